This design comes from an exercise in tuning for small area on the open sky130 flow, not from production work. Only simulation tests tie the RTL to the original design; equivalence was not proved. The runs stand in the order in which they began. Some may have run side by side, so a run need not build on the results above it, and the first need not be the original design. Some runs may be left out. An edit can pass the tests and still lose a function that they never use. Power and IR drop assume default switching activity. No driver is modelled on the clock port, so clocking that relies on it looks cheaper here than on a real chip.

==> design/flow/design.v <==
module alu(
    input   wire    [4:0]   opcode,
    input   wire    [15:0]  a,
    input   wire    [15:0]  b,
    output  logic   [15:0]  out
);
always_comb begin
    casez (opcode)
        5'd0:    out = a + b;
        5'd1:    out = a - b;
        5'd2:    out = $signed(a) * $signed(b);
        5'd3:    out = a & b;
        5'd4:     out = a | b;
        5'd5:    out = a ^ b;
        5'd6:    out = a << b;
        5'd7:    out = a >> b;
        5'd8:   out = $signed(a) >>> b;
        5'd9:     out = 16'(a == b);
        5'd10:    out = 16'(a != b);
        5'd11:     out = 16'($signed(a) < $signed(b));
        5'd12:     out = 16'($signed(a) <= $signed(b));
        5'd13:     out = 16'($signed(a) > $signed(b));
        5'd14:     out = 16'($signed(a) >= $signed(b));
        5'd15:    out = 16'(a < b);
        default: out = 16'b0;
    endcase
end
endmodule
module stack
#(
    parameter WIDTH = 5,  
    parameter SIZE  = 32
)
(
    input wire clk,
    input wire [WIDTH-1:0] mem_dout_addr0,
    output wire [15:0] mem_dout0,
    input wire [WIDTH-1:0] mem_dout_addr1,
    output wire [15:0] mem_dout1,
    input wire we,
    input wire [WIDTH-1:0] mem_din_addr,
    input wire [15:0] mem_din
);
reg [15:0] data [SIZE-1:0];
always @(posedge clk) begin
    if (we) begin
        data[mem_din_addr] <= mem_din;
    end
end
assign mem_dout0 = data[mem_dout_addr0];  
assign mem_dout1 = data[mem_dout_addr1];  
endmodule
module rstack
#(
    parameter WIDTH         = 4,
    parameter SIZE          = 16,
    parameter DATA_WIDTH    = 13
)
(
    input   wire                    clk,
    input   wire [WIDTH-1:0]        mem_dout_addr,
    output  wire [DATA_WIDTH-1:0]   mem_dout,
    input   wire                    we,
    input   wire [WIDTH-1:0]        mem_din_addr,
    input   wire [DATA_WIDTH-1:0]   mem_din
);
reg [DATA_WIDTH-1:0] data [SIZE-1:0];
always @(posedge clk) begin
    if (we) begin
        data[mem_din_addr] <= mem_din;
    end
end
assign mem_dout = data[mem_dout_addr];  
endmodule
module cpu
#(
    parameter CODE_ADDR_WIDTH   = 13,
    parameter DATA_ADDR_WIDTH   = 13,
    parameter STACK_DEPTH       = 5,
    parameter RSTACK_DEPTH      = 4,
    parameter FP                = (1 << 13) - (1 << 6) * 6 - 16 - 16 * 4
)
(
    input   wire                        clk,
    input   wire                        reset,           
    input   wire                        resume,          
    output  wire [CODE_ADDR_WIDTH-1:0]  code_addr,       
    input   wire [15:0]                 instruction,     
    output  wire [DATA_ADDR_WIDTH-1:0]  mem_addr,        
    input   wire [15:0]                 mem_din,         
    output  wire                        mem_dout_we,     
    output  wire [15:0]                 mem_dout         
);
reg     [STACK_DEPTH-1:0] sp;    
logic   [STACK_DEPTH-1:0] sp_new;
wire    [STACK_DEPTH-1:0] sp_plus_1  = sp + 1;
wire    [STACK_DEPTH-1:0] sp_minus_1 = sp - 1;
wire    [15:0] stack_top;        
logic   [15:0] stack_top_new;
wire    [15:0] stack_pre_top;    
logic write_to_stack;            
stack #(
    .WIDTH(STACK_DEPTH),
    .SIZE(1 << STACK_DEPTH)
)
stack(
    .clk(clk),
    .mem_dout_addr0(sp),
    .mem_dout0(stack_top),
    .mem_dout_addr1(sp_minus_1),
    .mem_dout1(stack_pre_top),
    .we(write_to_stack),
    .mem_din_addr(sp_new),
    .mem_din(stack_top_new)
);
reg     [RSTACK_DEPTH-1:0] rsp;              
logic   [RSTACK_DEPTH-1:0] rsp_new;
reg     [CODE_ADDR_WIDTH-1:0] rstack_top;    
logic   [CODE_ADDR_WIDTH-1:0] rstack_top_new;
logic write_to_rstack;                       
rstack #(
    .WIDTH(RSTACK_DEPTH),
    .SIZE(1 << RSTACK_DEPTH),
    .DATA_WIDTH(CODE_ADDR_WIDTH)
)
rstack(
    .clk(clk),
    .mem_dout_addr(rsp),
    .mem_dout(rstack_top),
    .we(write_to_rstack),
    .mem_din_addr(rsp_new),
    .mem_din(rstack_top_new)
);
wire [15:0] instr       = reset ? 18944 : instruction;  
wire [15:0] instr_simm9 = {{7{instr[8]}}, instr[8:0]};
wire [15:0] instr_imm13 = {3'b0, instr[12:0]};
wire [4:0]  opcode      = instr[14:10];
wire cmd_type   = instr[15];     
wire mode       = instr[9];      
reg     [CODE_ADDR_WIDTH-1:0] pc;    
logic   [CODE_ADDR_WIDTH-1:0] pc_new;
wire    [CODE_ADDR_WIDTH-1:0] pc_plus_1 = pc + 1;
wire    [CODE_ADDR_WIDTH-1:0] pc_jz     = (~|stack_top) ? instr_imm13[12:0] : pc_plus_1;
reg     [DATA_ADDR_WIDTH-1:0] fp;    
logic   [DATA_ADDR_WIDTH-1:0] fp_new;
reg     wait_flag;
logic   wait_flag_new;
assign code_addr = pc_new;
wire [DATA_ADDR_WIDTH-1:0] mem_abs_addr =  (mode ?
                                            fp :
                                            stack_top[DATA_ADDR_WIDTH-1:0]
                                            ) + instr_simm9[DATA_ADDR_WIDTH-1:0];
assign mem_dout_we   = (!cmd_type && opcode == 5'd17) ? 1'b1 : 1'b0;
assign mem_dout      = mode ? stack_top : stack_pre_top;
assign mem_addr = mem_abs_addr;
wire [15:0] alu_x = mode ? stack_top : stack_pre_top;
wire [15:0] alu_y = mode ? instr_simm9 : stack_top;
wire [15:0] alu_out;
wire is_alu = !cmd_type && opcode < 5'd16;
alu alu(
    .opcode(opcode),
    .a(alu_x),
    .b(alu_y),
    .out(alu_out)
);
always_comb begin
    casez ({cmd_type, opcode, wait_flag, resume})
        8'b?_??_???_?_1:     pc_new = pc_plus_1;          
        8'b?_??_???_1_0,                                  
        {1'b0, 5'd23, 2'b0}: pc_new = pc;                 
        8'b1_00_???_0_0,                                  
        8'b1_10_???_0_0:     pc_new = instr_imm13[12:0];  
        8'b1_01_???_0_0:     pc_new = pc_jz;              
        {1'b0, 5'd20, 2'b0}:  pc_new = rstack_top;         
        default:             pc_new = pc_plus_1;
    endcase
end
always_comb begin
    case ({cmd_type, opcode})
        {1'b0, 5'd18}: fp_new = fp - instr_simm9[DATA_ADDR_WIDTH-1:0];
        {1'b0, 5'd20}:    fp_new = fp + instr_simm9[DATA_ADDR_WIDTH-1:0];
        {1'b0, 5'd19}: fp_new = stack_top[DATA_ADDR_WIDTH-1:0];
        default:         fp_new = fp;
    endcase
end
always_comb begin
    casez ({cmd_type, opcode})
        6'b1_10_???: rstack_top_new = pc_plus_1;  
        default:     rstack_top_new = DATA_ADDR_WIDTH'('x);
    endcase
end
always_comb begin
    casez ({cmd_type, opcode})
        6'b1_10_???:  rsp_new = rsp + 1;  
        {1'b0, 5'd20}: rsp_new = rsp - 1;
        default:      rsp_new = rsp;
    endcase
end
always_comb begin
    casez ({cmd_type, opcode})
        6'b1_10_???: write_to_rstack = 1'b1;  
        default:     write_to_rstack = 1'b0;
    endcase
end
always_comb begin
    casez ({cmd_type, is_alu, opcode})
        {2'b00, 5'd16},
        7'b01?????:         sp_new = mode ? sp : sp_minus_1;     
        {2'b00, 5'd17}:    sp_new = mode ? sp_minus_1 : sp - 2;
        {2'b00, 5'd19},
        {7'b10_01_???}:     sp_new = sp_minus_1;                 
        {2'b00, 5'd21},
        {2'b00, 5'd22},
        7'b10_11_???:       sp_new = sp_plus_1;                  
        default:            sp_new = sp;                         
    endcase
end
always_comb begin
    casez ({cmd_type, is_alu, opcode})
        7'b01?????:         stack_top_new = alu_out;         
        {2'b00, 5'd21}: stack_top_new = instr_simm9;
        {2'b00, 5'd22}:  stack_top_new = mem_din;
        7'b10_11_???:       stack_top_new = instr_imm13;     
        default:            stack_top_new = 16'bx;
    endcase
end
always_comb begin
    casez ({cmd_type, is_alu, opcode})
        7'b01?????,                                  
        {2'b00, 5'd21},
        {2'b00, 5'd22},
        7'b10_11_???:       write_to_stack = 1'b1;   
        default:            write_to_stack = 1'b0;
    endcase
end
always_comb begin
    casez({cmd_type, opcode, resume})
        {1'b0, 5'd23, 1'b0}: wait_flag_new = 1'b1;
        {7'b?_?????_1}:      wait_flag_new = 1'b0;
        default:             wait_flag_new = wait_flag;
    endcase
end
always_ff @(posedge clk) begin
    if (reset) begin
        pc  <= {CODE_ADDR_WIDTH{1'b1}};
        sp  <= STACK_DEPTH'(0);
        rsp <= RSTACK_DEPTH'(0);
        fp  <= DATA_ADDR_WIDTH'(FP);
        wait_flag <= 1'b0;
    end else begin
        pc  <= pc_new;
        sp  <= sp_new;
        rsp <= rsp_new;
        fp  <= fp_new;
        wait_flag <= wait_flag_new;
    end
end
endmodule
==> design/flow/run.sh <==
#!/bin/bash
# synth_recipe.tcl (not shown) runs the flow's synth.tcl, then flattens the netlist and writes it again
# the make line also repeats each setting of config.mk as NAME=value (left out here)
make -C /OpenROAD-flow-scripts/flow DESIGN_CONFIG=/design/flow/config.mk WORK_HOME=/design/flow/orfs CLKGATE_MAP_FILE= SYNTH_SCRIPT=/design/flow/synth_recipe.tcl finish
==> design/flow/config.mk <==
export PLATFORM = sky130hd
export DESIGN_NAME = cpu
export DESIGN_NICKNAME = cpu
export VERILOG_FILES = /design/flow/design.v
export SDC_FILE = /design/flow/constraint.sdc
export NUM_CORES = 4
export LEC_CHECK = 0
export CAP_MARGIN = 20
export CORE_MARGIN = 2
export CORE_UTILIZATION = 40
export SLEW_MARGIN = 20
==> design/flow/constraint.sdc <==
create_clock -name core_clock -period 10.0 [get_ports {clk}]
set_input_delay 2.0000 -clock core_clock [delete_from_list [all_inputs] [get_ports {clk}]]
set_output_delay 2.0000 -clock core_clock [all_outputs]
set_load 0.01 [all_outputs]
==> results.toml, run 1 <==
[placement]
placed_cells = 4873
dp_hpwl_um = 107000
port_buffers = 77
globalplace.congestion = 1.01

[clock_tree]
cts_buffers = 82
cts_hold_buf = 0
path_clk_slew_ns = 0.06
clock_path_buffers = 3
h-tree-depth = 3
clock_sinks = 756
cts.repair.resized = 0
cts_tree = "built"
clock_latency_ns = 0.67
cts_setup_buffers = 0
clock_tree.root_cell = "clkbuf_16"

[synthesis]
ys.warnings.count = 4
syn_nets = 3563
synth.most_common_cell = "edfxtp_1"
synth_top_area_cell = "edfxtp_1"
synthArstFlopShare_pct = 0
ys_ff_latch = 756
synthFlopType = "edfxtp_1"
synthDominantCellAreaShare_pct = 48.2
postSynthCellCount = 3301
ys_seq_area_share_pct = 49.9
syn-mean-instance-area_um2 = 13.6
yosysUniqueCellTypes = 102
syn_area_um2 = 44800
synth_area_leaders = "edfxtp_1, mux4_2, ha_1"
synth_edf_count = 720
synthTopCellsByCount = "edfxtp_1, mux4_2, nor2_1"

[final_layout]
drive_gt1_share_pct = 22.1
fin_util_pct = 45.8
layout.nets = 3731
area_growth_pct = 13.4
post_layout_nonfiller_instances = 5021
fill_cells = 9942

[sta]
rsz0062_at_grt = "false"
relSlewSlack_pct = 28.2
slew_violations = 0
fmax_mhz = 104
skew_ns = 0.0567
hold-worst-slack_ns = 0.514
hold_viol = 0
fin_crit_sh_pct = 96.1
setup_violations = 0
min_period_ns = 9.61
fin_setup_tns_ns = 0
tightest_slew_ns = 1.07

[worst_setup_path]
cp.required_ns = 10.38
path_class = "register to register"
slowest_delay_ns = 0.74
cp-end-kind = "register"
cp_common_cell = "inv_1"
critical_path.max_fanout = 32
worst_ep_arrival_time_ns = 9.99
cpMaxStageDelayCell = "ha_4"
critPathLaunchType = "register"
ff2ff_setup_slack_ns = 0.39

[global_routing]
antenna_found_initial = 5
grt_usage_pct = 26.2
gr-total-overflow = 0
grt_pass1_wl_um = 218000
grt_max_degree = 105
grt_pass1_vias = 30300

[hold_path]
hold_class = "register to register"

[floorplan]
fp.dieW_um = 339
ioPinCount = 78
fp.dieH_um = 339
fp.coreArea_um2 = 111000
rows = 122
initial_core_util_pct = 40.4
die_area_um2 = 115000

[routing]
drc = 0
drt_iter0_drc = 4366
routed_wl_um = 153000
ant_nets = 0
wl_per_cell_um = 30.4
vias = 31400
firstDrtPassIters = 6
avgViaCountPerCell = 6.26

[status]
outcome = "no timing/DRC/antenna violations"

[power]
power_density_nw_per_um2 = 267
ir_drop_mv = 0.499
p_total_mw = 13.6
power_leakage_nw = 17.7

[job]
drv_cap = 0
layer usage:
| metal | share of wire, % | vias to the layer above | track usage [%] |
|---|---|---|---|
| li1 | - | 13100 | - |
| met1 | 40 | 16200 | 36.3 |
| met2 | 46 | 1842 | 40.3 |
| met3 | 9.6 | 334 | 5.30 |
| met4 | 4.6 | 2 | 11.0 |
| met5 | 0.010 | - | 0 |
layout make-up:
| type | instances | area (um2) | share of cell area, % |
|---|---|---|---|
| sequential | 756 | 22400 | 44.0 |
| multi-input combinational | 2114 | 20600 | 40.6 |
| timing repair buffer | 291 | 2470 | 4.87 |
| clock buffer | 107 | 2210 | 4.35 |
| tap | 1488 | 1860 | 3.66 |
| inverter | 224 | 841 | 1.65 |
| clock inverter | 40 | 422 | 0.830 |
| antenna | 1 | 2.50 | 0.00493 |
registers in the layout, indices dropped and copies added (netlist names):
name         flops
fp              13
wait_flag        1
pc              13
rstack.data    208
stack.data     512
rsp              4
sp               5
worst max-delay path: cells and delay by family (launching register included):
| kind | cells | cell delay (ns) |
|---|---|---|
| DFF | 1 | 0.35 |
| AOI/OAI and AO/OA | 5 | 1.03 |
| xor gates and xnor gates | 1 | 0.30 |
| muxes | 4 | 1.69 |
| adders and majority gates | 9 | 3.94 |
| buffers and inverters | 10 | 1.68 |
| and+or+nand+nor | 3 | 0.25 |
cell families after synthesis:
| logic type | share of synthesized area, % |
|---|---|
| buf+inv | 4.64 |
| fa+ha+maj | 7.73 |
| flops | 49.9 |
| mux | 19.0 |
| compound gates | 9.11 |
| simple gates | 7.73 |
| xor+xnor | 1.91 |
report_power, final:
group          leakage, nW  switching, mW  total (mW)  internal [mW]
Clock                 1.26           1.28        2.98           1.70
Sequential            6.84         0.0499        3.95           3.90
Combinational         9.59           4.17        6.66           2.48
Total                 17.7           5.50        13.6           8.09
placed cells by master (no fill, tap or decap), drive strengths merged, types with 83 or more instances in the layout:
master,instances
mux2i,115
inv,221
buf,215
a21oi,111
clkbuf,107
nand2,245
o21ai,133
fa,83
ha,144
mux4,318
nor2,246
edfxtp,720
metrics by stage:
stage	instance area (um2)	setup slack (ns)
floorplan	44800	0.396
global placement	48100	0.264
detailed placement	48200	0.210
CTS	50800	0.344
global route	50800	0.0339
finish	50800	0.395
final timing paths:
check | from | end | cells after the start
hold / removal | fp[11] | fp[11] | 2
setup reg to reg | sp[1] | stack.data[26][14] | 32
setup / recovery | sp[1] | stack.data[26][14] | 32
hold reg to reg | fp[11] | fp[11] | 2
==> run 2: changes to the inputs <==
==> design/flow/design.v (replaced) <==
module alu(
    input   wire    [3:0]   opcode,
    input   wire    [15:0]  a,       
    input   wire    [15:0]  b,       
    input   wire    [15:0]  sum,     
    input   wire            cout,    
    output  logic   [15:0]  out
);
wire [15:0] prod;
mul16 mul(.a(a), .b(b), .o(prod));
wire        shift_left = (opcode == 4'd6);
wire        fill       = (opcode == 4'd8) && a[15];
wire [15:0] a_rev;
wire [15:0] sh_res;
genvar gi;
generate for (gi = 0; gi < 16; gi = gi + 1) begin : g_rev
    assign a_rev[gi] = shift_left ? a[15-gi] : a[gi];
end endgenerate
wire [15:0] sh0 = b[0] ? {fill, a_rev[15:1]} : a_rev;
wire [15:0] sh1 = b[1] ? {{2{fill}}, sh0[15:2]} : sh0;
wire [15:0] sh2 = b[2] ? {{4{fill}}, sh1[15:4]} : sh1;
wire [15:0] sh3 = b[3] ? {{8{fill}}, sh2[15:8]} : sh2;
assign sh_res   = (|b[15:4]) ? {16{fill}} : sh3;
wire [15:0] shr = sh_res;
wire [15:0] shl;
generate for (gi = 0; gi < 16; gi = gi + 1) begin : g_unrev
    assign shl[gi] = sh_res[15-gi];
end endgenerate
wire eq  = (a == b);
wire ltu = !cout;
wire lt  = (a[15] ^ b[15]) ? a[15] : sum[15];
always_comb begin
    case (opcode)
        4'd0, 4'd1: out = sum;
        4'd2:   out = prod;
        4'd3:   out = a & b;
        4'd4:   out = a | b;
        4'd5:   out = a ^ b;
        4'd6:   out = shl;
        4'd7,
        4'd8:   out = shr;
        4'd9:   out = 16'(eq);
        4'd10:  out = 16'(!eq);
        4'd11:  out = 16'(lt);
        4'd12:  out = 16'(lt | eq);
        4'd13:  out = 16'(!(lt | eq));
        4'd14:  out = 16'(!lt);
        default: out = 16'(ltu);
    endcase
end
endmodule
module mul16(input wire [15:0] a, input wire [15:0] b, output wire [15:0] o);
wire [15:0] pp [15:0];
genvar gi;
generate for (gi = 0; gi < 16; gi = gi + 1) begin : g_pp
    assign pp[gi] = b[gi] ? a : 16'b0;
end endgenerate
wire t1 = pp[0][13] ^ pp[1][12];
wire t2 = pp[0][13] & pp[1][12];
wire t3 = pp[0][14] ^ pp[1][13] ^ pp[2][12];
wire t4 = (pp[0][14] & pp[1][13]) | (pp[0][14] & pp[2][12]) | (pp[1][13] & pp[2][12]);
wire t5 = pp[3][11] ^ pp[4][10];
wire t6 = pp[3][11] & pp[4][10];
wire t7 = pp[0][9] ^ pp[1][8];
wire t8 = pp[0][9] & pp[1][8];
wire t9 = pp[0][10] ^ pp[1][9] ^ pp[2][8];
wire t10 = (pp[0][10] & pp[1][9]) | (pp[0][10] & pp[2][8]) | (pp[1][9] & pp[2][8]);
wire t11 = pp[3][7] ^ pp[4][6];
wire t12 = pp[3][7] & pp[4][6];
wire t13 = pp[0][11] ^ pp[1][10] ^ pp[2][9];
wire t14 = (pp[0][11] & pp[1][10]) | (pp[0][11] & pp[2][9]) | (pp[1][10] & pp[2][9]);
wire t15 = pp[3][8] ^ pp[4][7] ^ pp[5][6];
wire t16 = (pp[3][8] & pp[4][7]) | (pp[3][8] & pp[5][6]) | (pp[4][7] & pp[5][6]);
wire t17 = pp[6][5] ^ pp[7][4];
wire t18 = pp[6][5] & pp[7][4];
wire t19 = pp[0][12] ^ pp[1][11] ^ pp[2][10];
wire t20 = (pp[0][12] & pp[1][11]) | (pp[0][12] & pp[2][10]) | (pp[1][11] & pp[2][10]);
wire t21 = pp[3][9] ^ pp[4][8] ^ pp[5][7];
wire t22 = (pp[3][9] & pp[4][8]) | (pp[3][9] & pp[5][7]) | (pp[4][8] & pp[5][7]);
wire t23 = pp[6][6] ^ pp[7][5] ^ pp[8][4];
wire t24 = (pp[6][6] & pp[7][5]) | (pp[6][6] & pp[8][4]) | (pp[7][5] & pp[8][4]);
wire t25 = pp[9][3] ^ pp[10][2];
wire t26 = pp[9][3] & pp[10][2];
wire t27 = pp[2][11] ^ pp[3][10] ^ pp[4][9];
wire t28 = (pp[2][11] & pp[3][10]) | (pp[2][11] & pp[4][9]) | (pp[3][10] & pp[4][9]);
wire t29 = pp[5][8] ^ pp[6][7] ^ pp[7][6];
wire t30 = (pp[5][8] & pp[6][7]) | (pp[5][8] & pp[7][6]) | (pp[6][7] & pp[7][6]);
wire t31 = pp[8][5] ^ pp[9][4] ^ pp[10][3];
wire t32 = (pp[8][5] & pp[9][4]) | (pp[8][5] & pp[10][3]) | (pp[9][4] & pp[10][3]);
wire t33 = pp[11][2] ^ pp[12][1] ^ pp[13][0];
wire t34 = (pp[11][2] & pp[12][1]) | (pp[11][2] & pp[13][0]) | (pp[12][1] & pp[13][0]);
wire t35 = pp[5][9] ^ pp[6][8] ^ pp[7][7];
wire t36 = (pp[5][9] & pp[6][8]) | (pp[5][9] & pp[7][7]) | (pp[6][8] & pp[7][7]);
wire t37 = pp[8][6] ^ pp[9][5] ^ pp[10][4];
wire t38 = (pp[8][6] & pp[9][5]) | (pp[8][6] & pp[10][4]) | (pp[9][5] & pp[10][4]);
wire t39 = pp[11][3] ^ pp[12][2] ^ pp[13][1];
wire t40 = (pp[11][3] & pp[12][2]) | (pp[11][3] & pp[13][1]) | (pp[12][2] & pp[13][1]);
wire t41 = pp[14][0] ^ t3 ^ t5;
wire t42 = (pp[14][0] & t3) | (pp[14][0] & t5) | (t3 & t5);
wire t43 = pp[0][6] ^ pp[1][5];
wire t44 = pp[0][6] & pp[1][5];
wire t45 = pp[0][7] ^ pp[1][6] ^ pp[2][5];
wire t46 = (pp[0][7] & pp[1][6]) | (pp[0][7] & pp[2][5]) | (pp[1][6] & pp[2][5]);
wire t47 = pp[3][4] ^ pp[4][3];
wire t48 = pp[3][4] & pp[4][3];
wire t49 = pp[0][8] ^ pp[1][7] ^ pp[2][6];
wire t50 = (pp[0][8] & pp[1][7]) | (pp[0][8] & pp[2][6]) | (pp[1][7] & pp[2][6]);
wire t51 = pp[3][5] ^ pp[4][4] ^ pp[5][3];
wire t52 = (pp[3][5] & pp[4][4]) | (pp[3][5] & pp[5][3]) | (pp[4][4] & pp[5][3]);
wire t53 = pp[6][2] ^ pp[7][1];
wire t54 = pp[6][2] & pp[7][1];
wire t55 = pp[2][7] ^ pp[3][6] ^ pp[4][5];
wire t56 = (pp[2][7] & pp[3][6]) | (pp[2][7] & pp[4][5]) | (pp[3][6] & pp[4][5]);
wire t57 = pp[5][4] ^ pp[6][3] ^ pp[7][2];
wire t58 = (pp[5][4] & pp[6][3]) | (pp[5][4] & pp[7][2]) | (pp[6][3] & pp[7][2]);
wire t59 = pp[8][1] ^ pp[9][0] ^ t7;
wire t60 = (pp[8][1] & pp[9][0]) | (pp[8][1] & t7) | (pp[9][0] & t7);
wire t61 = pp[5][5] ^ pp[6][4] ^ pp[7][3];
wire t62 = (pp[5][5] & pp[6][4]) | (pp[5][5] & pp[7][3]) | (pp[6][4] & pp[7][3]);
wire t63 = pp[8][2] ^ pp[9][1] ^ pp[10][0];
wire t64 = (pp[8][2] & pp[9][1]) | (pp[8][2] & pp[10][0]) | (pp[9][1] & pp[10][0]);
wire t65 = t9 ^ t11 ^ t8;
wire t66 = (t9 & t11) | (t9 & t8) | (t11 & t8);
wire t67 = pp[8][3] ^ pp[9][2] ^ pp[10][1];
wire t68 = (pp[8][3] & pp[9][2]) | (pp[8][3] & pp[10][1]) | (pp[9][2] & pp[10][1]);
wire t69 = pp[11][0] ^ t13 ^ t15;
wire t70 = (pp[11][0] & t13) | (pp[11][0] & t15) | (t13 & t15);
wire t71 = t17 ^ t10 ^ t12;
wire t72 = (t17 & t10) | (t17 & t12) | (t10 & t12);
wire t73 = pp[11][1] ^ pp[12][0] ^ t19;
wire t74 = (pp[11][1] & pp[12][0]) | (pp[11][1] & t19) | (pp[12][0] & t19);
wire t75 = t21 ^ t23 ^ t25;
wire t76 = (t21 & t23) | (t21 & t25) | (t23 & t25);
wire t77 = t14 ^ t16 ^ t18;
wire t78 = (t14 & t16) | (t14 & t18) | (t16 & t18);
wire t79 = t1 ^ t27 ^ t29;
wire t80 = (t1 & t27) | (t1 & t29) | (t27 & t29);
wire t81 = t31 ^ t33 ^ t20;
wire t82 = (t31 & t33) | (t31 & t20) | (t33 & t20);
wire t83 = t22 ^ t24 ^ t26;
wire t84 = (t22 & t24) | (t22 & t26) | (t24 & t26);
wire t85 = t2 ^ t35 ^ t37;
wire t86 = (t2 & t35) | (t2 & t37) | (t35 & t37);
wire t87 = t39 ^ t41 ^ t28;
wire t88 = (t39 & t41) | (t39 & t28) | (t41 & t28);
wire t89 = t30 ^ t32 ^ t34;
wire t90 = (t30 & t32) | (t30 & t34) | (t32 & t34);
wire t91 = pp[0][4] ^ pp[1][3];
wire t92 = pp[0][4] & pp[1][3];
wire t93 = pp[0][5] ^ pp[1][4] ^ pp[2][3];
wire t94 = (pp[0][5] & pp[1][4]) | (pp[0][5] & pp[2][3]) | (pp[1][4] & pp[2][3]);
wire t95 = pp[3][2] ^ pp[4][1];
wire t96 = pp[3][2] & pp[4][1];
wire t97 = pp[2][4] ^ pp[3][3] ^ pp[4][2];
wire t98 = (pp[2][4] & pp[3][3]) | (pp[2][4] & pp[4][2]) | (pp[3][3] & pp[4][2]);
wire t99 = pp[5][1] ^ pp[6][0] ^ t43;
wire t100 = (pp[5][1] & pp[6][0]) | (pp[5][1] & t43) | (pp[6][0] & t43);
wire t101 = pp[5][2] ^ pp[6][1] ^ pp[7][0];
wire t102 = (pp[5][2] & pp[6][1]) | (pp[5][2] & pp[7][0]) | (pp[6][1] & pp[7][0]);
wire t103 = t45 ^ t47 ^ t44;
wire t104 = (t45 & t47) | (t45 & t44) | (t47 & t44);
wire t105 = pp[8][0] ^ t49 ^ t51;
wire t106 = (pp[8][0] & t49) | (pp[8][0] & t51) | (t49 & t51);
wire t107 = t53 ^ t46 ^ t48;
wire t108 = (t53 & t46) | (t53 & t48) | (t46 & t48);
wire t109 = t55 ^ t57 ^ t59;
wire t110 = (t55 & t57) | (t55 & t59) | (t57 & t59);
wire t111 = t50 ^ t52 ^ t54;
wire t112 = (t50 & t52) | (t50 & t54) | (t52 & t54);
wire t113 = t61 ^ t63 ^ t65;
wire t114 = (t61 & t63) | (t61 & t65) | (t63 & t65);
wire t115 = t56 ^ t58 ^ t60;
wire t116 = (t56 & t58) | (t56 & t60) | (t58 & t60);
wire t117 = t67 ^ t69 ^ t71;
wire t118 = (t67 & t69) | (t67 & t71) | (t69 & t71);
wire t119 = t62 ^ t64 ^ t66;
wire t120 = (t62 & t64) | (t62 & t66) | (t64 & t66);
wire t121 = t73 ^ t75 ^ t77;
wire t122 = (t73 & t75) | (t73 & t77) | (t75 & t77);
wire t123 = t68 ^ t70 ^ t72;
wire t124 = (t68 & t70) | (t68 & t72) | (t70 & t72);
wire t125 = t79 ^ t81 ^ t83;
wire t126 = (t79 & t81) | (t79 & t83) | (t81 & t83);
wire t127 = t74 ^ t76 ^ t78;
wire t128 = (t74 & t76) | (t74 & t78) | (t76 & t78);
wire t129 = t85 ^ t87 ^ t89;
wire t130 = (t85 & t87) | (t85 & t89) | (t87 & t89);
wire t131 = t80 ^ t82 ^ t84;
wire t132 = (t80 & t82) | (t80 & t84) | (t82 & t84);
wire t133 = pp[0][3] ^ pp[1][2];
wire t134 = pp[0][3] & pp[1][2];
wire t135 = pp[2][2] ^ pp[3][1] ^ pp[4][0];
wire t136 = (pp[2][2] & pp[3][1]) | (pp[2][2] & pp[4][0]) | (pp[3][1] & pp[4][0]);
wire t137 = pp[5][0] ^ t93 ^ t95;
wire t138 = (pp[5][0] & t93) | (pp[5][0] & t95) | (t93 & t95);
wire t139 = t97 ^ t99 ^ t94;
wire t140 = (t97 & t99) | (t97 & t94) | (t99 & t94);
wire t141 = t101 ^ t103 ^ t98;
wire t142 = (t101 & t103) | (t101 & t98) | (t103 & t98);
wire t143 = t105 ^ t107 ^ t102;
wire t144 = (t105 & t107) | (t105 & t102) | (t107 & t102);
wire t145 = t109 ^ t111 ^ t106;
wire t146 = (t109 & t111) | (t109 & t106) | (t111 & t106);
wire t147 = t113 ^ t115 ^ t110;
wire t148 = (t113 & t115) | (t113 & t110) | (t115 & t110);
wire t149 = t117 ^ t119 ^ t114;
wire t150 = (t117 & t119) | (t117 & t114) | (t119 & t114);
wire t151 = t121 ^ t123 ^ t118;
wire t152 = (t121 & t123) | (t121 & t118) | (t123 & t118);
wire t153 = t125 ^ t127 ^ t122;
wire t154 = (t125 & t127) | (t125 & t122) | (t127 & t122);
wire t155 = t129 ^ t131 ^ t126;
wire t156 = (t129 & t131) | (t129 & t126) | (t131 & t126);
wire t157 = pp[0][2] ^ pp[1][1];
wire t158 = pp[0][2] & pp[1][1];
wire t159 = pp[2][1] ^ pp[3][0] ^ t133;
wire t160 = (pp[2][1] & pp[3][0]) | (pp[2][1] & t133) | (pp[3][0] & t133);
wire t161 = t91 ^ t135 ^ t134;
wire t162 = (t91 & t135) | (t91 & t134) | (t135 & t134);
wire t163 = t92 ^ t137 ^ t136;
wire t164 = (t92 & t137) | (t92 & t136) | (t137 & t136);
wire t165 = t96 ^ t139 ^ t138;
wire t166 = (t96 & t139) | (t96 & t138) | (t139 & t138);
wire t167 = t100 ^ t141 ^ t140;
wire t168 = (t100 & t141) | (t100 & t140) | (t141 & t140);
wire t169 = t104 ^ t143 ^ t142;
wire t170 = (t104 & t143) | (t104 & t142) | (t143 & t142);
wire t171 = t108 ^ t145 ^ t144;
wire t172 = (t108 & t145) | (t108 & t144) | (t145 & t144);
wire t173 = t112 ^ t147 ^ t146;
wire t174 = (t112 & t147) | (t112 & t146) | (t147 & t146);
wire t175 = t116 ^ t149 ^ t148;
wire t176 = (t116 & t149) | (t116 & t148) | (t149 & t148);
wire t177 = t120 ^ t151 ^ t150;
wire t178 = (t120 & t151) | (t120 & t150) | (t151 & t150);
wire t179 = t124 ^ t153 ^ t152;
wire t180 = (t124 & t153) | (t124 & t152) | (t153 & t152);
wire t181 = t128 ^ t155 ^ t154;
wire t182 = (t128 & t155) | (t128 & t154) | (t155 & t154);
wire t183 = pp[0][1] ^ pp[1][0];
wire t184 = pp[0][1] & pp[1][0];
wire t185 = pp[2][0] ^ t157 ^ t184;
wire t186 = (pp[2][0] & t157) | (pp[2][0] & t184) | (t157 & t184);
wire t187 = t159 ^ t158 ^ t186;
wire t188 = (t159 & t158) | (t159 & t186) | (t158 & t186);
wire t189 = t161 ^ t160 ^ t188;
wire t190 = (t161 & t160) | (t161 & t188) | (t160 & t188);
wire t191 = t163 ^ t162 ^ t190;
wire t192 = (t163 & t162) | (t163 & t190) | (t162 & t190);
wire t193 = t165 ^ t164 ^ t192;
wire t194 = (t165 & t164) | (t165 & t192) | (t164 & t192);
wire t195 = t167 ^ t166 ^ t194;
wire t196 = (t167 & t166) | (t167 & t194) | (t166 & t194);
wire t197 = t169 ^ t168 ^ t196;
wire t198 = (t169 & t168) | (t169 & t196) | (t168 & t196);
wire t199 = t171 ^ t170 ^ t198;
wire t200 = (t171 & t170) | (t171 & t198) | (t170 & t198);
wire t201 = t173 ^ t172 ^ t200;
wire t202 = (t173 & t172) | (t173 & t200) | (t172 & t200);
wire t203 = t175 ^ t174;
wire t204 = t175 & t174;
wire t205 = t177 ^ t176 ^ t204;
wire t206 = (t177 & t176) | (t177 & t204) | (t176 & t204);
wire t207 = t179 ^ t178 ^ t206;
wire t208 = (t179 & t178) | (t179 & t206) | (t178 & t206);
wire t209 = t181 ^ t180 ^ t208;
wire t210 = (t181 & t180) | (t181 & t208) | (t180 & t208);
wire t211 = pp[0][15] ^ pp[1][14];
wire t212 = pp[2][13] ^ pp[3][12];
wire t213 = pp[4][11] ^ pp[5][10];
wire t214 = pp[6][9] ^ pp[7][8];
wire t215 = pp[8][7] ^ pp[9][6];
wire t216 = pp[10][5] ^ pp[11][4];
wire t217 = pp[12][3] ^ pp[13][2];
wire t218 = pp[14][1] ^ pp[15][0];
wire t219 = t4 ^ t6;
wire t220 = t36 ^ t38;
wire t221 = t40 ^ t42;
wire t222 = t86 ^ t88;
wire t223 = t90 ^ t130;
wire t224 = t132 ^ t156;
wire t225 = t211 ^ t212;
wire t226 = t213 ^ t214;
wire t227 = t215 ^ t216;
wire t228 = t217 ^ t218;
wire t229 = t219 ^ t220;
wire t230 = t221 ^ t222;
wire t231 = t223 ^ t224;
wire t232 = t225 ^ t226;
wire t233 = t227 ^ t228;
wire t234 = t229 ^ t230;
wire t235 = t231 ^ t182;
wire t236 = t232 ^ t233;
wire t237 = t234 ^ t235;
wire t238 = t236 ^ t237;
wire t239 = t238 ^ t210;
wire t240 = ~(t175 ^ t174);
wire t241 = t175 | t174;
wire t242 = t177 ^ t176 ^ t241;
wire t243 = (t177 & t176) | (t177 & t241) | (t176 & t241);
wire t244 = t179 ^ t178 ^ t243;
wire t245 = (t179 & t178) | (t179 & t243) | (t178 & t243);
wire t246 = t181 ^ t180 ^ t245;
wire t247 = (t181 & t180) | (t181 & t245) | (t180 & t245);
wire t248 = pp[0][15] ^ pp[1][14];
wire t249 = pp[2][13] ^ pp[3][12];
wire t250 = pp[4][11] ^ pp[5][10];
wire t251 = pp[6][9] ^ pp[7][8];
wire t252 = pp[8][7] ^ pp[9][6];
wire t253 = pp[10][5] ^ pp[11][4];
wire t254 = pp[12][3] ^ pp[13][2];
wire t255 = pp[14][1] ^ pp[15][0];
wire t256 = t4 ^ t6;
wire t257 = t36 ^ t38;
wire t258 = t40 ^ t42;
wire t259 = t86 ^ t88;
wire t260 = t90 ^ t130;
wire t261 = t132 ^ t156;
wire t262 = t248 ^ t249;
wire t263 = t250 ^ t251;
wire t264 = t252 ^ t253;
wire t265 = t254 ^ t255;
wire t266 = t256 ^ t257;
wire t267 = t258 ^ t259;
wire t268 = t260 ^ t261;
wire t269 = t262 ^ t263;
wire t270 = t264 ^ t265;
wire t271 = t266 ^ t267;
wire t272 = t268 ^ t182;
wire t273 = t269 ^ t270;
wire t274 = t271 ^ t272;
wire t275 = t273 ^ t274;
wire t276 = t275 ^ t247;
wire t277 = t202 ? t240 : t203;
wire t278 = t202 ? t242 : t205;
wire t279 = t202 ? t244 : t207;
wire t280 = t202 ? t246 : t209;
wire t281 = t202 ? t276 : t239;
assign o = {t281, t280, t279, t278, t277, t201, t199, t197, t195, t193, t191, t189, t187, t185, t183, pp[0][0]};
endmodule
module stack
#(
    parameter WIDTH = 5,  
    parameter SIZE  = 32
)
(
    input wire clk,
    input wire [WIDTH-1:0] sp,
    input wire [WIDTH-2:0] sp_minus_1_hi,
    output wire [15:0] even_out,     
    output wire [15:0] odd_out,      
    input wire we,
    input wire [WIDTH-1:0] mem_din_addr,
    input wire [15:0] mem_din
);
localparam HALF = SIZE / 2;
reg [15:0] even [HALF-1:0];
reg [15:0] odd  [HALF-1:0];
always @(posedge clk) begin
    if (we && !mem_din_addr[0]) even[mem_din_addr[WIDTH-1:1]] <= mem_din;
    if (we &&  mem_din_addr[0]) odd[mem_din_addr[WIDTH-1:1]]  <= mem_din;
end
wire [WIDTH-2:0] even_addr = sp[WIDTH-1:1];
wire [WIDTH-2:0] odd_addr  = sp_minus_1_hi;   
wire [16*HALF-1:0] even_flat;
wire [16*HALF-1:0] odd_flat;
genvar k;
generate for (k = 0; k < HALF; k = k + 1) begin : g_flat
    assign even_flat[k*16 +: 16] = even[k];
    assign odd_flat[k*16 +: 16]  = odd[k];
end endgenerate
mux16 #(.W(16)) even_mux(.d(even_flat), .sel(even_addr), .out(even_out));
mux16 #(.W(16)) odd_mux(.d(odd_flat), .sel(odd_addr), .out(odd_out));
endmodule
module mux16
#(
    parameter W = 16
)
(
    input  wire [16*W-1:0] d,      
    input  wire [3:0]   sel,
    output wire [W-1:0] out
);
wire [W-1:0] s0 [7:0];
wire [W-1:0] s1 [3:0];
wire [W-1:0] s2 [1:0];
genvar i;
generate
    for (i = 0; i < 8; i = i + 1) begin : g_s0
        assign s0[i] = sel[0] ? d[(2*i+1)*W +: W] : d[2*i*W +: W];
    end
    for (i = 0; i < 4; i = i + 1) begin : g_s1
        assign s1[i] = sel[1] ? s0[2*i+1] : s0[2*i];
    end
    for (i = 0; i < 2; i = i + 1) begin : g_s2
        assign s2[i] = sel[2] ? s1[2*i+1] : s1[2*i];
    end
endgenerate
assign out = sel[3] ? s2[1] : s2[0];
endmodule
module rstack
#(
    parameter WIDTH         = 4,
    parameter SIZE          = 16,
    parameter DATA_WIDTH    = 13
)
(
    input   wire                    clk,
    input   wire [WIDTH-1:0]        mem_dout_addr,
    output  wire [DATA_WIDTH-1:0]   mem_dout,
    input   wire                    we,
    input   wire [WIDTH-1:0]        mem_din_addr,
    input   wire [DATA_WIDTH-1:0]   mem_din
);
reg [DATA_WIDTH-1:0] data [SIZE-1:0];
always @(posedge clk) begin
    if (we) begin
        data[mem_din_addr] <= mem_din;
    end
end
wire [SIZE*DATA_WIDTH-1:0] data_flat;
genvar k;
generate for (k = 0; k < SIZE; k = k + 1) begin : g_flat
    assign data_flat[k*DATA_WIDTH +: DATA_WIDTH] = data[k];
end endgenerate
mux16 #(.W(DATA_WIDTH)) read_mux(.d(data_flat), .sel(mem_dout_addr), .out(mem_dout));  
endmodule
module cpu
#(
    parameter CODE_ADDR_WIDTH   = 13,
    parameter DATA_ADDR_WIDTH   = 13,
    parameter STACK_DEPTH       = 5,
    parameter RSTACK_DEPTH      = 4,
    parameter FP                = (1 << 13) - (1 << 6) * 6 - 16 - 16 * 4
)
(
    input   wire                        clk,
    input   wire                        reset,           
    input   wire                        resume,          
    output  wire [CODE_ADDR_WIDTH-1:0]  code_addr,       
    input   wire [15:0]                 instruction,     
    output  wire [DATA_ADDR_WIDTH-1:0]  mem_addr,        
    input   wire [15:0]                 mem_din,         
    output  wire                        mem_dout_we,     
    output  wire [15:0]                 mem_dout         
);
wire [15:0] instr       = instruction;
wire [15:0] instr_simm9 = {{7{instr[8]}}, instr[8:0]};
wire [15:0] instr_imm13 = {3'b0, instr[12:0]};
wire [4:0]  opcode      = instr[14:10];
wire [1:0]  op1         = instr[14:13];
wire cmd_type   = instr[15];     
wire mode       = instr[9];      
wire is_f2      = !cmd_type;
wire is_alu     = is_f2 && !opcode[4];
wire is_load    = is_f2 && opcode == 5'd16;
wire is_store   = is_f2 && opcode == 5'd17;
wire is_locals  = is_f2 && opcode == 5'd18;
wire is_set_fp  = is_f2 && opcode == 5'd19;
wire is_ret     = is_f2 && opcode == 5'd20;
wire is_push_int= is_f2 && opcode == 5'd21;
wire is_push_mr = is_f2 && opcode == 5'd22;
wire is_wait    = is_f2 && opcode == 5'd23;
wire is_jmp     = cmd_type && op1 == 2'd0;
wire is_jz      = cmd_type && op1 == 2'd1;
wire is_call    = cmd_type && op1 == 2'd2;
wire is_push_addr = cmd_type && op1 == 2'd3;
reg     [CODE_ADDR_WIDTH-1:0] pc;    
reg     [DATA_ADDR_WIDTH-1:0] fp;    
reg     [STACK_DEPTH-1:0]     sp;    
reg     [STACK_DEPTH-2:0]     sp_minus_1_hi;   
reg     [RSTACK_DEPTH-1:0]    rsp;   
reg                           wait_flag;
logic   [STACK_DEPTH-1:0] sp_new;
wire    [STACK_DEPTH-1:0] sp_new_minus_1 = sp_new - 1;
logic   [15:0] stack_top_new;
wire    write_to_stack = !reset && (is_alu || is_push_int || is_push_mr || is_push_addr);
wire    [15:0] even_out;
wire    [15:0] odd_out;
stack #(
    .WIDTH(STACK_DEPTH),
    .SIZE(1 << STACK_DEPTH)
)
stack(
    .clk(clk),
    .sp(sp),
    .sp_minus_1_hi(sp_minus_1_hi),
    .even_out(even_out),
    .odd_out(odd_out),
    .we(write_to_stack),
    .mem_din_addr(sp_new),
    .mem_din(stack_top_new)
);
wire [15:0] stack_top = sp[0] ? odd_out : even_out;             
wire [15:0] alu_x     = (mode == sp[0]) ? odd_out : even_out;   
wire    [RSTACK_DEPTH-1:0]    rsp_plus_1 = rsp + 1;
wire    [CODE_ADDR_WIDTH-1:0] rstack_top;
wire    [CODE_ADDR_WIDTH-1:0] pc_plus_1 = pc + 1;
rstack #(
    .WIDTH(RSTACK_DEPTH),
    .SIZE(1 << RSTACK_DEPTH),
    .DATA_WIDTH(CODE_ADDR_WIDTH)
)
rstack(
    .clk(clk),
    .mem_dout_addr(rsp),
    .mem_dout(rstack_top),
    .we(!reset && is_call),
    .mem_din_addr(rsp_plus_1),
    .mem_din(pc_plus_1)
);
wire use_fp    = mode || opcode[1] || opcode[2];    
wire [15:0] add_a = is_alu ? alu_x : (use_fp ? {3'b0, fp} : stack_top);
wire [15:0] alu_y = mode ? instr_simm9 : stack_top;
wire add_sub   = opcode[4] ? opcode[1] : (opcode[0] || opcode[3]);
wire [15:0] add_b = (is_alu ? alu_y : instr_simm9) ^ {16{add_sub}};
wire [16:0] add_c;
wire [16:0] add_out;
assign add_c[0] = add_sub;
genvar gi;
generate for (gi = 0; gi < 16; gi = gi + 1) begin : g_add     
    assign add_out[gi]  = add_a[gi] ^ add_b[gi] ^ add_c[gi];
    assign add_c[gi+1]  = (add_a[gi] & add_b[gi]) | (add_a[gi] & add_c[gi]) | (add_b[gi] & add_c[gi]);
end endgenerate
assign add_out[16] = add_c[16];
wire [15:0] sum = add_out[15:0];
wire [15:0] alu_out;
alu alu(
    .opcode(opcode[3:0]),
    .a(alu_x),
    .b(alu_y),
    .sum(sum),
    .cout(add_out[16]),
    .out(alu_out)
);
wire [DATA_ADDR_WIDTH-1:9] addr_base_hi = add_a[DATA_ADDR_WIDTH-1:9];
wire [DATA_ADDR_WIDTH-1:9] addr_hi_inc  = addr_base_hi + 1'b1;
wire [DATA_ADDR_WIDTH-1:9] addr_hi_dec  = addr_base_hi - 1'b1;
wire simm_sign = instr[8];
wire carry_9   = add_c[9];
wire [DATA_ADDR_WIDTH-1:9] addr_hi_c1 = simm_sign ? addr_base_hi : addr_hi_inc;
wire [DATA_ADDR_WIDTH-1:9] addr_hi_c0 = simm_sign ? addr_hi_dec : addr_base_hi;
wire [DATA_ADDR_WIDTH-1:9] addr_hi = carry_9 ? addr_hi_c1 : addr_hi_c0;
assign mem_addr    = {addr_hi, sum[8:0]};
assign mem_dout    = alu_x;
assign mem_dout_we = !reset && is_store;
logic [CODE_ADDR_WIDTH-1:0] pc_new;
assign code_addr = pc_new;
always_comb begin
    if (resume)
        pc_new = pc_plus_1;
    else if (wait_flag || is_wait)
        pc_new = pc;
    else if (is_jmp || is_call || (is_jz && ~|stack_top))
        pc_new = instr[12:0];
    else if (is_ret)
        pc_new = rstack_top;
    else
        pc_new = pc_plus_1;
end
always_comb begin
    if (is_push_int || is_push_mr || is_push_addr)
        sp_new = sp + 1;
    else if (is_store && !mode)
        sp_new = sp - 2;
    else if (((is_alu || is_load) && !mode) || (is_store && mode) || is_set_fp || is_jz)
        sp_new = sp - 1;
    else
        sp_new = sp;
end
always_comb begin
    if (is_alu)
        stack_top_new = alu_out;
    else if (is_push_int)
        stack_top_new = instr_simm9;
    else if (is_push_mr)
        stack_top_new = mem_din;
    else
        stack_top_new = instr_imm13;
end
logic [DATA_ADDR_WIDTH-1:0] fp_new;
always_comb begin
    if (is_locals || is_ret)
        fp_new = sum[DATA_ADDR_WIDTH-1:0];
    else if (is_set_fp)
        fp_new = stack_top[DATA_ADDR_WIDTH-1:0];
    else
        fp_new = fp;
end
logic [RSTACK_DEPTH-1:0] rsp_new;
always_comb begin
    if (is_call)
        rsp_new = rsp_plus_1;
    else if (is_ret)
        rsp_new = rsp - 1;
    else
        rsp_new = rsp;
end
wire wait_flag_new = resume ? 1'b0 : (is_wait ? 1'b1 : wait_flag);
always_ff @(posedge clk) begin
    if (reset) begin
        pc  <= {CODE_ADDR_WIDTH{1'b1}};
        sp  <= STACK_DEPTH'(0);
        sp_minus_1_hi <= {(STACK_DEPTH-1){1'b1}};
        rsp <= RSTACK_DEPTH'(0);
        fp  <= DATA_ADDR_WIDTH'(FP);
        wait_flag <= 1'b0;
    end else begin
        pc  <= pc_new;
        sp  <= sp_new;
        sp_minus_1_hi <= sp_new_minus_1[STACK_DEPTH-1:1];
        rsp <= rsp_new;
        fp  <= fp_new;
        wait_flag <= wait_flag_new;
    end
end
endmodule
--- a/design/flow/config.mk
+++ b/design/flow/config.mk
@@ -7,5 +7,8 @@
 export LEC_CHECK = 0
 export CAP_MARGIN = 20
 export CORE_MARGIN = 2
-export CORE_UTILIZATION = 40
+export CORE_UTILIZATION = 70
+export CTS_CLUSTER_DIAMETER = 100
+export CTS_CLUSTER_SIZE = 30
+export SETUP_SLACK_MARGIN = 0.1
 export SLEW_MARGIN = 20
==> run 2 against run 1 <==
First-iteration DRC count increased by 7.6%. Cell count decreased by 27%. Clock power decreased by about 50%. Largest power group unchanged.
==> results.toml, run 2 <==
[hold_path]
hold_end = "fp[10]"
hold_depth = 2
min-delay-start = "fp[10]"
hold_class = "register to register"

[final_layout]
layout_commonest_cell = "edfxtp_1"
final_area_um2 = 42300
fin_util_pct = 77.2
drive_gt1_share_pct = 17.2
layout_common_cells = "edfxtp_1, nor2_1, buf_4"
diodes = 0
layout.nets = 3126
fill_cells = 3023
area_growth_pct = 9.63

[routing]
avgViaCountPerCell = 7.40
firstDrtPassIters = 9
drc = 0
wl_per_cell_um = 33.7
ant_nets = 0
routed_wl_um = 123000
drt_iter0_drc = 4697
vias = 27000

[clock_tree]
clock_tree.root_cell = "clkbuf_16"
clock_path_buffers = 3
h-tree-depth = 1
clock_latency_ns = 0.66
clock_sinks = 760
cts_tree = "built"
cts_buffers = 29
cts_hold_buf = 0
path_clk_slew_ns = 0.12

[synthesis]
synth_area_leaders = "edfxtp_1, mux4_2, fa_1"
synthSimpleGateAreaFrac_pct = 7.49
syn-mean-instance-area_um2 = 14.0
synthTopCellsByCount = "edfxtp_1, nor2_1, nand2_1"
synth_top_family_by_area = "multiplexers"
synthArstFlopShare_pct = 0
synth_top_area_cell = "edfxtp_1"
synthFlopType = "edfxtp_1"
syn_area_um2 = 38600
synth_fa_ha_area_share_pct = 7.43
synth_edf_count = 720
ys.warnings.count = 7
synth.most_common_cell = "edfxtp_1"
yosysUniqueCellTypes = 80
syn_nets = 2959
postSynthCellCount = 2756
synth_compound_area_share_pct = 7.41
synth-xor-area-share_pct = 1.89
synthMuxAreaShare_pct = 14.3
synthDominantCellAreaShare_pct = 56.0
ys_ff_latch = 760
ys_seq_area_share_pct = 58.1

[job]
drv_cap = 0

[sta]
hold_viol = 0
setup_violations = 0
fin_crit_sh_pct = 97.9
relSlewSlack_pct = 20.4
fmax_mhz = 102
rsz0062_at_grt = "false"
skew_ns = 0.0497
fin_setup_tns_ns = 0
min_period_ns = 9.79
slew_violations = 0
tightest_slew_ns = 1.19

[floorplan]
die_area_um2 = 57000
ioPinCount = 78
fp.dieW_um = 239
rows = 86
fp.dieH_um = 239
fp.coreArea_um2 = 54800
initial_core_util_pct = 70.4

[worst_setup_path]
r2r-end = "stack.odd[0][0]"
path_class = "register to output port"
cp-end-kind = "output port"
critPathLaunchType = "register"
worst_ep_arrival_time_ns = 7.79
r2r_start = "sp[1]"
cp.required_ns = 8.00
ff2ff_setup_slack_ns = 0.52
ff2ff_path_depth = 34
critical_path.max_fanout = 16

[global_routing]
grt_usage_pct = 43.7
antenna_found_initial = 3
grt_pass1_vias = 26500
grt_pass1_wl_um = 179000
gr-total-overflow = 0
grt_max_degree = 56

[power]
pwr-share-comb_pct = 65.2
ir_drop_mv = 1.23
power_leakage_nw = 14.9
p_int_mw = 8.87
seq_power_share_pct = 25.1
switchingPower_mw = 6.57
power_density_nw_per_um2 = 365
power_frac_clock_pct = 9.7
swShare_pct = 42.5

[placement]
port_buffers = 77
placed_area_um2 = 41300
dp_hpwl_um = 83300
globalplace.congestion = 1.06

[status]
outcome = "no timing/DRC/antenna violations"
-- run 2: cell count changes after synthesis, moves of 33 or more --
cell     before  now
mux4_2      316  159
ha_1        144   66
inv_1       212  151
nand2_1     242  192
mux2i_1     110  155
a21o_1       42    6
nor2_1      245  278
-- run 2: repair_timing --
action	in CTS	in global routing
gates cloned	0	0
setup endpoints to repair	1	32
resized for setup	1	5
buffers inserted	0	6
pin swaps	0	0
-- run 2: final cells by class --
type | instances | area (um2) | area share [%]
Sequential cell | 760 | 22400 | 53.1
Multi-Input combinational cell | 1677 | 15000 | 35.5
Timing Repair Buffer | 300 | 2530 | 5.98
Tap cell | 704 | 881 | 2.08
Clock buffer | 50 | 805 | 1.90
Inverter | 155 | 582 | 1.38
Clock inverter | 4 | 45.0 | 0.106
-- run 2: power by group through the flow --
stage / combinational [mW] / clock [mW] / sequential [mW]
6_report: 10.1 / 1.49 / 3.88
5_1_grt: 10.8 / 1.57 / 3.88
4_1_cts: 9.83 / 1.48 / 3.89
3_5_place_dp: 9.73 / 0 / 3.96
3_3_place_gp: 9.54 / 0 / 3.95
2_1_floorplan: 6.70 / 0 / 3.89
-- run 2: how the worst max path moves through the flow --
stage                           from               end  slack [ns]  depth (start not counted)
floorplan             instruction[9]  stack.even[0][0]        0.21                         36
global placement      instruction[9]   stack.odd[0][0]      0.0007                         34
detailed placement    instruction[9]  stack.odd[12][0]       -0.29                         34
CTS                 sp_minus_1_hi[0]      mem_addr[12]        0.23                         23
global route                   sp[1]      mem_addr[12]        0.09                         23
finish                         sp[1]      mem_addr[12]        0.21                         23
-- run 2: cells by family after synthesis --
family,Yosys count
DFF,760
xor gates and xnor gates,77
AOI/OAI and AO/OA,421
and+or+nand+nor,662
adders and majority gates,168
buffers and inverters,319
muxes,349
-- run 2: routing by layer --
| metal | share of wire [%] | track usage, % | vias up |
|---|---|---|---|
| met4 | 6.9 | 23.2 | 4 |
| met2 | 45 | 66.6 | 2598 |
| li1 | - | - | 10700 |
| met5 | 0.022 | 0.260 | - |
| met3 | 15 | 11.4 | 553 |
| met1 | 33 | 58.5 | 13200 |
-- run 2: per-stage QoR --
step / cells / hold slack, ns / setup slack, ns / power [mW]
detailed placement: 3587 / 0.485 / -0.287 / 13.7
floorplan: 2756 / 0.460 / 0.209 / 10.6
global route: 3650 / 0.540 / 0.0896 / 16.3
global placement: 3587 / 0.474 / 0.000749 / 13.5
finish: 3650 / 0.514 / 0.206 / 15.4
CTS: 3641 / 0.513 / 0.232 / 15.2
-- run 2: worst max-delay path, stage by stage, from the launching register on --
cell and delay, ns:
dfxtp_2 0.74, and2b_2 0.47, a22oi_1 0.20, nand3_1 0.32, nand4_1 0.44, mux2i_2 0.32
o21ai_0 0.13, xor2_1 0.17, fa_1 0.41, inv_1 0.08, fa_1 0.16, inv_1 0.05
fa_1 0.37, fa_1 0.39, fa_1 0.39, fa_1 0.39, fa_1 0.40, fa_1 0.40
buf_4 0.19, nor2_1 0.15, nand4_1 0.11, o21ai_0 0.14, xor2_1 0.16, clkdlybuf4s50_1 0.55
==> run 3: changes to the inputs <==
==> design/flow/flow/run.sh (new file) <==
#!/bin/bash
# Layout flow: the standard ORFS flow (standard.sh) with these changes
# to how the layout is made:
#  - synthesis is synth_recipe.tcl with ABC's combinational mapping script
#    replaced (flow/synth_abc.tcl, flow/abc_map.script);
#  - the buffer that buffer_ports puts on every input and output port is
#    sky130_fd_sc_hd__buf_1 instead of the delay cell the tool picks itself;
#  - clock tree synthesis inserts no dummy loads (same clustering settings as
#    config.mk's CTS_CLUSTER_SIZE / CTS_CLUSTER_DIAMETER).
# The full output goes to flow_standard.log in the work folder; each ORFS
# step also keeps its own log under orfs/logs/.
set -euo pipefail
here=$(cd "$(dirname "$0")" && pwd)
export BUFFER_PORTS_ARGS="-buffer_cell sky130_fd_sc_hd__buf_1"
export CTS_ARGS="-sink_clustering_enable -repair_clock_nets -sink_clustering_size 30 -sink_clustering_max_diameter 100 -dont_use_dummy_load"
bash standard.sh finish "SYNTH_SCRIPT=$here/synth_abc.tcl" > flow_standard.log 2>&1
==> design/flow/flow/abc_map.script (new file) <==
&get -n
&st
&dch
&nf -R 1000
&put
==> design/flow/flow/synth_abc.tcl (new file) <==
# The standard synthesis (synth_recipe.tcl, beside this folder), with one
# change: ABC maps the combinational logic with abc_map.script (one
# choice-based mapping with extended area recovery, no buffering or sizing,
# which the placer's repair does later) instead of ORFS's speed script.
# The flip-flops are mapped before ABC runs, so they are the same.
set ::abc_map_script [file join [file dirname [file normalize [info script]]] abc_map.script]
proc abc {args} {
  set i [lsearch -exact $args -script]
  if { $i >= 0 } {
    lset args [expr { $i + 1 }] $::abc_map_script
  }
  yosys abc {*}$args
}
source [file join [file dirname [file dirname $::abc_map_script]] synth_recipe.tcl]
==> design/flow/standard.sh (new file) <==
#!/bin/bash
# synth_recipe.tcl (not shown) runs the flow's synth.tcl, then flattens the netlist and writes it again
# the make line also repeats each setting of config.mk as NAME=value (left out here)
make -C /OpenROAD-flow-scripts/flow DESIGN_CONFIG=/design/flow/config.mk WORK_HOME=/design/flow/orfs CLKGATE_MAP_FILE= SYNTH_SCRIPT=/design/flow/synth_recipe.tcl "${@:-finish}"
--- a/design/flow/config.mk
+++ b/design/flow/config.mk
@@ -10,5 +10,5 @@
 export CORE_UTILIZATION = 70
 export CTS_CLUSTER_DIAMETER = 100
 export CTS_CLUSTER_SIZE = 30
-export SETUP_SLACK_MARGIN = 0.1
+export SETUP_SLACK_MARGIN = 0.15
 export SLEW_MARGIN = 20
removed: design/flow/run.sh
==> run 3 against run 2 <==
Routed wire length shrank 5.7%. Largest power group unchanged. Worst setup slack lost 0.0090 ns. Synthesized cell count shrank 11%. Clock power shrank 4%. First-iteration DRC count shrank 7.4%. Clock skew grew 0.021 ns. Still clean. Largest cell class unchanged. Register-to-register slack lost 0.32 ns. Critical path type is now register to register.
==> results.toml, run 3 <==
[routing]
vias = 25500
ant_nets = 0
routed_wl_um = 116000
firstDrtPassIters = 8
drc = 0
wl_per_cell_um = 33.9
drt_iter0_drc = 4349
avgViaCountPerCell = 7.45

[power]
seq_power_share_pct = 29.1
switchingPower_mw = 5.76
pwr-share-comb_pct = 59.9
power_leakage_nw = 13.2
power_frac_clock_pct = 11.0
ir_drop_mv = 0.925
swShare_pct = 44.2
power_density_nw_per_um2 = 324
p_int_mw = 7.28

[global_routing]
grt_max_degree = 60
grtUsageMet3_pct = 8.45
grt_use_met2_pct = 65.4
antenna_found_initial = 1
gr-total-overflow = 0
grt_pass1_wl_um = 159000
grt_pass1_vias = 24000
grt_usage_pct = 41.3
top_usage_layer = "met2"
grt_use_met1_pct = 56.4

[final_layout]
seq_area_um2 = 22400
fill_cells = 2784
layout.nets = 2942
post_layout_nonfiller_instances = 3417
multi_input_area_um2 = 13900
layout_commonest_cell = "edfxtp_1"
area_growth_pct = 10.4
layout_common_cells = "edfxtp_1, nor2_1, mux4_2"
drive_gt1_share_pct = 16.8
diodes = 0

[hold_path]
hold_class = "register to register"
min-delay-start = "fp[5]"

[floorplan]
die_area_um2 = 53900
rows = 83
fp.dieH_um = 232
fp.coreArea_um2 = 51400
ioPinCount = 78
fp.dieW_um = 232
initial_core_util_pct = 70.8

[synthesis]
ys.warnings.count = 7
syn_nets = 2660
yosysUniqueCellTypes = 48
synthTopCellsByCount = "edfxtp_1, nor2_1, mux4_2"
synth_edf_count = 720
synth_top_area_cell = "edfxtp_1"
ys_ff_latch = 760
synthDominantCellAreaShare_pct = 59.4
syn_area_um2 = 36400
ys_seq_area_share_pct = 61.6
synthFlopType = "edfxtp_1"
synth.most_common_cell = "edfxtp_1"
synth_area_leaders = "edfxtp_1, mux4_2, fa_1"
postSynthCellCount = 2457
synthArstFlopShare_pct = 0
syn-mean-instance-area_um2 = 14.8

[sta]
tightest_slew_ns = 1.24
hold_viol = 0
min_period_ns = 9.80
fin_setup_tns_ns = 0
relSlewSlack_pct = 17.3
slew_violations = 0
setup_violations = 0
skew_ns = 0.0708
fin_crit_sh_pct = 98.0
fmax_mhz = 102

[clock_tree]
clock_path_buffers = 3
cts_hold_buf = 0
clock_tree.root_cell = "clkbuf_16"
path_clk_slew_ns = 0.12
cts_tree = "built"
h-tree-depth = 1
cts_buffers = 29
clock_sinks = 760
clock_latency_ns = 0.66

[worst_setup_path]
slowest_delay_ns = 0.50
critical_path.max_fanout = 32
cp-startpoint = "sp_minus_1_hi[0]"
cp_common_cell = "fa_1"
cpMaxStageDelayCell = "nor2_1"
critPathLaunchType = "register"
cp.required_ns = 10.35
path_class = "register to register"
ff2ff_setup_slack_ns = 0.20
worst_ep_arrival_time_ns = 10.16
r2r_start = "sp_minus_1_hi[0]"
cp-end-kind = "register"
r2r-end = "stack.odd[2][0]"
ff2ff_path_depth = 40
cp-endpoint = "stack.odd[2][0]"

[placement]
port_buffers = 77
placed_cells = 3367
globalplace.congestion = 1.04
dp_hpwl_um = 70900

[status]
outcome = "no timing/DRC/antenna violations"

[job]
drv_cap = 0
==> run 3: cell count changes after synthesis, moves of 43 or more <==
cell,change
inv_1,-151
clkinv_1,+147
mux2i_1,-115
clkbuf_1,-99
nor2_1,+72
o21ai_0,+70
nand2_1,-54
a21oi_1,+49
a22oi_1,-43
==> run 3: final cells by class <==
cell class                      count  share of cell area (%)
Tap cell                          680                    2.12
Inverter                          150                    1.40
Sequential cell                   760                    55.8
Clock buffer                       29                    1.81
Timing Repair Buffer              251                    4.27
Multi-Input combinational cell   1547                    34.6
==> run 3: power groups by stage <==
stage          Sequential, mW  Clock (mW)  Combinational (mW)
6_report                 3.79        1.43                7.81
5_1_grt                  3.80        1.49                8.41
4_1_cts                  3.80        1.40                7.63
3_5_place_dp             3.87           0                7.54
3_3_place_gp             3.86           0                7.29
2_1_floorplan            3.95           0                4.83
==> run 3: metrics by stage <==
stage	power, mW	util, %	setup slack, ns	instance area, um2	hold WS (ns)
after detailed placement	11.4	76.3	-0.0870	39200	0.482
after global placement	11.2	76.3	0.197	39200	0.476
after floorplan	8.78	-	0.186	36500	0.451
final	13.0	78.2	0.197	40200	0.516
after CTS	12.8	77.7	0.306	39900	0.509
after global routing	13.7	78.2	-0.146	40200	0.536
==> run 3: timing repair <==
action                     CTS  global route
hold endpoints to repair     0             0
resized for setup            0             9
setup endpoints to repair    0            92
setup buffers                0            18
==> run 3: worst min path at each step <==
| stage | slack, ns | cells after the start | endpoint |
|---|---|---|---|
| finish | 0.52 | 2 | fp[5] |
| global route | 0.54 | 2 | fp[5] |
| CTS | 0.51 | 2 | fp[5] |
| detailed placement | 0.48 | 2 | fp[5] |
| global placement | 0.48 | 2 | fp[5] |
| floorplan | 0.45 | 2 | fp[12] |
==> run 3: kinds of logic after synthesis <==
| logic type | Yosys count | synth area share, % |
|---|---|---|
| XOR/XNOR | 75 | 1.80 |
| buffers and inverters | 150 | 1.55 |
| AO/OA/AOI/OAI | 448 | 7.48 |
| flip-flops | 760 | 61.6 |
| adder cells (fa/ha/maj) | 168 | 7.87 |
| multiplexers | 225 | 12.5 |
| AND/OR/NAND/NOR | 631 | 7.26 |
==> run 3: critical path, delay by kind of cell, from the launching register on <==
kind,cells,cell delay (ns)
xor+xnor,1,0.17
fa+ha+maj,15,4.74
buf+inv,7,0.74
simple gates,5,0.92
flops,1,0.48
compound gates,11,1.95
mux,1,0.49
==> run 3: per-layer routing <==
layer | part of all wire (%) | routed length [um]
met2 | 46 | 53800
met5 | 0.011 | 13
met1 | 33 | 38000
met3 | 14 | 15700
met4 | 7.1 | 8270
==> run 4: changes to the inputs <==
--- a/design/flow/design.v
+++ b/design/flow/design.v
@@ -26,7 +26,7 @@
 generate for (gi = 0; gi < 16; gi = gi + 1) begin : g_unrev
     assign shl[gi] = sh_res[15-gi];
 end endgenerate
-wire eq  = (a == b);
+wire eq  = ~|sum;        
 wire ltu = !cout;
 wire lt  = (a[15] ^ b[15]) ? a[15] : sum[15];
 always_comb begin
@@ -511,9 +511,9 @@
 );
 wire use_fp    = mode || opcode[1] || opcode[2];    
 wire [15:0] add_a = is_alu ? alu_x : (use_fp ? {3'b0, fp} : stack_top);
-wire [15:0] alu_y = mode ? instr_simm9 : stack_top;
+wire [15:0] alu_y = (is_alu && !mode) ? stack_top : instr_simm9;
 wire add_sub   = opcode[4] ? opcode[1] : (opcode[0] || opcode[3]);
-wire [15:0] add_b = (is_alu ? alu_y : instr_simm9) ^ {16{add_sub}};
+wire [15:0] add_b = alu_y ^ {16{add_sub}};
 wire [16:0] add_c;
 wire [16:0] add_out;
 assign add_c[0] = add_sub;
==> design/flow/flow/run.sh (replaced) <==
#!/bin/bash
# Layout flow: the standard ORFS flow (standard.sh) with these changes
# to how the layout is made:
#  - synthesis is synth_recipe.tcl with ABC's combinational mapping script
#    replaced and only full adders extracted before ABC (flow/synth_abc.tcl,
#    flow/abc_map.script);
#  - the buffer that buffer_ports puts on every input and output port is
#    sky130_fd_sc_hd__buf_1 instead of the delay cell the tool picks itself;
#  - clock tree synthesis inserts no dummy loads (same clustering settings as
#    config.mk's CTS_CLUSTER_SIZE / CTS_CLUSTER_DIAMETER).
# The full output goes to flow_standard.log in the work folder; each ORFS
# step also keeps its own log under orfs/logs/.
set -euo pipefail
here=$(cd "$(dirname "$0")" && pwd)
export BUFFER_PORTS_ARGS="-buffer_cell sky130_fd_sc_hd__buf_1"
export CTS_ARGS="-sink_clustering_enable -repair_clock_nets -sink_clustering_size 24 -sink_clustering_max_diameter 80 -dont_use_dummy_load"
bash standard.sh finish "SYNTH_SCRIPT=$here/synth_abc.tcl" > flow_standard.log 2>&1
==> design/flow/flow/synth_abc.tcl (replaced) <==
# The standard synthesis (synth_recipe.tcl, beside this folder), with two
# changes to how the combinational logic is mapped:
#  - ABC uses abc_map.script (one choice-based mapping with extended area
#    recovery, no buffering or sizing, which the placer's repair does later)
#    instead of ORFS's speed script;
#  - the adder extraction before ABC takes only full adders (extract_fa -fa),
#    leaving half adders to ABC.
# The flip-flops are mapped before either step, so they are the same.
set ::abc_map_script [file join [file dirname [file normalize [info script]]] abc_map.script]
proc abc {args} {
  set i [lsearch -exact $args -script]
  if { $i >= 0 } {
    lset args [expr { $i + 1 }] $::abc_map_script
  }
  yosys abc {*}$args
}
proc extract_fa {args} {
  yosys extract_fa -fa
}
source [file join [file dirname [file dirname $::abc_map_script]] synth_recipe.tcl]
--- a/design/flow/config.mk
+++ b/design/flow/config.mk
@@ -8,7 +8,7 @@
 export CAP_MARGIN = 20
 export CORE_MARGIN = 2
 export CORE_UTILIZATION = 70
-export CTS_CLUSTER_DIAMETER = 100
-export CTS_CLUSTER_SIZE = 30
+export CTS_CLUSTER_DIAMETER = 80
+export CTS_CLUSTER_SIZE = 24
 export SETUP_SLACK_MARGIN = 0.15
 export SLEW_MARGIN = 20
==> run 4 against run 3 <==
Clock-buffer cell count rose by 9. Critical path depth down 3. Power shrank 7.1%. Global-route usage is 6.7 points higher. Clock power increased by 15%. Highest routed layer unchanged.
==> results.toml, run 4 <==
[status]
outcome = "no timing/DRC/antenna violations"

[synthesis]
synth_edf_count = 720
syn-mean-instance-area_um2 = 14.4
synth_top_area_cell = "edfxtp_1"
postSynthCellCount = 2455
ys_seq_area_share_pct = 63.5
syn_area_um2 = 35300
ys.warnings.count = 7
synth.most_common_cell = "edfxtp_1"
synth_area_leaders = "edfxtp_1, mux4_2, fa_1"
synthFlopType = "edfxtp_1"
syn_nets = 2592
synthArstFlopShare_pct = 0
synthDominantCellAreaShare_pct = 61.3
ys_ff_latch = 760
synthTopCellsByCount = "edfxtp_1, nor2_1, nand2_1"
yosysUniqueCellTypes = 54

[floorplan]
fp.dieH_um = 229
ioPinCount = 78
fp.dieW_um = 229
initial_core_util_pct = 70.6
rows = 82
die_area_um2 = 52200
fp.coreArea_um2 = 50000

[worst_setup_path]
path_depth = 37
cp-endpoint = "stack.odd[8][0]"
cp_num_buf_inv = 6
cp_common_cell = "fa_2"
path_delay_family = "adder cells"
critical_path.max_fanout = 16
worst_ep_arrival_time_ns = 9.87
ff2ff_setup_slack_ns = 0.37
r2r-end = "stack.odd[8][0]"
critPathLaunchType = "register"
path_class = "register to register"
cp-startpoint = "sp[1]"
r2r_start = "sp[1]"
cp-end-kind = "register"
ff2ff_path_depth = 37
slowest_delay_ns = 0.55
cpMaxStageDelayCell = "fa_1"
cp.required_ns = 10.24

[routing]
drc = 0
routed_wl_um = 124000
avgViaCountPerCell = 7.84
wl_per_cell_um = 36.2
ant_nets = 0
vias = 26900
firstDrtPassIters = 11
drt_iter0_drc = 6013

[clock_tree]
path_clk_slew_ns = 0.10
cts_tree = "built"
clock_latency_ns = 0.62
cts_hold_buf = 0
cts_buffers = 38
clock_sinks = 760
h-tree-depth = 2
clock_path_buffers = 3
clock_tree.root_cell = "clkbuf_16"

[placement]
globalplace.congestion = 1.02
placed_cells = 3376
dp_hpwl_um = 74500
port_buffers = 77

[sta]
skew_ns = 0.0604
setup_violations = 0
fmax_mhz = 104
fin_setup_tns_ns = 0
fin_crit_sh_pct = 96.3
tightest_slew_ns = 1.13
min_period_ns = 9.63
relSlewSlack_pct = 24.2
slew_violations = 0
rsz0062_at_grt = "false"
hold_viol = 0

[global_routing]
gr-total-overflow = 0
grt_pass1_vias = 25800
antenna_found_initial = 2
grt_pass1_wl_um = 179000
grt_usage_pct = 48.0
grt_max_degree = 57

[job]
drv_cap = 0

[final_layout]
layout_common_cells = "edfxtp_1, nor2_1, nand2_1"
area_growth_pct = 11.0
layout_commonest_cell = "edfxtp_1"
layout.nets = 2893
fill_cells = 2613
post_layout_nonfiller_instances = 3428
drive_gt1_share_pct = 14.7

[power]
power_leakage_nw = 12.7
power_density_nw_per_um2 = 309
ir_drop_mv = 0.401

[hold_path]
hold_class = "register to register"
==> run 4: repair_timing <==
action	CTS	global route
buffers inserted	0	9
resized for setup	0	12
endpoints found under the setup margin	0	96
==> run 4: cell type report <==
class | count | area (um2) | area share [%]
diodes | 2 | 5.00 | 0.0128
clock buffers | 38 | 951 | 2.43
inverters | 115 | 438 | 1.12
multi-input cells | 1581 | 12700 | 32.5
flip-flops and latches | 760 | 22400 | 57.3
well taps | 672 | 841 | 2.15
repair buffers | 260 | 1780 | 4.55
==> run 4: kinds of logic (layout without fill, tap and decap cells) <==
logic type,after synthesis,count (layout),share of synthesized area (%)
xor+xnor,78,78,1.94
simple gates,702,702,8.37
compound gates,528,529,9.77
other cells,0,2,0
mux,168,168,9.31
fa+ha+maj,104,104,5.84
flops,760,760,63.5
buf+inv,115,413,1.22
==> run 4: routing by layer <==
metal / share of wire [%] / track usage [%] / wire (um) / up-vias
met5: 0.052 / 0.919 / 64 / -
met3: 16 / 15.3 / 20000 / 782
met1: 31 / 61.9 / 38300 / 12700
li1: - / - / - / 10100
met4: 8.4 / 28.3 / 10400 / 2
met2: 45 / 72.7 / 55300 / 3236
==> run 4: worst register-to-register path: cells and delay by family, from the launching register on <==
kind                     cells  cell delay [ns]
AND/OR/NAND/NOR              7             1.63
flip-flops                   1             0.51
AO/OA/AOI/OAI                7             1.36
adder cells (fa/ha/maj)     15             4.56
buffers and inverters        6             0.52
multiplexers                 2             0.65
==> run 4: stage by stage <==
stage	cell area [um2]	power [mW]	hold WS (ns)	utilization, %	setup slack [ns]
final	39200	12.1	0.572	78.4	0.370
after detailed placement	38000	10.1	0.485	76.1	-0.114
after floorplan	35400	8.03	0.452	-	-0.191
after global routing	39200	12.6	0.608	78.4	0.102
after global placement	38000	9.90	0.476	76.0	0.101
after CTS	39000	11.8	0.561	78.0	0.168
==> run 4: worst min-delay path by stage <==
| stage | start | endpoint | cells past startpoint |
|---|---|---|---|
| floorplan | fp[10] | fp[10] | 2 |
| global placement | fp[4] | fp[4] | 2 |
| detailed placement | fp[5] | fp[5] | 2 |
| CTS | fp[9] | fp[9] | 2 |
| global route | fp[10] | fp[10] | 2 |
| finish | fp[9] | fp[9] | 2 |
==> run 4: power by group <==
group          switching, mW  internal, mW  total [mW]  leakage (nW)
registers             0.0703          3.70        3.77          6.87
logic                   4.12          2.58        6.70          5.34
clock network          0.955         0.683        1.64         0.468
==> run 5: changes to the inputs <==
--- a/design/flow/flow/run.sh
+++ b/design/flow/flow/run.sh
@@ -13,5 +13,5 @@
 set -euo pipefail
 here=$(cd "$(dirname "$0")" && pwd)
 export BUFFER_PORTS_ARGS="-buffer_cell sky130_fd_sc_hd__buf_1"
-export CTS_ARGS="-sink_clustering_enable -repair_clock_nets -sink_clustering_size 24 -sink_clustering_max_diameter 80 -dont_use_dummy_load"
+export CTS_ARGS="-sink_clustering_enable -repair_clock_nets -sink_clustering_size 28 -sink_clustering_max_diameter 90 -dont_use_dummy_load"
 bash standard.sh finish "SYNTH_SCRIPT=$here/synth_abc.tcl" > flow_standard.log 2>&1
--- a/design/flow/config.mk
+++ b/design/flow/config.mk
@@ -8,7 +8,7 @@
 export CAP_MARGIN = 20
 export CORE_MARGIN = 2
 export CORE_UTILIZATION = 70
-export CTS_CLUSTER_DIAMETER = 80
-export CTS_CLUSTER_SIZE = 24
+export CTS_CLUSTER_DIAMETER = 90
+export CTS_CLUSTER_SIZE = 28
 export SETUP_SLACK_MARGIN = 0.15
 export SLEW_MARGIN = 20
==> run 5 against run 4 <==
Still clean on timing, DRC and antenna. Fmax fell by 0.21%. Sequential share of layout area up 0.33 points. Sequential power about the same. Hold slack improved by 0.0099 ns. Die area did not move. Worst setup slack got worse by 0.020 ns. Critical endpoint is now stack.odd[4][0]. Highest routed layer unchanged.
==> results.toml, run 5 <==
[status]
outcome = "no timing/DRC/antenna violations"

[hold_path]
hold_depth = 2
hold_class = "register to register"

[routing]
vias = 26500
drt_iter0_drc = 5350
ant_nets = 0
avgViaCountPerCell = 7.75
routed_wl_um = 121000
drc = 0
firstDrtPassIters = 14
wl_per_cell_um = 35.4

[floorplan]
initial_core_util_pct = 70.6
fp.dieH_um = 229
ioPinCount = 78
die_area_um2 = 52200
fp.dieW_um = 229
fp.coreArea_um2 = 50000
rows = 82

[clock_tree]
h-tree-depth = 1
cts_buffers = 31
clock_latency_ns = 0.66
path_clk_slew_ns = 0.11
cts_tree = "built"
clock_tree.root_cell = "clkbuf_16"
clock_sinks = 760
clock_path_buffers = 3

[final_layout]
area_growth_pct = 10.4
drive_gt1_share_pct = 14.2
layout.nets = 2882
fin_util_pct = 77.9
layout_common_cells = "edfxtp_1, nor2_1, nand2_1"
fill_cells = 2686
layout_commonest_cell = "edfxtp_1"

[global_routing]
grt_pass1_vias = 25800
grt_pass1_wl_um = 174000
grt_max_degree = 57
gr-total-overflow = 0
grt_usage_pct = 46.2
antenna_found_initial = 4

[worst_setup_path]
cp.required_ns = 10.30
ff2ff_path_depth = 34
critPathLaunchType = "register"
cp_common_cell = "fa_2"
cp-end-kind = "register"
cp_num_buf_inv = 4
critical_path.max_fanout = 22
cpMaxStageDelayCell = "dfxtp_2"
path_delay_family = "adder cells"
worst_ep_arrival_time_ns = 9.95
path_class = "register to register"
slowest_delay_ns = 0.83
path_depth = 34

[synthesis]
syn_nets = 2592
synth.most_common_cell = "edfxtp_1"
synthDominantCellAreaShare_pct = 61.3
synth_top_family_by_area = "compound AO/OA/AOI/OAI gates"
synth_compound_area_share_pct = 9.77
synth_area_leaders = "edfxtp_1, mux4_2, fa_1"
syn-mean-instance-area_um2 = 14.4
synthTopCellsByCount = "edfxtp_1, nor2_1, nand2_1"
synthArstFlopShare_pct = 0
ys.warnings.count = 7
synth_top_area_cell = "edfxtp_1"
ys_ff_latch = 760
syn_area_um2 = 35300
yosysUniqueCellTypes = 54
postSynthCellCount = 2455
ys_seq_area_share_pct = 63.5
synth-xor-area-share_pct = 1.94
synthMuxAreaShare_pct = 9.31
synth_fa_ha_area_share_pct = 5.84
synth_edf_count = 720
synthFlopType = "edfxtp_1"
synthSimpleGateAreaFrac_pct = 8.37

[sta]
tightest_slew_ns = 1.29
min_period_ns = 9.65
hold-worst-slack_ns = 0.582
fmax_mhz = 104
setup_violations = 0
skew_ns = 0.0766
layout_setup_ws_ns = 0.350
fin_setup_tns_ns = 0
slew_violations = 0
rsz0062_at_grt = "false"
fin_crit_sh_pct = 96.5
relSlewSlack_pct = 13.7
hold_viol = 0

[job]
drv_cap = 0

[placement]
place_ws_ns = -0.114
port_buffers = 77
dp_hpwl_um = 74500
globalplace.congestion = 1.02

[power]
power_leakage_nw = 12.6
power_frac_clock_pct = 12.3
seq_power_share_pct = 31.8
swShare_pct = 42.2
power_density_nw_per_um2 = 304
ir_drop_mv = 0.398
pwr-share-comb_pct = 55.9
p_int_mw = 6.83
switchingPower_mw = 4.99
==> run 5: changes by cell type in the layout (fill, tap and decap cells not counted), sizes merged <==
cell,before,now
clkbuf,39,32
buf,259,255
diode,2,1
==> run 5: worst paths after layout <==
| check | startpoint | to | slack [ns] |
|---|---|---|---|
| worst min register to register | fp[4] | fp[4] | 0.58 |
| worst max register to register | sp_minus_1_hi[1] | stack.odd[4][0] | 0.35 |
| worst max-delay path | sp_minus_1_hi[1] | stack.odd[4][0] | 0.35 |
| worst min-delay path | fp[4] | fp[4] | 0.58 |
==> run 5: per-stage QoR <==
stage | cells | cell area, um2 | total power, mW
2_1_floorplan | 2455 | 35400 | 8.03
3_3_place_gp | 3376 | 38000 | 9.90
3_5_place_dp | 3376 | 38000 | 10.1
4_1_cts | 3407 | 38800 | 11.6
5_1_grt | 3415 | 38900 | 12.3
6_report | 3416 | 38900 | 11.8
==> run 5: metal layers <==
| layer | up-vias | track usage [%] | share of wire, % |
|---|---|---|---|
| li1 | 10100 | - | - |
| met1 | 12600 | 60.8 | 32 |
| met2 | 3008 | 70.5 | 45 |
| met3 | 758 | 11.8 | 15 |
| met4 | 6 | 28.5 | 8.5 |
| met5 | - | 0 | 0.031 |
==> run 5: layout make-up <==
type	count	area (um2)	share of cell area (%)
diodes	1	2.50	0.00643
clock buffers	31	776	1.99
inverters	115	438	1.12
multi-input cells	1581	12700	32.6
flip-flops and latches	760	22400	57.6
well taps	672	841	2.16
repair buffers	256	1760	4.51
==> run 5: repair_timing <==
action / 4_1_cts / 5_1_grt
setup endpoints to repair: 0 / 64
resized for setup: 0 / 6
hold buffers: 0 / 0
setup buffers: 0 / 5
==> run 5: tightest hold or removal path, stage by stage (launching register included) <==
cell      delay, ns
dfxtp_1        0.35
a221oi_1       0.09
o21ai_0        0.10
==> run 5: logic make-up (layout without fill, tap and decap cells) <==
group                      Yosys count  after routing
AOI/OAI and AO/OA                  528            529
muxes                              168            168
other                                0              1
and+or+nand+nor                    702            702
xor gates and xnor gates            78             78
DFF                                760            760
adders and majority gates          104            104
buffers and inverters              115            402
==> run 5: power groups by stage <==
stage	logic [mW]	registers [mW]	clock network, mW
6_report	6.61	3.76	1.45
5_1_grt	7.03	3.76	1.52
4_1_cts	6.38	3.76	1.44
3_5_place_dp	6.26	3.83	0
3_3_place_gp	6.08	3.82	0
2_1_floorplan	4.13	3.90	0
==> run 6: changes to the inputs <==
--- a/design/flow/design.v
+++ b/design/flow/design.v
@@ -257,8 +257,8 @@
 wire t200 = (t171 & t170) | (t171 & t198) | (t170 & t198);
 wire t201 = t173 ^ t172 ^ t200;
 wire t202 = (t173 & t172) | (t173 & t200) | (t172 & t200);
-wire t203 = t175 ^ t174;
-wire t204 = t175 & t174;
+wire t203 = t175 ^ t174 ^ t202;
+wire t204 = (t175 & t174) | (t175 & t202) | (t174 & t202);
 wire t205 = t177 ^ t176 ^ t204;
 wire t206 = (t177 & t176) | (t177 & t204) | (t176 & t204);
 wire t207 = t179 ^ t178 ^ t206;
@@ -294,49 +294,7 @@
 wire t237 = t234 ^ t235;
 wire t238 = t236 ^ t237;
 wire t239 = t238 ^ t210;
-wire t240 = ~(t175 ^ t174);
-wire t241 = t175 | t174;
-wire t242 = t177 ^ t176 ^ t241;
-wire t243 = (t177 & t176) | (t177 & t241) | (t176 & t241);
-wire t244 = t179 ^ t178 ^ t243;
-wire t245 = (t179 & t178) | (t179 & t243) | (t178 & t243);
-wire t246 = t181 ^ t180 ^ t245;
-wire t247 = (t181 & t180) | (t181 & t245) | (t180 & t245);
-wire t248 = pp[0][15] ^ pp[1][14];
-wire t249 = pp[2][13] ^ pp[3][12];
-wire t250 = pp[4][11] ^ pp[5][10];
-wire t251 = pp[6][9] ^ pp[7][8];
-wire t252 = pp[8][7] ^ pp[9][6];
-wire t253 = pp[10][5] ^ pp[11][4];
-wire t254 = pp[12][3] ^ pp[13][2];
-wire t255 = pp[14][1] ^ pp[15][0];
-wire t256 = t4 ^ t6;
-wire t257 = t36 ^ t38;
-wire t258 = t40 ^ t42;
-wire t259 = t86 ^ t88;
-wire t260 = t90 ^ t130;
-wire t261 = t132 ^ t156;
-wire t262 = t248 ^ t249;
-wire t263 = t250 ^ t251;
-wire t264 = t252 ^ t253;
-wire t265 = t254 ^ t255;
-wire t266 = t256 ^ t257;
-wire t267 = t258 ^ t259;
-wire t268 = t260 ^ t261;
-wire t269 = t262 ^ t263;
-wire t270 = t264 ^ t265;
-wire t271 = t266 ^ t267;
-wire t272 = t268 ^ t182;
-wire t273 = t269 ^ t270;
-wire t274 = t271 ^ t272;
-wire t275 = t273 ^ t274;
-wire t276 = t275 ^ t247;
-wire t277 = t202 ? t240 : t203;
-wire t278 = t202 ? t242 : t205;
-wire t279 = t202 ? t244 : t207;
-wire t280 = t202 ? t246 : t209;
-wire t281 = t202 ? t276 : t239;
-assign o = {t281, t280, t279, t278, t277, t201, t199, t197, t195, t193, t191, t189, t187, t185, t183, pp[0][0]};
+assign o = {t239, t209, t207, t205, t203, t201, t199, t197, t195, t193, t191, t189, t187, t185, t183, pp[0][0]};
 endmodule
 module stack
 #(
--- a/design/flow/flow/run.sh
+++ b/design/flow/flow/run.sh
@@ -13,5 +13,5 @@
 set -euo pipefail
 here=$(cd "$(dirname "$0")" && pwd)
 export BUFFER_PORTS_ARGS="-buffer_cell sky130_fd_sc_hd__buf_1"
-export CTS_ARGS="-sink_clustering_enable -repair_clock_nets -sink_clustering_size 28 -sink_clustering_max_diameter 90 -dont_use_dummy_load"
+export CTS_ARGS="-sink_clustering_enable -repair_clock_nets -sink_clustering_size 24 -sink_clustering_max_diameter 80 -dont_use_dummy_load"
 bash standard.sh finish "SYNTH_SCRIPT=$here/synth_abc.tcl" > flow_standard.log 2>&1
--- a/design/flow/config.mk
+++ b/design/flow/config.mk
@@ -8,7 +8,7 @@
 export CAP_MARGIN = 20
 export CORE_MARGIN = 2
 export CORE_UTILIZATION = 70
-export CTS_CLUSTER_DIAMETER = 90
-export CTS_CLUSTER_SIZE = 28
+export CTS_CLUSTER_DIAMETER = 80
+export CTS_CLUSTER_SIZE = 24
 export SETUP_SLACK_MARGIN = 0.15
 export SLEW_MARGIN = 20
==> run 6 against run 5 <==
Critical path type unchanged. Clock skew is 0.036 ns higher. Die area is 1.1% lower. Still clean on timing, DRC and antenna. Clock power is 16% higher. Combinational power is about 10% higher. Largest cell class unchanged. Cell count is 5.5% higher. Register-to-register slack worse by 0.15 ns. Largest power group unchanged. Hold slack worse by 0.087 ns.
==> results.toml, run 6 <==
[status]
outcome = "no timing/DRC/antenna violations"

[clock_tree]
cts_hold_buf = 0
h-tree-depth = 2
clock_latency_ns = 0.63
clock_tree.root_cell = "clkbuf_16"
cts_buffers = 39
path_clk_slew_ns = 0.10
clock_path_buffers = 3
clock_sinks = 760
cts_tree = "built"

[worst_setup_path]
path_class = "register to register"
cp_common_cell = "fa_1"
slowest_delay_ns = 0.88
cp.required_ns = 10.22
critical_path.max_fanout = 17
cp-end-kind = "register"
cpMaxStageDelayCell = "o32ai_1"
worst_ep_arrival_time_ns = 10.02
critPathLaunchType = "register"

[placement]
placed_area_um2 = 37900
placed_cells = 3555
globalplace.congestion = 1.03
dp_hpwl_um = 75500
port_buffers = 77

[power]
switchingPower_mw = 5.54
seq_power_share_pct = 29.7
pwr-share-comb_pct = 57.1
swShare_pct = 43.5
p_int_mw = 7.21
power_leakage_nw = 12.8
power_density_nw_per_um2 = 326
ir_drop_mv = 0.536
power_frac_clock_pct = 13.2

[floorplan]
ioPinCount = 78
initial_core_util_pct = 71.1
fp.coreArea_um2 = 49100
fp.dieW_um = 227
rows = 81
die_area_um2 = 51600
fp.dieH_um = 227

[sta]
relSlewSlack_pct = 5.41
hold-worst-slack_ns = 0.494
fmax_mhz = 102
slew_violations = 0
hold_viol = 0
fin_setup_tns_ns = 0
fin_crit_sh_pct = 98.0
tightest_slew_ns = 1.41
min_period_ns = 9.80
setup_violations = 0
skew_ns = 0.112

[synthesis]
synthFlopType = "edfxtp_1"
postSynthCellCount = 2605
synthTopCellsByCount = "edfxtp_1, nor2_1, nand2_1"
syn_area_um2 = 34900
syn_nets = 2746
yosysUniqueCellTypes = 57
synth_edf_count = 720
synthArstFlopShare_pct = 0
synth.most_common_cell = "edfxtp_1"
ys.warnings.count = 7
ys_ff_latch = 760
synthDominantCellAreaShare_pct = 62.0
ys_seq_area_share_pct = 64.3
synth_area_leaders = "edfxtp_1, fa_1, nor2_1"
synth_top_area_cell = "edfxtp_1"
syn-mean-instance-area_um2 = 13.4

[routing]
firstDrtPassIters = 12
ant_nets = 0
drc = 0
vias = 28100
wl_per_cell_um = 35.1
drt_iter0_drc = 5946
routed_wl_um = 126000
avgViaCountPerCell = 7.79

[global_routing]
grt_pass1_vias = 26400
grt_pass1_wl_um = 175000
grt_max_degree = 57
gr-total-overflow = 0
antenna_found_initial = 6
grt_usage_pct = 47.9

[hold_path]
hold_class = "register to register"

[final_layout]
post_layout_nonfiller_instances = 3603
area_growth_pct = 12.1
drive_gt1_share_pct = 13.5
layout.nets = 3080
layout_commonest_cell = "edfxtp_1"
final_area_um2 = 39100
layout_common_cells = "edfxtp_1, nor2_1, buf_4"
fill_cells = 2602
fin_util_pct = 79.7

[job]
drv_cap = 0
-- run 6: cell count changes in the layout (fill, tap and decap cells not counted), moves of 13 or more --
cell,before,now
a21oi_1,145,174
nand2_1,172,196
nor3_1,28,46
mux4_2,128,64
nor4_1,3,29
nand3_1,37,20
mux2i_1,40,18
o32ai_1,10,23
o22ai_1,18,82
buf_4,169,208
nor2_1,373,436
-- run 6: power groups by stage --
stage | Clock, mW | Sequential (mW) | Combinational, mW
6_report | 1.68 | 3.79 | 7.28
3_3_place_gp | 0 | 3.85 | 6.48
4_1_cts | 1.62 | 3.79 | 6.87
3_5_place_dp | 0 | 3.86 | 6.69
2_1_floorplan | 0 | 3.90 | 4.24
5_1_grt | 1.73 | 3.79 | 7.72
-- run 6: metrics by stage --
step / setup slack (ns) / power, mW
3_3_place_gp: 0.113 / 10.3
6_report: 0.203 / 12.8
5_1_grt: -0.0929 / 13.2
3_5_place_dp: -0.0888 / 10.5
2_1_floorplan: 0.152 / 8.13
4_1_cts: 0.353 / 12.3
-- run 6: final cells by class --
| type | count | area [um2] | share of cell area, % |
|---|---|---|---|
| diodes | 2 | 5.00 | 0.0128 |
| clock buffers | 39 | 976 | 2.50 |
| inverters | 111 | 419 | 1.07 |
| multi-input cells | 1736 | 12500 | 31.9 |
| flip-flops and latches | 760 | 22400 | 57.4 |
| well taps | 664 | 831 | 2.13 |
| repair buffers | 291 | 1960 | 5.02 |
-- run 6: final timing paths --
path                    startpoint               to  slack, ns  cells after the start
hold / removal               fp[9]            fp[9]       0.49                      2
setup / recovery  sp_minus_1_hi[1]  stack.odd[4][0]       0.20                     34
setup reg to reg  sp_minus_1_hi[1]  stack.odd[4][0]       0.20                     34
hold reg to reg              fp[9]            fp[9]       0.49                      2
-- run 6: cell families after synthesis --
family          Yosys count  share of synthesized area [%]
fa+ha+maj               106                           6.08
xor+xnor                 73                           1.83
compound gates          641                           11.8
mux                      85                           4.74
simple gates            829                           10.1
buf+inv                 111                           1.19
flops                   760                           64.3
-- run 6: critical path: cells and delay by family (launching register included) --
| kind | cells | cell delay [ns] |
|---|---|---|
| buffers and inverters | 5 | 0.38 |
| AO/OA/AOI/OAI | 7 | 1.93 |
| flip-flops | 1 | 0.78 |
| AND/OR/NAND/NOR | 6 | 1.36 |
| adder cells (fa/ha/maj) | 15 | 4.61 |
| multiplexers | 1 | 0.34 |
-- run 6: per-layer routing --
metal	vias up	part of all wire, %	GRT usage [%]
met4	4	8.8	27.0
met2	3464	43	72.8
li1	10700	-	-
met5	-	0.013	0
met1	13000	30	61.9
met3	891	17	15.4
-- run 6: timing repair --
action / 4_1_cts / 5_1_grt
setup buffers: 0 / 5
gates resized for setup: 0 / 15
endpoints found under the setup margin: 0 / 65

-- re-timing with driven ports --
Ports are ideal in the flow. The routed layouts listed here were re-timed in OpenROAD.
Step 1: set_driving_cell puts a clkbuf_16 on clk and a buf_2 on each other input, an assumption about the parent block.
Step 2, shift: input delay + t, output delay - t, t = (earliest + latest rising clock arrival at the registers) / 2. This alone moves slack from input paths to output paths.
Slacks: ideal ports / drivers / drivers and shift; pairs: ideal ports / drivers.
| run | t, ns | setup slack, ns | hold WS [ns] | worst slew at a driven data input, ns | pins driven straight from the clock port |
|---|---|---|---|---|---|
| run 1 | 0.711 | 0.395 / 0.395 / 0.146 | 0.514 / 0.514 / 0.514 | 0.11 | 1 |
| run 2 | 0.705 | 0.206 / 0.139 / -0.258 | 0.514 / 0.514 / 0.514 | 0.05 | 1 |
| run 3 | 0.687 | 0.197 / 0.197 / -0.209 | 0.516 / 0.516 / 0.516 | 0.09 | 1 |
| run 4 | 0.658 | 0.370 / 0.370 / -0.177 | 0.572 / 0.572 / 0.572 | 0.04 | 1 |
| run 5 | 0.690 | 0.350 / 0.350 / -0.217 | 0.582 / 0.582 / 0.582 | 0.04 | 1 |
| run 6 | 0.636 | 0.203 / 0.203 / -0.287 | 0.494 / 0.494 / 0.494 | 0.11 | 1 |
Met with ideal ports but missed after step 2: setup timing in 5 of these runs. The setup slack of run 5, which loses most, moves by 0.000 ns with the drivers and by -0.567 ns with both steps.
